Context: an optimization exercise on an open-source flow, tuned for small area. The choices shown serve that exercise and are no tape-out recipe. In this exercise RTL edits were held to simulation tests only and were not proved equivalent to the original. Runs are listed by start time; runs that overlapped did not see each other's results, and the first one shown may already differ from the original design. The series may have gaps, and a smaller design here may also do less where the tests do not look. No activity file was given, so power comes from the tool's default toggle rates. The clock port is modelled as an ideal driver; clocking choices that lean on that would not hold on a real chip.

File: config.mk
export PLATFORM = sky130hd
export DESIGN_NAME = qoi_encoder
export DESIGN_NICKNAME = qoi_encoder
export VERILOG_FILES = /design/flow/design.v
export SDC_FILE = /design/flow/constraint.sdc
export NUM_CORES = 4
export LEC_CHECK = 0
export CAP_MARGIN = 20
export CORE_MARGIN = 2
export CORE_UTILIZATION = 40
export SLEW_MARGIN = 20
export SYNTH_HIERARCHICAL = 1
File: constraint.sdc
create_clock -name core_clock -period 10.0 [get_ports {clk}]
set_input_delay 2.0000 -clock core_clock [delete_from_list [all_inputs] [get_ports {clk}]]
set_output_delay 2.0000 -clock core_clock [all_outputs]
set_load 0.01 [all_outputs]
File: design.v
module qoi_encoder(
	input wire[7:0] r,
	input wire[7:0] g,
	input wire[7:0] b,
	input wire[7:0] a,
	input wire finish,
	input wire clk,
	input wire rst,
	output wire[39:0] chunk,
	output wire[2:0] chunk_len
);
reg[7:0] pr, pg, pb, pa;
reg[7:0] ppa;
reg[7:0] c0, c1;
reg[2:0] clen;
reg rep;       
reg[5:0] runm1;  
reg pre_run;   
reg pre_pend;  
reg ph;
reg[25:0] st[0:63];
reg[63:0] valid;
wire[5:0] h = r[5:0] * 6'd3 + g[5:0] * 6'd5 + b[5:0] * 6'd7 + a[5:0] * 6'd11;
wire[25:0] px26 = {r, g, b, a[7:6]};
wire[25:0] wd = px26 ^ {26{ph}};
wire[63:0] we = 64'd1 << h;
wire[25:0] rd = st[h];
wire match = valid[h] ? (rd == wd) : (h == 6'd0 && px26 == 26'd0);
wire[25:0] st_d[0:63];
genvar e, i;
generate for (e = 0; e < 64; e = e + 1) begin : ent
	wire nwe = ~we[e];
	for (i = 0; i < 26; i = i + 1) begin : bt
		qoi_encoder_cell c(.s(st[e][i]), .we(we[e]), .nwe(nwe), .d(wd[i]), .y(st_d[e][i]));
	end
	always @(posedge clk)
		st[e] <= st_d[e];
end endgenerate
wire is_rep = {pr, pg, pb, pa} == {r, g, b, a};
wire[7:0] vr = r - pr;
wire[7:0] vg = g - pg;
wire[7:0] vb = b - pb;
wire[7:0] vg_r = vr - vg;
wire[7:0] vg_b = vb - vg;
wire[7:0] vr_p2 = vr + 8'd2;
wire[7:0] vg_p2 = vg + 8'd2;
wire[7:0] vb_p2 = vb + 8'd2;
wire[7:0] vg_p32 = vg + 8'd32;
wire[7:0] vg_r_p8 = vg_r + 8'd8;
wire[7:0] vg_b_p8 = vg_b + 8'd8;
wire is_diff = vr_p2[7:2] == 0 && vg_p2[7:2] == 0 && vb_p2[7:2] == 0;
wire is_luma = vg_p32[7:6] == 0 && vg_r_p8[7:4] == 0 && vg_b_p8[7:4] == 0;
wire k = pre_run | pre_pend;
wire[7:0] pfx = pre_pend ? ppa : {2'b11, runm1};
assign chunk[7:0]   = k ? pfx : c0;
assign chunk[15:8]  = k ? c0 : c1;
assign chunk[23:16] = k ? c1 : pg;
assign chunk[31:24] = k ? pg : pb;
assign chunk[39:32] = k ? pb : pa;
assign chunk_len = (k && clen == 3'd5) ? 3'd5 : clen + {2'b00, k};
wire ovf = k && clen == 3'd5;
always @(posedge clk) begin
	ph <= ~ph;
	ppa <= pa;
	pr <= r;
	pg <= g;
	pb <= b;
	pa <= a;
	pre_pend <= ovf;
	c1 <= r;
	if (finish) begin
		clen <= 0;
		rep <= 0;
		pre_run <= rep;
	end else if (is_rep) begin
		clen <= 0;
		if (rep) begin
			runm1 <= runm1 + 6'd1;
			pre_run <= runm1 == 6'd60;
			rep <= runm1 != 6'd60;
		end else begin
			runm1 <= 0;
			pre_run <= 0;
			rep <= 1;
		end
	end else begin
		pre_run <= rep;
		rep <= 0;
		if (match) begin
			c0 <= {2'b00, h};
			clen <= 1;
		end else if (pa != a) begin
			c0 <= 8'hff;
			clen <= 5;
		end else if (is_diff) begin
			c0 <= {2'b01, vr_p2[1:0], vg_p2[1:0], vb_p2[1:0]};
			clen <= 1;
		end else if (is_luma) begin
			c0 <= {2'b10, vg_p32[5:0]};
			c1 <= {vg_r_p8[3:0], vg_b_p8[3:0]};
			clen <= 2;
		end else begin
			c0 <= 8'hfe;
			clen <= 4;
		end
	end
	if (rst) begin
		pr <= 0;
		pg <= 0;
		pb <= 0;
		pa <= 255;
		clen <= 0;
		rep <= 0;
		pre_run <= 0;
		pre_pend <= 0;
		valid <= 0;
	end else begin
		valid[h] <= 1'b1;
	end
end
endmodule
module qoi_encoder_cell(input wire s, input wire we, input wire nwe, input wire d, output wire y);
assign y = ~((s | we) & (nwe | d));
endmodule
File: run.sh
#!/bin/bash
# synth_recipe.tcl (not shown) runs the flow's synth.tcl, then flattens the netlist and writes it again
# the make line also repeats each setting of config.mk as NAME=value (left out here)
make -C /OpenROAD-flow-scripts/flow DESIGN_CONFIG=/design/flow/config.mk WORK_HOME=/design/flow/orfs CLKGATE_MAP_FILE= SYNTH_SCRIPT=/design/flow/synth_recipe.tcl finish
==> results of run 1 <==
[worst paths after layout]
| kind | cells after the start | to |
|---|---|---|
| worst max-delay path | 27 | c1[2]$_DFF_P_ |
| worst min-delay path | 0 | ppa[7]$_DFF_P_ |
| worst max register to register | 23 | c1[1]$_DFF_P_ |
| worst min register to register | 0 | ppa[7]$_DFF_P_ |
[Yosys stat by module (local to each module, per instance)]
module	cell area (um^2)	cells
qoi_encoder	56200	4816
qoi_encoder_cell	6.26	1
[cell families (layout without fill, tap and decap cells)]
logic type / Yosys count / in the layout / share of synthesized area
compound gates: 2922 / 2922 / 0.295
xor+xnor: 116 / 116 / 0.0160
fa+ha+maj: 112 / 112 / 0.0242
buf+inv: 485 / 1568 / 0.0290
flops: 1797 / 1797 / 0.543
mux: 150 / 150 / 0.0280
other cells: 0 / 8 / 0
simple gates: 898 / 898 / 0.0655
[sequential cells by signal (all words and copies together) (netlist names)]
signal and cells:
pb 8, pre_pend 1, pre_run 1, runm1 6, c1 8, pa 8, pr 8, pg 8
ph 1, c0 8, st 1664, ppa 8, valid 64, rep 1, clen 3
[timing repair]
item | 4_1_cts | 5_1_grt
resized for setup | 4 | 9
hold buffers | 0 | 0
setup endpoints to repair | 8 | 18
pin swaps | 0 | 0
[metrics by stage]
step	hold slack [ps]	utilization	worst slack [ps]	cells	setup TNS, ps
final	415	0.513	-124	9760	-831
after global routing	416	0.513	3.70	9752	0
after CTS	409	0.512	24.5	9752	0
after detailed placement	406	0.473	-1170	9407	-18430
after global placement	399	0.473	-2010	9406	-34580
after floorplan	360	-	792	6480	0
[metal layers]
layer  vias to the layer above  track usage
met5                         -            0
met2                      6284        0.635
met4                        24        0.362
met3                      1899        0.165
met1                     35273        0.575
li1                      27933            -
[layout make-up]
type	instances	area, um^2	area share
multi-input cells	4198	29200	0.344
inverters	175	657	0.00775
repair buffers	1048	9570	0.113
clock buffers	272	5540	0.0654
flip-flops and latches	1797	36100	0.426
clock inverters	73	912	0.0108
well taps	2189	2740	0.0323
diodes	8	20.0	0.000236
[cell usage in the layout, fill, tap and decap left out, types with 35 or more instances in the layout]
cell type,count
a21oi_1,220
a221oi_1,134
a222oi_1,59
a22o_1,91
a22oi_1,279
a31oi_1,36
buf_12,121
buf_4,849
clkbuf_16,190
clkbuf_8,48
clkdlybuf4s50_1,76
clkinv_2,39
dfxtp_1,1782
ha_1,79
inv_1,161
mux2_2,45
mux2i_1,78
nand2_1,274
nand3_1,111
nor2_1,205
nor3_1,40
o21ai_0,130
o22ai_1,1702
xnor2_1,56
xor2_1,35
==> run_results.csv, run 1 <==
group,metric,value,unit
setup_path,critical_path_class,"input port to flip-flop",
synth,async_flop_share,0,
synth,syn_nets,6627,
die,die_y,412,um
setup_path,crit_path_start,"b[1]",
setup_path,cp_slowest_cell,"fa_4",
die,coreArea,165000,um^2
routing,wl,404000,um
timing,fmax,98.8,MHz
global_routing,grt_max_degree,98,
setup_path,critical_path.top_delay_family,"adder cells",
routing,top_layer_used,"met5",
synth,synth.most_common_cell,"dfxtp_1",
status,so.violations,"setup timing",
die,num_rows,149,
clock_network,clock_latency,890,ps
routing,first_pass_iters,8,
routing,route.met2.wl,159000,um
cells_and_area,drive_gt1_frac,0.194,
clock_network,cts_tree,"built",
routing,wl_met1,146000,um
placed_design,gp_congestion,1.05,
setup_path,cp-end-kind,"flip-flop",
timing,rsz0062_at_grt,"no",
die,pin_count,78,
setup_path,crit_required,10760,ps
synth,yosys.area.top_type_share,0.536,
routing,route.detailed.drc,0,
die,fp.dieW,412,um
timing,setup_violations,8,
timing,tightest_slew,1330,ps
synth,syn_inst,6480,
die,die-area,170000,um^2
setup_path,cp_slowest_stage_delay,670,ps
setup_path,crit_buf_inv,9,
cells_and_area,nFillCells,15170,
placed_design,dpl.hpwl,271000,um
clock_network,cts_buffers,190,
setup_path,r2r_setup_slack,3970,ps
global_routing,antenna_found_initial,26,
cells_and_area,final_area,84700,um^2
clock_network,cts_buffer_depth,3,
synth,synthTopCellsByCount,"dfxtp_1, o22ai_1, a22oi_1",
synth,yosys.area.top_type,"dfxtp_1",
synth,yosys_warnings,9,
timing,hold_viol,0,
cells_and_area,finalNetCount,7557,
clock_network,clk_pin_slew,60,ps
setup_path,critPathLaunchType,"input port",
synth,ys.flop_type,"dfxtp_1",
timing,clock_skew,44.9,ps
routing,wl_met3,58200,um
synth,synth-seq-area-share,0.543,
routing,viasPerCell,7.32,
placed_design,placed_area,78200,um^2
die,initial_core_util,0.403,
cells_and_area,area_growth,27.3,%
min_path,hold_class,"flip-flop to flip-flop",
status,status,"finished with violations",
placed_design,numPortBuffers,77,
min_path,min_from,"pa[7]$_SDFF_PP1_",
setup_path,arrival,10880,ps
global_routing,grt_pass1_vias,65276,
setup_path,cp_max_fo,21,
routing,vias,71413,
synth,synth.avg_cell_area,10.3,um^2
synth,synth-seq-cells,1797,
synth,yosysUniqueCellTypes,89,
global_routing,grtUsageTotal,0.459,
timing,relSlewSlack,0.0891,
setup_path,r2r-start,"pb[1]$_SDFF_PP0_",
clock_network,htree_levels,4,
synth,syn-cell-area,66600,um^2
timing,fin_crit_sh,1.01,
clock_network,numClockSinks,1797,
timing,setup_ws,-124,ps
routing,final_antenna_net_count,0,
timing,period_needed,10120,ps
global_routing,grt_overflow,0,
clock_network,post_cts_buffers,0,
clock_network,cts-root-buf,"clkbuf_16",
synth,synth_edf_count,14,
timing,drv_slew,0,
run,maxCapViolCount,0,
routing,drtIter0Drc,12224,
global_routing,grt_pass1_wl,543000,um
routing,wl_per_cell,41.4,um
synth,yosys-top-cells-area,"dfxtp_1, o22ai_1, a22oi_1",
Power of run 1 is left out: the tool's default activity adds up to more than one toggle a clock period on the data nets, which glitch-free logic cannot reach.
==> inputs of run 2 (changes only) <==
==> design.v (replaced) <==
module qoi_encoder(
	input wire[7:0] r,
	input wire[7:0] g,
	input wire[7:0] b,
	input wire[7:0] a,
	input wire finish,
	input wire clk,
	input wire rst,
	output wire[39:0] chunk,
	output wire[2:0] chunk_len
);
reg[7:0] pr, pg, pb, pa;
reg[7:0] ppa;
reg[5:0] ph_hash;  
reg wv;            
reg pix;           
reg[7:0] c0;
reg[7:0] c1;
reg[2:0] clen;
reg rep;         
reg[5:0] runm1;  
reg pre_run;     
reg pre_pend;    
reg ph;
reg[25:0] st[0:63];
reg[63:0] valid;
wire[25:0] cur26 = {pr, pg, pb, pa[7:6]};
wire[25:0] wd = cur26 ^ {26{ph}};
wire[63:0] we = 64'd1 << ph_hash;
wire[25:0] st_d[0:63];
genvar e, i;
generate for (e = 0; e < 64; e = e + 1) begin : ent
	wire wr = we[e] & wv;
	wire nwr = ~wr;
	for (i = 0; i < 26; i = i + 1) begin : bt
		qoi_encoder_cell c(.s(st[e][i]), .we(wr), .nwe(nwr), .d(wd[i]), .y(st_d[e][i]));
	end
	always @(posedge clk)
		st[e] <= st_d[e];
end endgenerate
wire[26:0] rdn[0:21];
wire[26:0] rd;
generate for (e = 0; e < 21; e = e + 1) begin : rg
	for (i = 0; i < 27; i = i + 1) begin : rb
		qoi_encoder_sel3 s(
			.a0(i < 26 ? st[3*e][i] : valid[3*e]), .s0(we[3*e]),
			.a1(i < 26 ? st[3*e+1][i] : valid[3*e+1]), .s1(we[3*e+1]),
			.a2(i < 26 ? st[3*e+2][i] : valid[3*e+2]), .s2(we[3*e+2]),
			.y(rdn[e][i]));
	end
end endgenerate
assign rdn[21] = ~({valid[63], st[63]} & {27{we[63]}});
generate for (i = 0; i < 27; i = i + 1) begin : ro
	wire[21:0] col;
	for (e = 0; e < 22; e = e + 1) begin : rc
		assign col[e] = rdn[e][i];
	end
	assign rd[i] = ~&col;
end endgenerate
wire match = rd[26] ? (rd[25:0] == wd) : (ph_hash == 6'd0 && cur26 == 26'd0);
wire k = pre_run | pre_pend;
wire[7:0] pfx = pre_pend ? ppa : {2'b11, runm1};
wire[7:0] b0 = match ? {2'b00, ph_hash} : c0;
wire[2:0] len = !pix ? 3'd0 : match ? 3'd1 : clen;
assign chunk[7:0]   = k ? pfx : b0;
assign chunk[15:8]  = k ? b0 : c1;
assign chunk[23:16] = k ? c1 : pg;
assign chunk[31:24] = k ? pg : pb;
assign chunk[39:32] = k ? pb : pa;
assign chunk_len = (k && len == 3'd5) ? 3'd5 : len + {2'b00, k};
wire ovf = k && len == 3'd5;
wire[5:0] h = r[5:0] * 6'd3 + g[5:0] * 6'd5 + b[5:0] * 6'd7 + a[5:0] * 6'd11;
wire is_rep = {pr, pg, pb, pa} == {r, g, b, a};
wire[7:0] vr = r - pr;
wire[7:0] vg = g - pg;
wire[7:0] vb = b - pb;
wire[7:0] vg_r = vr - vg;
wire[7:0] vg_b = vb - vg;
wire is_diff = (vr[7:1] == 7'h00 || vr[7:1] == 7'h7f) &&
               (vg[7:1] == 7'h00 || vg[7:1] == 7'h7f) &&
               (vb[7:1] == 7'h00 || vb[7:1] == 7'h7f);
wire is_luma = (vg[7:5] == 3'h0 || vg[7:5] == 3'h7) &&
               (vg_r[7:3] == 5'h00 || vg_r[7:3] == 5'h1f) &&
               (vg_b[7:3] == 5'h00 || vg_b[7:3] == 5'h1f);
always @(posedge clk) begin
	ph <= ~ph;
	ppa <= pa;
	pr <= r;
	pg <= g;
	pb <= b;
	pa <= a;
	ph_hash <= h;
	wv <= !finish;
	pre_pend <= ovf;
	c1 <= r;
	if (pa != a) begin
		c0 <= 8'hff;
		clen <= 5;
	end else if (is_diff) begin
		c0 <= {2'b01, ~vr[1], vr[0], ~vg[1], vg[0], ~vb[1], vb[0]};
		clen <= 1;
	end else if (is_luma) begin
		c0 <= {2'b10, ~vg[5], vg[4:0]};
		c1 <= {~vg_r[3], vg_r[2:0], ~vg_b[3], vg_b[2:0]};
		clen <= 2;
	end else begin
		c0 <= 8'hfe;
		clen <= 4;
	end
	if (finish) begin
		pix <= 0;
		rep <= 0;
		pre_run <= rep;
	end else if (is_rep) begin
		pix <= 0;
		if (rep) begin
			runm1 <= runm1 + 6'd1;
			pre_run <= runm1 == 6'd60;
			rep <= runm1 != 6'd60;
		end else begin
			runm1 <= 0;
			pre_run <= 0;
			rep <= 1;
		end
	end else begin
		pix <= 1;
		pre_run <= rep;
		rep <= 0;
	end
	if (wv)
		valid[ph_hash] <= 1'b1;
	if (rst) begin
		pr <= 0;
		pg <= 0;
		pb <= 0;
		pa <= 255;
		wv <= 0;
		pix <= 0;
		rep <= 0;
		pre_run <= 0;
		pre_pend <= 0;
		valid <= 0;
	end
end
endmodule
module qoi_encoder_cell(input wire s, input wire we, input wire nwe, input wire d, output wire y);
assign y = ~((s | we) & (nwe | d));
endmodule
module qoi_encoder_sel3(input wire a0, input wire s0, input wire a1, input wire s1,
	input wire a2, input wire s2, output wire y);
assign y = ~(a0 & s0 | a1 & s1 | a2 & s2);
endmodule
--- a/config.mk
+++ b/config.mk
@@ -8,5 +8,5 @@
 export CAP_MARGIN = 20
 export CORE_MARGIN = 2
-export CORE_UTILIZATION = 40
+export CORE_UTILIZATION = 65
 export SLEW_MARGIN = 20
 export SYNTH_HIERARCHICAL = 1
==> run 2 against run 1 <==
Still fails the layout checks on setup timing. Cell area is 17% lower. Synthesized cell count is 16% lower. Count of clock-buffer cells in the layout is 16 lower. Critical path depth is 10 lower. Utilization is 25 points higher. Maximum frequency is 0.83% higher. First-iteration DRC count is 4.7% lower. Global-route usage is 1.0 points higher. Setup slack better by 84 ps. Sequential share of layout area is 8.6 points higher. Critical path type is now flip-flop to primary output. Highest routed layer unchanged.
==> run_results.csv, run 2 <==
group,metric,value,unit
timing,hold_viol,0,
die,initial_core_util,0.653,
clock_network,clk_pin_slew,60,ps
synth,synth-seq-area-share,0.597,
power,intPower,14.9,mW
placed_design,gp_congestion,1.07,
clock_network,ctsHoldBuffers,0,
die,pin_count,78,
global_routing,grtUsageTotal,0.469,
cells_and_area,top_register,"st",
synth,synth_xor_area_frac,0.0141,
global_routing,grt_pass1_wl,339000,um
placed_design,dpl.hpwl,144000,um
synth,synth.avg_cell_area,11.2,um^2
cells_and_area,layout_common_cells,"dfxtp_1, o22ai_1, a222oi_1, clkbuf_16, buf_4",
power,clkPwrFrac,0.299,
global_routing,grt_pass1_vias,51628,
power,switching_power,7.40,mW
timing,period_needed,10040,ps
synth,yosysUniqueCellTypes,69,
synth,synth_compound_area_frac,0.287,
routing,first_pass_iters,14,
run,maxCapViolCount,0,
synth,ys.flop_type,"dfxtp_1",
cells_and_area,largest_register_ffs,1664,
cells_and_area,final_area,70600,um^2
placed_design,dp_cells,6875,
die,coreArea,92900,um^2
setup_path,critPathLaunchType,"flip-flop",
power,p_per_area,315,nW/um^2
synth,yosys.area.top_type,"dfxtp_1",
setup_path,cp-endpoint,"chunk[11]",
routing,wl_per_cell,32.5,um
placed_design,numPortBuffers,77,
power,combPwrFrac,0.246,
routing,drtIter0Drc,11647,
timing,hold_ws,395,ps
die,fp.dieW,310,um
clock_network,cts_buffer_depth,3,
cells_and_area,final_core_util,0.760,
synth,syn_nets,5551,
synth,yosys_warnings,9,
global_routing,grt_overflow,0,
global_routing,antenna_found_initial,6,
timing,tightest_slew,1230,ps
timing,setup_ws,-39.9,ps
setup_path,critical_path_class,"flip-flop to primary output",
synth,synth_top_family_by_area,"compound AO/OA/AOI/OAI gates",
setup_path,ff2ff_path_depth,16,
setup_path,cp_max_fo,27,
synth,synthMuxAreaShare,0.00320,
setup_path,cp-end-kind,"primary output",
synth,async_flop_share,0,
timing,drv_slew,0,
synth,synth-seq-cells,1805,
timing,setup_violations,3,
cells_and_area,reg_top3,"st x1664, valid x64",
routing,vias,57241,
routing,wl,233000,um
routing,route.detailed.drc,0,
timing,clock_skew,34.6,ps
clock_network,numClockSinks,1805,
synth,syn_inst,5423,
clock_network,cts_buffers,171,
synth,synthTopCellsByCount,"dfxtp_1, o22ai_1, a222oi_1",
min_path,whs_path_depth,0,
placed_design,placed_area,64800,um^2
timing,rsz0062_at_grt,"no",
setup_path,crit_path_start,"ph_hash[0]$_DFF_P_",
global_routing,met3_usage,0.140,
setup_path,arrival,8040,ps
setup_path,r2r-start,"ph_hash[0]$_DFF_P_",
power,swShare,0.333,
die,die-area,95800,um^2
timing,fmax,99.6,MHz
synth,yosys-top-cells-area,"dfxtp_1, o22ai_1, a222oi_1",
cells_and_area,area_growth,16.4,%
synth,synth_edf_count,6,
setup_path,r2r_setup_slack,3840,ps
synth,syn-cell-area,60700,um^2
clock_network,htree_levels,4,
synth,synth_fa_ha_area_frac,0.0226,
status,status,"finished with violations",
status,so.violations,"setup timing",
clock_network,cts_resized,0,
timing,fin_crit_sh,1.00,
global_routing,busiest_layer,"met2",
die,num_rows,112,
clock_network,clock_latency,790,ps
synth,yosys.area.top_type_share,0.594,
placed_design,dpl_worst_slack,1300,ps
cells_and_area,finalNetCount,5924,
synth,synth-simple-area-share,0.0634,
cells_and_area,layout_commonest_cell,"dfxtp_1",
routing,final_antenna_net_count,0,
setup_path,reg2reg_to,"pre_pend$_SDFF_PP0_",
global_routing,use_met2,0.659,
power,ir_drop,0.199,mV
power,power_leakage,27.7,nW
synth,synth.most_common_cell,"dfxtp_1",
routing,viasPerCell,7.96,
timing,relSlewSlack,0.180,
setup_path,crit_required,8000,ps
cells_and_area,drive_gt1_frac,0.101,
global_routing,grtUsageMet1,0.634,
clock_network,post_cts_buffers,0,
power,seqPwrFrac,0.454,
clock_network,cts-root-buf,"clkbuf_16",
timing,setup_tns,-65.7,ps
global_routing,grt_max_degree,101,
cells_and_area,fin_cells,7190,
power,power,22.3,mW
die,die_y,310,um
clock_network,cts_tree,"built",
min_path,hold_class,"flip-flop to flip-flop",
-- run 2: cell types whose count changed after synthesis, moves of 44 or more --
cell / change
o21ai_0: -106
mux2_2: -44
nand2_1: -103
a21oi_1: -133
a22o_1: -91
buf_1: -45
a221oi_1: -135
a22oi_1: -274
nand4_1: +126
mux2i_1: -62
a222oi_1: +508
clkbuf_1: -150
buf_2: -57
-- run 2: cell families (layout without fill, tap and decap cells) --
logic type	count (synthesis)	in the layout
AO/OA/AOI/OAI	2432	2432
XOR/XNOR	95	95
adder cells (fa/ha/maj)	93	93
flip-flops	1805	1805
multiplexers	19	19
other	0	3
buffers and inverters	206	716
AND/OR/NAND/NOR	773	773
-- run 2: worst max-delay path, stage by stage, from the launching register on --
cell and delay [ps]:
dfxtp_1 630, inv_1 140, ha_1 270, ha_1 330, inv_1 520, nor2_2 80
buf_4 270, a222oi_1 630, nand4_1 520, nor4_2 650, nand3_2 130, xor2_1 190
or4_1 550, or3_4 370, o41ai_4 750, mux2i_1 490, a21oi_1 130, clkdlybuf4s50_1 540
-- run 2: Yosys stat by module, one instance, submodules excluded --
| module | cell area (um^2) | copies in the design | flip-flops and latches | cells |
|---|---|---|---|---|
| qoi_encoder_cell | 6.26 | 1664 | 0 | 1 |
| qoi_encoder_sel3 | 10.0 | 567 | 0 | 1 |
| qoi_encoder | 44600 | 1 | 1805 | 3192 |
-- run 2: worst min-delay path by stage --
stage	start	to	slack (ps)
6_report	pa[0]$_SDFF_PP1_	ppa[0]$_DFF_P_	390
5_1_grt	pa[5]$_SDFF_PP1_	ppa[5]$_DFF_P_	410
4_1_cts	pa[0]$_SDFF_PP1_	ppa[0]$_DFF_P_	400
3_5_place_dp	pa[0]$_SDFF_PP1_	ppa[0]$_DFF_P_	390
3_3_place_gp	pa[0]$_SDFF_PP1_	ppa[0]$_DFF_P_	380
2_1_floorplan	pa[0]$_SDFF_PP1_	ppa[0]$_DFF_P_	360
-- run 2: layer usage --
layer  vias up  part of all wire  wire [um]
met3       880              0.15      33900
met5         -           0.00015         35
li1      23751                 -          -
met1     27997              0.37      86100
met2      4607              0.41      95900
met4         6             0.075      17500
-- run 2: area by class of cell --
type                       instances  area [um^2]
antenna                            3         7.51
clock buffer                     256         5210
clock inverter                    54          599
fill                            6438        22300
inverter                         152          571
multi-input combinational       3412        24400
sequential                      1805        36200
tap                             1254         1570
timing repair buffer             254         2110
-- run 2: power by group through the flow --
stage	Clock, mW	Combinational (mW)	Sequential (mW)
after global placement	0	4.98	10.1
after detailed placement	0	5.10	10.2
after floorplan	0	3.11	9.89
after global routing	6.93	5.60	10.3
after CTS	6.63	5.12	10.1
final	6.66	5.48	10.1
==> inputs of run 3 (changes only) <==
--- a/design.v
+++ b/design.v
@@ -7,11 +7,11 @@
 	input wire clk,
 	input wire rst,
-	output wire[39:0] chunk,
-	output wire[2:0] chunk_len
+	output reg[39:0] chunk,
+	output reg[2:0] chunk_len
 );
 reg[7:0] pr, pg, pb, pa;
 reg[7:0] ppa;
 reg[5:0] ph_hash;  
-reg wv;            
+reg[7:0] sel_lo, sel_hi;
 reg pix;           
 reg[7:0] c0;
@@ -27,10 +27,11 @@
 wire[25:0] cur26 = {pr, pg, pb, pa[7:6]};
 wire[25:0] wd = cur26 ^ {26{ph}};
-wire[63:0] we = 64'd1 << ph_hash;
+wire[63:0] we;
 wire[25:0] st_d[0:63];
 genvar e, i;
 generate for (e = 0; e < 64; e = e + 1) begin : ent
-	wire wr = we[e] & wv;
-	wire nwr = ~wr;
+	assign we[e] = sel_lo[e % 8] & sel_hi[e / 8];
+	wire wr = we[e];
+	wire nwr = ~(sel_lo[e % 8] & sel_hi[e / 8]);
 	for (i = 0; i < 26; i = i + 1) begin : bt
 		qoi_encoder_cell c(.s(st[e][i]), .we(wr), .nwe(nwr), .d(wd[i]), .y(st_d[e][i]));
@@ -63,10 +64,6 @@
 wire[7:0] b0 = match ? {2'b00, ph_hash} : c0;
 wire[2:0] len = !pix ? 3'd0 : match ? 3'd1 : clen;
-assign chunk[7:0]   = k ? pfx : b0;
-assign chunk[15:8]  = k ? b0 : c1;
-assign chunk[23:16] = k ? c1 : pg;
-assign chunk[31:24] = k ? pg : pb;
-assign chunk[39:32] = k ? pb : pa;
-assign chunk_len = (k && len == 3'd5) ? 3'd5 : len + {2'b00, k};
+wire[39:0] chunk_d = {k ? pb : pa, k ? pg : pb, k ? c1 : pg, k ? b0 : c1, k ? pfx : b0};
+wire[2:0] chunk_len_d = (k && len == 3'd5) ? 3'd5 : len + {2'b00, k};
 wire ovf = k && len == 3'd5;
 wire[5:0] h = r[5:0] * 6'd3 + g[5:0] * 6'd5 + b[5:0] * 6'd7 + a[5:0] * 6'd11;
@@ -85,4 +82,6 @@
 always @(posedge clk) begin
 	ph <= ~ph;
+	chunk <= chunk_d;
+	chunk_len <= chunk_len_d;
 	ppa <= pa;
 	pr <= r;
@@ -91,5 +90,6 @@
 	pa <= a;
 	ph_hash <= h;
-	wv <= !finish;
+	sel_lo <= (8'd1 << h[2:0]) & {8{!finish && !rst}};
+	sel_hi <= 8'd1 << h[5:3];
 	pre_pend <= ovf;
 	c1 <= r;
@@ -128,6 +128,5 @@
 		rep <= 0;
 	end
-	if (wv)
-		valid[ph_hash] <= 1'b1;
+	valid <= valid | we;
 	if (rst) begin
 		pr <= 0;
@@ -135,5 +134,4 @@
 		pb <= 0;
 		pa <= 255;
-		wv <= 0;
 		pix <= 0;
 		rep <= 0;
--- a/config.mk
+++ b/config.mk
@@ -9,4 +9,7 @@
 export CORE_MARGIN = 2
 export CORE_UTILIZATION = 65
+export CTS_BUF_LIST = sky130_fd_sc_hd__clkbuf_8
+export CTS_CLUSTER_DIAMETER = 45
+export CTS_CLUSTER_SIZE = 16
 export SLEW_MARGIN = 20
 export SYNTH_HIERARCHICAL = 1
==> run 3 against run 2 <==
The run now finishes clean. Maximum frequency grew 44%. Critical path depth shrank 2. Largest power group unchanged. Non-clock buffer count shrank 8. Cell count shrank 2.3%. Sequential share of layout area grew 3.6 points.
==> run_results.csv, run 3 <==
group,metric,value,unit
power,swShare,0.293,
setup_path,cp_slowest_cell,"a211oi_1",
global_routing,grt_pass1_vias,48121,
synth,async_flop_share,0,
clock_network,clk_pin_slew,90,ps
cells_and_area,layout_common_cells,"dfxtp_1, o22ai_1, a222oi_1, clkbuf_8, nor2_1",
global_routing,grtUsageTotal,0.395,
setup_path,path_cells,"nand2_1, buf_4, clkinv_1, buf_4, a222oi_1, nand4_1, a211oi_1, a21oi_1, or4_1, nor4_1, a41oi_2, mux2i_1, nand2_1, o21ai_0, o21ai_0",
placed_design,placed_area,64800,um^2
synth,syn_inst,5317,
synth,yosysUniqueCellTypes,74,
clock_network,cts_tree,"built",
placed_design,dpl.hpwl,118000,um
synth,yosys.area.top_type,"dfxtp_1",
timing,fmax,143,MHz
synth,syn_nets,5436,
cells_and_area,reg_top3,"st x1664, valid x64, chunk x40",
synth,synth.most_common_cell,"dfxtp_1",
setup_path,r2r-start,"sel_lo[2]$_DFF_P_",
timing,setup_violations,0,
synth,synthTopCellsByCount,"dfxtp_1, o22ai_1, a222oi_1",
power,ir_drop,0.221,mV
routing,first_pass_iters,10,
timing,drv_slew,0,
min_path,hold_class,"flip-flop to flip-flop",
timing,period_needed,6980,ps
placed_design,gp_congestion,0.945,
cells_and_area,drive_gt1_frac,0.0815,
synth,yosys_warnings,9,
power,intPower,13.1,mW
clock_network,cts_resized,0,
timing,clock_skew,47.1,ps
routing,final_antenna_net_count,0,
cells_and_area,area_growth,11.9,%
setup_path,crit_path_start,"sel_lo[2]$_DFF_P_",
cells_and_area,multiInputGateArea,23300,um^2
synth,synth.avg_cell_area,11.5,um^2
die,num_rows,112,
setup_path,arrival,7690,ps
cells_and_area,regArea,37400,um^2
synth,synth_edf_count,6,
die,coreArea,93000,um^2
setup_path,critPathLaunchType,"flip-flop",
global_routing,antenna_found_initial,10,
clock_network,cts-root-buf,"clkbuf_8",
setup_path,critical_path_class,"flip-flop to flip-flop",
timing,fin_crit_sh,0.698,
cells_and_area,final_area,68200,um^2
timing,relSlewSlack,0.197,
die,die-area,96200,um^2
die,fp.dieW,310,um
timing,hold_viol,0,
timing,rsz0062_at_grt,"no",
timing,setup_tns,0,ps
synth,synth-seq-cells,1863,
global_routing,grt_pass1_wl,292000,um
setup_path,crit_required,10710,ps
timing,tightest_slew,1190,ps
cells_and_area,final_core_util,0.733,
synth,syn-cell-area,60900,um^2
routing,drtIter0Drc,7844,
min_path,min_from,"pa[1]$_SDFF_PP1_",
die,die_y,310,um
power,clkPwrFrac,0.249,
setup_path,cp_slowest_stage_delay,940,ps
synth,synth-seq-area-share,0.613,
run,maxCapViolCount,0,
clock_network,cts_buffer_depth,3,
cells_and_area,largest_register_ffs,1664,
power,power_leakage,26.7,nW
clock_network,post_cts_buffers,0,
synth,ys.flop_type,"dfxtp_1",
clock_network,cts_buffers,155,
die,initial_core_util,0.655,
setup_path,cp_max_fo,34,
cells_and_area,layout_commonest_cell,"dfxtp_1",
synth,yosys-top-cells-area,"dfxtp_1, o22ai_1, a222oi_1",
power,combPwrFrac,0.174,
routing,vias,52687,
routing,route.detailed.drc,0,
clock_network,ctsHoldBuffers,0,
routing,wl,196000,um
synth,yosys.area.top_type_share,0.610,
cells_and_area,finalNetCount,5792,
power,seqPwrFrac,0.577,
timing,hold_ws,391,ps
global_routing,grt_overflow,0,
routing,wl_per_cell,27.8,um
clock_network,htree_levels,4,
cells_and_area,top_register,"st",
clock_network,numClockSinks,1863,
clock_network,clock_latency,890,ps
routing,viasPerCell,7.50,
power,p_per_area,271,nW/um^2
cells_and_area,nFillCells,6958,
die,pin_count,78,
power,switching_power,5.40,mW
setup_path,cp-end-kind,"flip-flop",
placed_design,numPortBuffers,77,
status,status,"no timing/DRC/antenna violations",
global_routing,grt_max_degree,67,
-- run 3: cell families after synthesis --
family,count (synthesis),synth area share
AOI/OAI and AO/OA,2402,0.283
DFF,1863,0.613
and+or+nand+nor,662,0.0539
buffers and inverters,191,0.0121
xor gates and xnor gates,90,0.0132
adders and majority gates,88,0.0214
muxes,21,0.00361
-- run 3: layout make-up --
cell class | count | area share
inverter | 144 | 0.00793
antenna | 2 | 0.0000734
tap | 1254 | 0.0230
clock buffer | 182 | 0.0367
sequential | 1863 | 0.548
timing repair buffer | 246 | 0.0299
clock inverter | 72 | 0.0120
multi-input combinational | 3263 | 0.342
-- run 3: final timing paths --
check | to | slack, ps | depth (start not counted)
max reg2reg | chunk[4]$_DFF_P_ | 3020 | 15
max | chunk[4]$_DFF_P_ | 3020 | 15
min reg2reg | ppa[1]$_DFF_P_ | 390 | 0
min | ppa[1]$_DFF_P_ | 390 | 0
-- run 3: metrics by stage --
step,cells,power (mW),setup slack (ps)
3_3_place_gp,6770,13.7,2610
2_1_floorplan,5317,12.7,3860
6_report,7026,18.5,3020
3_5_place_dp,6770,13.9,2520
4_1_cts,7024,18.4,3290
5_1_grt,7025,19.2,2810
-- run 3: layer usage --
layer  vias to the layer above  part of all wire  track usage
li1                      23264                 -            -
met2                      2906              0.43        0.592
met3                       551              0.11       0.0823
met4                         6             0.054        0.203
met5                         -           0.00035            0
met1                     25960              0.40        0.542
-- run 3: Yosys stat by module (local to each module, per instance) --
module,cells inside,cell area [um^2]
qoi_encoder,3086,44800
qoi_encoder_sel3,1,10.0
qoi_encoder_cell,1,6.26
-- run 3: power by group through the flow --
| stage | sequential, mW | combinational (mW) | clock [mW] |
|---|---|---|---|
| after global placement | 10.7 | 2.99 | 0 |
| final | 10.6 | 3.21 | 4.60 |
| after floorplan | 10.5 | 2.26 | 0 |
| after CTS | 10.6 | 3.13 | 4.63 |
| after detailed placement | 10.8 | 3.13 | 0 |
| after global routing | 10.9 | 3.48 | 4.89 |
-- run 3: worst max-delay path: cells and delay by family (launching register included) --
kind                   cells  cell delay (ps)
AOI/OAI and AO/OA          6             2340
muxes                      1              780
and+or+nand+nor            5             1600
DFF                        1              560
buffers and inverters      3             1490
==> inputs of run 4 (changes only) <==
--- a/design.v
+++ b/design.v
@@ -12,10 +12,12 @@
 reg[7:0] pr, pg, pb, pa;
 reg[7:0] ppa;
-reg[5:0] ph_hash;  
 reg[7:0] sel_lo, sel_hi;
+wire[5:0] ph_hash = {
+	|sel_hi[7:4], sel_hi[7] | sel_hi[6] | sel_hi[3] | sel_hi[2], sel_hi[7] | sel_hi[5] | sel_hi[3] | sel_hi[1],
+	|sel_lo[7:4], sel_lo[7] | sel_lo[6] | sel_lo[3] | sel_lo[2], sel_lo[7] | sel_lo[5] | sel_lo[3] | sel_lo[1]};
 reg pix;           
 reg[7:0] c0;
 reg[7:0] c1;
-reg[2:0] clen;
+wire[2:0] clen = c0[7:6] == 2'b11 ? (c0[0] ? 3'd5 : 3'd4) : c0[7] ? 3'd2 : 3'd1;
 reg rep;         
 reg[5:0] runm1;  
@@ -59,5 +61,5 @@
 	assign rd[i] = ~&col;
 end endgenerate
-wire match = rd[26] ? (rd[25:0] == wd) : (ph_hash == 6'd0 && cur26 == 26'd0);
+wire match = rd[26] ? (rd[25:0] == wd) : (sel_lo[0] && sel_hi[0] && cur26 == 26'd0);
 wire k = pre_run | pre_pend;
 wire[7:0] pfx = pre_pend ? ppa : {2'b11, runm1};
@@ -89,5 +91,4 @@
 	pb <= b;
 	pa <= a;
-	ph_hash <= h;
 	sel_lo <= (8'd1 << h[2:0]) & {8{!finish && !rst}};
 	sel_hi <= 8'd1 << h[5:3];
@@ -96,15 +97,11 @@
 	if (pa != a) begin
 		c0 <= 8'hff;
-		clen <= 5;
 	end else if (is_diff) begin
 		c0 <= {2'b01, ~vr[1], vr[0], ~vg[1], vg[0], ~vb[1], vb[0]};
-		clen <= 1;
 	end else if (is_luma) begin
 		c0 <= {2'b10, ~vg[5], vg[4:0]};
 		c1 <= {~vg_r[3], vg_r[2:0], ~vg_b[3], vg_b[2:0]};
-		clen <= 2;
 	end else begin
 		c0 <= 8'hfe;
-		clen <= 4;
 	end
 	if (finish) begin
--- a/config.mk
+++ b/config.mk
@@ -9,7 +9,7 @@
 export CORE_MARGIN = 2
 export CORE_UTILIZATION = 65
-export CTS_BUF_LIST = sky130_fd_sc_hd__clkbuf_8
-export CTS_CLUSTER_DIAMETER = 45
-export CTS_CLUSTER_SIZE = 16
+export CTS_BUF_LIST = sky130_fd_sc_hd__clkbuf_16
+export CTS_CLUSTER_DIAMETER = 80
+export CTS_CLUSTER_SIZE = 32
 export SLEW_MARGIN = 20
 export SYNTH_HIERARCHICAL = 1
==> run 4 against run 3 <==
Sequential power barely moved. Maximum frequency down 4.1%. Sequential cell count shrank 9. Hold slack lost 19 ps.
==> run_results.csv, run 4 <==
group,metric,value,unit
synth,yosys_warnings,9,
synth,synth.avg_cell_area,11.6,um^2
timing,setup_ws,2730,ps
synth,synth-seq-cells,1854,
routing,first_pass_iters,14,
clock_network,cts_tree,"built",
die,pin_count,78,
power,p_per_area,261,nW/um^2
timing,setup_violations,0,
synth,synth-seq-area-share,0.613,
timing,clock_skew,47.5,ps
synth,synth_compound_area_frac,0.280,
cells_and_area,drive_gt1_frac,0.0594,
synth,synth.most_common_cell,"dfxtp_1",
routing,final_antenna_net_count,0,
power,power_leakage,25.9,nW
timing,fin_crit_sh,0.727,
run,maxCapViolCount,0,
synth,synth_xor_area_frac,0.0177,
synth,synthMuxAreaShare,0.00570,
placed_design,gp_congestion,0.955,
timing,rsz0062_at_grt,"no",
die,initial_core_util,0.658,
clock_network,clock_latency,710,ps
global_routing,grt_pass1_wl,293000,um
cells_and_area,area_growth,9.64,%
power,ir_drop,0.222,mV
synth,yosys.area.top_type_share,0.611,
min_path,hold_class,"flip-flop to flip-flop",
status,status,"no timing/DRC/antenna violations",
cells_and_area,largest_register_ffs,1664,
global_routing,grt_pass1_vias,47108,
synth,ys.flop_type,"dfxtp_1",
cells_and_area,layout_commonest_cell,"dfxtp_1",
cells_and_area,reg_top3,"st x1664, valid x64, chunk x40",
cells_and_area,nFillCells,6755,
routing,wl,198000,um
placed_design,numPortBuffers,77,
die,num_rows,111,
synth,synth_edf_count,6,
routing,route.detailed.drc,0,
placed_design,dpl_worst_slack,2850,ps
die,coreArea,92100,um^2
synth,synth_fa_ha_area_frac,0.0211,
cells_and_area,regArea,37200,um^2
cells_and_area,finalNetCount,5632,
timing,hold_viol,0,
cells_and_area,top_register,"st",
setup_path,critPathLaunchType,"flip-flop",
die,fp.dieW,309,um
clock_network,cts_buffers,69,
setup_path,cp-end-kind,"flip-flop",
clock_network,clk_pin_slew,120,ps
routing,wl_per_cell,29.2,um
timing,relSlewSlack,0.300,
setup_path,arrival,7850,ps
timing,tightest_slew,1050,ps
synth,async_flop_share,0,
routing,drtIter0Drc,8300,
placed_design,dpl.hpwl,121000,um
clock_network,post_cts_buffers,0,
cells_and_area,layout_common_cells,"dfxtp_1, o22ai_1, a222oi_1, buf_4, nor2_1",
synth,yosys.area.top_type,"dfxtp_1",
global_routing,antenna_found_initial,27,
synth,synth_top_family_by_area,"compound AO/OA/AOI/OAI gates",
synth,yosys-top-cells-area,"dfxtp_1, o22ai_1, a222oi_1",
timing,setup_tns,0,ps
die,die_y,309,um
timing,drv_slew,0,
synth,syn_nets,5361,
clock_network,cts-root-buf,"clkbuf_16",
global_routing,grt_max_degree,71,
global_routing,grt_overflow,0,
setup_path,crit_required,10580,ps
synth,synthTopCellsByCount,"dfxtp_1, o22ai_1, a222oi_1",
die,die-area,95700,um^2
routing,viasPerCell,7.66,
global_routing,grtUsageTotal,0.401,
setup_path,critical_path_class,"flip-flop to flip-flop",
cells_and_area,multiInputGateArea,23200,um^2
synth,syn-cell-area,60600,um^2
synth,syn_inst,5242,
clock_network,htree_levels,3,
synth,yosysUniqueCellTypes,68,
clock_network,cts_buffer_depth,3,
synth,synth-simple-area-share,0.0501,
routing,vias,51927,
timing,period_needed,7270,ps
timing,fmax,137,MHz
setup_path,cp_max_fo,30,
clock_network,numClockSinks,1854,
clock_network,ctsHoldBuffers,0,
clock_network,cts_resized,0,
==> run 4: cell types whose count changed in the layout (fill, tap and decap cells not counted), sizes merged, moves of 24 or more <==
cell | previous run | this run
a211oi | 25 | 1
clkbuf | 182 | 71
xor2 | 41 | 66
a21oi | 49 | 14
nand2 | 162 | 137
clkinv | 49 | 24
==> run 4: worst max-delay path, stage by stage (launching register included) <==
cell and delay, ps:
dfxtp_1 600, nand2_1 160, buf_4 390, clkinv_1 730
buf_4 510, a222oi_1 410, nand4_1 400, or4_1 620
a2111oi_0 430, xor2_1 190, nand4_1 150, nor4_2 880
a41o_1 680, nor2_1 170, a21boi_0 200, ha_1 170
ha_1 160, nand2_1 50, mux2_2 250
==> run 4: report_power, final <==
group	leakage (nW)	total [mW]	internal [mW]	switching, mW
combinational	9.48	3.24	1.46	1.78
clock	0.940	3.54	1.34	2.20
sequential	15.5	10.6	9.46	1.11
total	25.9	17.4	12.3	5.09
==> run 4: cells by family (layout without fill, tap and decap cells) <==
family,count (synthesis),count (layout)
compound gates,2356,2356
xor+xnor,121,121
fa+ha+maj,86,86
buf+inv,192,472
flops,1854,1854
mux,31,31
other cells,0,11
simple gates,602,602
==> run 4: per-stage QoR <==
stage | area [um^2] | utilization | total power, mW | std cells | hold WS (ps)
floorplan | 60600 | - | 12.7 | 5242 | 360
global placement | 64500 | 0.701 | 13.6 | 6685 | 381
detailed placement | 64500 | 0.701 | 13.8 | 6685 | 381
CTS | 66400 | 0.721 | 17.2 | 6765 | 377
global route | 66400 | 0.721 | 18.1 | 6766 | 369
finish | 66400 | 0.722 | 17.4 | 6776 | 372
==> run 4: final cells by class <==
type,count,area share
sequential,1854,0.560
multi-input combinational,3196,0.349
timing repair buffer,247,0.0308
clock buffer,71,0.0267
tap,1243,0.0234
inverter,145,0.00819
clock inverter,9,0.00181
antenna,11,0.000414
==> run 4: layer usage <==
metal  up-vias  routed length, um  track usage
met5         -                252            0
met4        30              11300        0.205
met3       557              23000       0.0924
met2      3017              85800        0.601
met1     25557              77700        0.544
li1      22766                  -            -
==> run 4: path summary, 6_finish.rpt <==
kind / endpoint / cells past startpoint / start / slack [ps]
hold reg to reg: ppa[2]$_DFF_P_ / 0 / pa[2]$_SDFF_PP1_ / 370
setup reg to reg: chunk_len[2]$_SDFF_PP1_ / 18 / sel_lo[7]$_DFF_P_ / 2730
hold / removal: ppa[2]$_DFF_P_ / 0 / pa[2]$_SDFF_PP1_ / 370
setup / recovery: chunk_len[2]$_SDFF_PP1_ / 18 / sel_lo[7]$_DFF_P_ / 2730
==> run 4: modules after synthesis, one instance, submodules excluded <==
| module | cell area, um^2 | cells |
|---|---|---|
| qoi_encoder | 44500 | 3011 |
| qoi_encoder_sel3 | 10.0 | 1 |
| qoi_encoder_cell | 6.26 | 1 |
==> inputs of run 5 (changes only) <==
--- a/config.mk
+++ b/config.mk
@@ -6,10 +6,10 @@
 export NUM_CORES = 4
 export LEC_CHECK = 0
-export CAP_MARGIN = 20
+export CAP_MARGIN = 10
 export CORE_MARGIN = 2
-export CORE_UTILIZATION = 65
+export CORE_UTILIZATION = 80
 export CTS_BUF_LIST = sky130_fd_sc_hd__clkbuf_16
 export CTS_CLUSTER_DIAMETER = 80
 export CTS_CLUSTER_SIZE = 32
-export SLEW_MARGIN = 20
+export SLEW_MARGIN = 10
 export SYNTH_HIERARCHICAL = 1
==> run 5 against run 4 <==
Global-route usage is 9.4 points higher. Power is 1.2% higher. Via count is 5.2% higher. Critical path type unchanged.
==> run_results.csv, run 5 <==
group,metric,value,unit
clock_network,post_cts_buffers,0,
synth,syn_inst,5242,
cells_and_area,top_register,"st",
timing,fin_crit_sh,0.706,
global_routing,grt_overflow,0,
cells_and_area,reg_top3,"st x1664, valid x64, chunk x40",
die,die-area,78000,um^2
routing,final_antenna_net_count,0,
cells_and_area,nFillCells,3567,
power,ir_drop,0.229,mV
clock_network,htree_levels,3,
clock_network,cts_resized,0,
routing,first_pass_iters,15,
cells_and_area,regArea,37200,um^2
power,combPwrFrac,0.189,
synth,yosys_warnings,9,
run,maxCapViolCount,0,
timing,drv_slew,0,
power,intPower,12.3,mW
synth,synth-seq-cells,1854,
cells_and_area,multiInputGateArea,23200,um^2
placed_design,placed_area,64100,um^2
routing,viasPerCell,8.42,
routing,drtIter0Drc,11212,
die,die_y,279,um
die,initial_core_util,0.811,
setup_path,critPathLaunchType,"flip-flop",
clock_network,cts_buffer_depth,3,
clock_network,cts_buffers,69,
synth,ys.flop_type,"dfxtp_1",
power,seqPwrFrac,0.609,
cells_and_area,final_area,66100,um^2
min_path,hold_class,"flip-flop to flip-flop",
clock_network,ctsHoldBuffers,0,
setup_path,crit_required,10570,ps
global_routing,grt_pass1_vias,51891,
synth,synth.most_common_cell,"dfxtp_1",
synth,synth_edf_count,6,
timing,rsz0062_at_grt,"no",
routing,wl_per_cell,30.9,um
setup_path,critical_path_class,"flip-flop to flip-flop",
timing,relSlewSlack,0.134,
global_routing,antenna_found_initial,17,
clock_network,numClockSinks,1854,
routing,wl,201000,um
synth,yosys.area.top_type_share,0.611,
timing,tightest_slew,1300,ps
power,power_leakage,26.0,nW
synth,async_flop_share,0,
cells_and_area,layout_commonest_cell,"dfxtp_1",
power,swShare,0.302,
synth,synthTopCellsByCount,"dfxtp_1, o22ai_1, a222oi_1",
clock_network,clk_pin_slew,120,ps
die,pin_count,78,
die,coreArea,74700,um^2
timing,setup_violations,0,
routing,route.detailed.drc,0,
min_path,min_from,"pa[5]$_SDFF_PP1_",
clock_network,clock_latency,690,ps
setup_path,ff2ff_path_depth,18,
setup_path,r2r-start,"sel_lo[6]$_DFF_P_",
die,fp.dieW,279,um
placed_design,gp_congestion,0.972,
setup_path,cp-end-kind,"flip-flop",
setup_path,reg2reg_to,"chunk_len[2]$_SDFF_PP1_",
timing,period_needed,7060,ps
cells_and_area,area_growth,9.02,%
placed_design,numPortBuffers,77,
die,num_rows,100,
setup_path,r2r_setup_slack,2940,ps
synth,syn_nets,5361,
synth,yosys-top-cells-area,"dfxtp_1, o22ai_1, a222oi_1",
global_routing,grtUsageTotal,0.494,
cells_and_area,final_core_util,0.884,
synth,synth.avg_cell_area,11.6,um^2
cells_and_area,finalNetCount,5626,
cells_and_area,largest_register_ffs,1664,
power,switching_power,5.29,mW
status,status,"no timing/DRC/antenna violations",
setup_path,arrival,7630,ps
timing,hold_viol,0,
timing,clock_skew,37.6,ps
global_routing,grt_pass1_wl,300000,um
placed_design,dpl.hpwl,121000,um
timing,setup_tns,0,ps
cells_and_area,layout_common_cells,"dfxtp_1, o22ai_1, a222oi_1, nor2_1, buf_4",
power,p_per_area,266,nW/um^2
synth,yosys.area.top_type,"dfxtp_1",
min_path,whs_path_depth,0,
routing,vias,54648,
synth,yosysUniqueCellTypes,68,
clock_network,cts_tree,"built",
cells_and_area,drive_gt1_frac,0.0562,
synth,synth-seq-area-share,0.613,
power,clkPwrFrac,0.202,
setup_path,cp_max_fo,32,
timing,fmax,142,MHz
timing,hold_ws,398,ps
min_path,holdPathEnd,"ppa[5]$_DFF_P_",
global_routing,grt_max_degree,79,
clock_network,cts-root-buf,"clkbuf_16",
synth,syn-cell-area,60600,um^2
run 5: cell counts after synthesis:
No cell type changed its count.
run 5: cell type report:
cell class / count / area share
Sequential cell: 1854 / 0.563
Multi-Input combinational cell: 3196 / 0.351
Timing Repair Buffer: 241 / 0.0303
Clock buffer: 72 / 0.0273
Tap cell: 969 / 0.0184
Inverter: 145 / 0.00824
Clock inverter: 9 / 0.00197
Antenna cell: 7 / 0.000265
run 5: cell families after synthesis:
kind of cell	Yosys count	share of synthesized area
simple gates	602	0.0501
buf+inv	192	0.0121
mux	31	0.00570
compound gates	2356	0.280
fa+ha+maj	86	0.0211
flops	1854	0.613
xor+xnor	121	0.0177
run 5: metal layers:
metal  GRT usage  wire [um]  vias to the layer above  share of wire
met2       0.729      84800                     4718           0.42
met4       0.394      18900                       24          0.094
met1       0.611      66900                    25970           0.33
met3       0.140      30000                     1216           0.15
li1            -          -                    22720              -
met5     0.00250        147                        -        0.00073
run 5: worst max path at each step:
stage / from / endpoint / slack [ps]
after floorplan: b[2] / sel_hi[4]$_SDFF_PN0_ / 3960
after global placement: b[1] / sel_hi[6]$_SDFF_PN0_ / 3020
after detailed placement: b[1] / sel_hi[5]$_SDFF_PN0_ / 2860
after CTS: sel_lo[6]$_DFF_P_ / chunk_len[2]$_SDFF_PP1_ / 3230
after global routing: sel_lo[6]$_DFF_P_ / chunk_len[2]$_SDFF_PP1_ / 2750
final: sel_lo[6]$_DFF_P_ / chunk_len[2]$_SDFF_PP1_ / 2940
run 5: power by group through the flow:
stage	combinational [mW]	clock, mW	sequential (mW)
after floorplan	2.26	0	10.4
after global placement	2.86	0	10.6
after detailed placement	3.08	0	10.8
after CTS	3.17	3.50	10.6
after global routing	3.49	3.75	10.9
final	3.32	3.54	10.7
run 5: modules after synthesis, one instance, submodules excluded:
module,copies in the design,flops+latches,cell area [um^2],cells inside
qoi_encoder_sel3,567,0,10.0,1
qoi_encoder_cell,1664,0,6.26,1
qoi_encoder,1,1854,44500,3011
run 5: stage by stage:
step	cells	total power, mW	worst slack, ps
after floorplan	5242	12.7	3960
after global placement	6405	13.5	3020
after detailed placement	6405	13.8	2860
after CTS	6486	17.3	3230
after global routing	6487	18.1	2750
final	6493	17.6	2940
run 5: critical path: stages (launching register included):
cell       delay (ps)
dfxtp_1           630
nand2_1           200
buf_4             370
clkinv_1          820
buf_4             530
a222oi_1          290
nand4_1           420
or4_1             690
a2111oi_0         410
xor2_1            200
nand4_1           140
nor4_1            400
a41o_1            750
nor2_1            190
a21boi_0          230
ha_1              180
ha_1              150
nand2_1            50
mux2_2            260
==> inputs of run 6 (changes only) <==
--- a/design.v
+++ b/design.v
@@ -7,6 +7,6 @@
 	input wire clk,
 	input wire rst,
-	output reg[39:0] chunk,
-	output reg[2:0] chunk_len
+	output wire[39:0] chunk,
+	output wire[2:0] chunk_len
 );
 reg[7:0] pr, pg, pb, pa;
@@ -64,9 +64,18 @@
 wire k = pre_run | pre_pend;
 wire[7:0] pfx = pre_pend ? ppa : {2'b11, runm1};
-wire[7:0] b0 = match ? {2'b00, ph_hash} : c0;
-wire[2:0] len = !pix ? 3'd0 : match ? 3'd1 : clen;
-wire[39:0] chunk_d = {k ? pb : pa, k ? pg : pb, k ? c1 : pg, k ? b0 : c1, k ? pfx : b0};
-wire[2:0] chunk_len_d = (k && len == 3'd5) ? 3'd5 : len + {2'b00, k};
-wire ovf = k && len == 3'd5;
+wire[7:0] hb = {2'b00, ph_hash};
+wire[7:0] x0 = k ? pfx : hb;   
+wire[7:0] y0 = k ? pfx : c0;   
+wire[7:0] x1 = k ? hb : c1;
+wire[7:0] y1 = k ? c0 : c1;
+wire[2:0] len_x = {2'b00, k} + {2'b00, pix};
+wire[2:0] len_y = !pix ? {2'b00, k} : (k && clen == 3'd5) ? 3'd5 : clen + {2'b00, k};
+assign chunk[7:0]   = match ? x0 : y0;
+assign chunk[15:8]  = match ? x1 : y1;
+assign chunk[23:16] = k ? c1 : pg;
+assign chunk[31:24] = k ? pg : pb;
+assign chunk[39:32] = k ? pb : pa;
+assign chunk_len = match ? len_x : len_y;
+wire ovf = k && pix && !match && clen == 3'd5;
 wire[5:0] h = r[5:0] * 6'd3 + g[5:0] * 6'd5 + b[5:0] * 6'd7 + a[5:0] * 6'd11;
 wire is_rep = {pr, pg, pb, pa} == {r, g, b, a};
@@ -84,6 +93,4 @@
 always @(posedge clk) begin
 	ph <= ~ph;
-	chunk <= chunk_d;
-	chunk_len <= chunk_len_d;
 	ppa <= pa;
 	pr <= r;
--- a/config.mk
+++ b/config.mk
@@ -6,10 +6,10 @@
 export NUM_CORES = 4
 export LEC_CHECK = 0
-export CAP_MARGIN = 10
+export CAP_MARGIN = 20
 export CORE_MARGIN = 2
-export CORE_UTILIZATION = 80
+export CORE_UTILIZATION = 65
 export CTS_BUF_LIST = sky130_fd_sc_hd__clkbuf_16
 export CTS_CLUSTER_DIAMETER = 80
-export CTS_CLUSTER_SIZE = 32
-export SLEW_MARGIN = 10
+export CTS_CLUSTER_SIZE = 28
+export SLEW_MARGIN = 20
 export SYNTH_HIERARCHICAL = 1
==> run 6 against run 5 <==
Still clean. Power down 1.2%. Hold slack worse by 10 ps. Sequential power about the same. Cell count increased by 3.3%. Maximum frequency is 28% lower. Combinational power decreased by 1%. Register-to-register slack improved by 740 ps. First-iteration DRC count fell by 18%. Via count is 4.4% lower. Area after synthesis down 1.3%. Clock power is 3% higher. Die area up 21%. Critical endpoint is now chunk[8]. Largest cell class unchanged. Largest power group unchanged.
==> run_results.csv, run 6 <==
group,metric,value,unit
status,status,"no timing/DRC/antenna violations",
power,power_leakage,25.6,nW
placed_design,dpl.hpwl,131000,um
cells_and_area,layout_common_cells,"dfxtp_1, o22ai_1, a222oi_1, buf_4, nor2_1",
placed_design,numPortBuffers,77,
cells_and_area,layout_commonest_cell,"dfxtp_1",
synth,syn-cell-area,59800,um^2
run,maxCapViolCount,0,
die,pin_count,78,
setup_path,cp-end-kind,"primary output",
timing,clock_skew,43.1,ps
clock_network,post_cts_buffers,0,
timing,setup_violations,0,
clock_network,htree_levels,3,
synth,synthTopCellsByCount,"dfxtp_1, o22ai_1, a222oi_1",
routing,drtIter0Drc,9187,
power,power,17.3,mW
synth,synth-seq-cells,1811,
routing,viasPerCell,7.79,
setup_path,crit_required,8000,ps
synth,yosys.area.top_type,"dfxtp_1",
routing,wl_per_cell,30.9,um
die,initial_core_util,0.655,
cells_and_area,final_core_util,0.722,
setup_path,critical_path.top_delay_family,"simple AND/OR/NAND/NOR gates",
synth,yosys-top-cells-area,"dfxtp_1, o22ai_1, a222oi_1",
clock_network,cts_buffer_depth,3,
global_routing,grt_overflow,0,
cells_and_area,top_register,"st",
setup_path,path_cells,"nand2_1, buf_4, clkinv_1, buf_4, a222oi_1, nand4_1, or4_1, a2111oi_0, xor2_1, nand4_1, nor4_1, a31o_1, mux2i_1, o21ai_0, clkdlybuf4s50_1",
synth,ys.flop_type,"dfxtp_1",
clock_network,numClockSinks,1811,
clock_network,clock_latency,700,ps
cells_and_area,largest_register_ffs,1664,
clock_network,cts_resized,0,
cells_and_area,area_growth,10.3,%
timing,drv_slew,0,
setup_path,cp_max_fo,38,
synth,async_flop_share,0,
routing,vias,52243,
setup_path,crit_buf_inv,4,
power,intPower,12.2,mW
routing,route.detailed.drc,0,
die,die-area,94500,um^2
power,seqPwrFrac,0.601,
placed_design,dpl_worst_slack,1280,ps
timing,relSlewSlack,0.214,
global_routing,antenna_found_initial,18,
setup_path,critPathLaunchType,"flip-flop",
synth,yosys.area.top_type_share,0.604,
placed_design,gp_congestion,0.998,
cells_and_area,fin_cells,6706,
cells_and_area,finalNetCount,5625,
synth,synth_edf_count,6,
synth,syn_nets,5324,
cells_and_area,reg_top3,"st x1664, valid x64",
cells_and_area,drive_gt1_frac,0.0642,
min_path,hold_class,"flip-flop to flip-flop",
global_routing,grt_pass1_wl,302000,um
synth,synth.avg_cell_area,11.5,um^2
power,p_per_area,263,nW/um^2
power,ir_drop,0.184,mV
die,num_rows,111,
timing,rsz0062_at_grt,"no",
routing,wl,207000,um
timing,setup_tns,0,ps
placed_design,placed_area,63900,um^2
timing,fin_crit_sh,0.976,
timing,tightest_slew,1170,ps
synth,yosysUniqueCellTypes,75,
global_routing,grtUsageTotal,0.421,
setup_path,cp_slowest_cell,"a31o_1",
power,clkPwrFrac,0.210,
synth,synth-seq-area-share,0.607,
clock_network,ctsHoldBuffers,0,
clock_network,cts-root-buf,"clkbuf_16",
setup_path,critical_path_class,"flip-flop to primary output",
placed_design,dp_cells,6613,
die,die_y,307,um
power,swShare,0.298,
power,combPwrFrac,0.189,
timing,setup_ws,239,ps
synth,yosys_warnings,9,
timing,period_needed,9760,ps
clock_network,clk_pin_slew,110,ps
cells_and_area,final_area,66000,um^2
synth,syn_inst,5204,
setup_path,arrival,7760,ps
timing,fmax,102,MHz
clock_network,cts_buffers,76,
die,coreArea,91400,um^2
timing,hold_viol,0,
clock_network,cts_tree,"built",
timing,hold_ws,388,ps
global_routing,grt_max_degree,78,
die,fp.dieW,307,um
routing,first_pass_iters,14,
cells_and_area,nFillCells,6721,
routing,final_antenna_net_count,0,
global_routing,grt_pass1_vias,47089,
power,switching_power,5.18,mW
synth,synth.most_common_cell,"dfxtp_1",
setup_path,cp_slowest_stage_delay,780,ps
run 6: cell types whose count changed after synthesis, moves of 4 or more:
| cell | before | now |
|---|---|---|
| nand4_1 | 121 | 125 |
| nor4_1 | 21 | 12 |
| mux2i_1 | 15 | 10 |
| o21ai_1 | 0 | 8 |
| a22oi_1 | 4 | 0 |
| clkbuf_1 | 40 | 33 |
| mux2_2 | 12 | 17 |
| nand2_1 | 137 | 147 |
| dfxtp_1 | 1848 | 1805 |
run 6: area by class of cell:
type / count / area (um^2) / share of cell area
flip-flops and latches: 1811 / 36300 / 0.550
multi-input cells: 3207 / 23300 / 0.353
clock buffers: 78 / 1950 / 0.0296
well taps: 1186 / 1480 / 0.0225
inverters: 143 / 537 / 0.00814
repair buffers: 266 / 2310 / 0.0350
clock inverters: 7 / 81.3 / 0.00123
diodes: 8 / 20.0 / 0.000303
run 6: power by group through the flow:
stage | clock network, mW | logic [mW] | registers (mW)
after floorplan | 0 | 2.29 | 10.2
after global placement | 0 | 3.03 | 10.5
after detailed placement | 0 | 3.17 | 10.5
after CTS | 3.64 | 3.17 | 10.4
after global routing | 3.88 | 3.51 | 10.6
final | 3.64 | 3.28 | 10.4
run 6: worst paths after layout:
path                     startpoint                  end  slack (ps)  cells past startpoint
setup / recovery  sel_lo[4]$_DFF_P_             chunk[8]         240                     15
hold / removal     pa[0]$_SDFF_PP1_       ppa[0]$_DFF_P_         390                      0
setup reg to reg  sel_lo[4]$_DFF_P_  pre_pend$_SDFF_PP0_        3680                     15
hold reg to reg    pa[0]$_SDFF_PP1_       ppa[0]$_DFF_P_         390                      0
run 6: cell families after synthesis:
logic type | Yosys count | synth area share
AO/OA/AOI/OAI | 2367 | 0.285
XOR/XNOR | 122 | 0.0182
adder cells (fa/ha/maj) | 86 | 0.0215
buffers and inverters | 186 | 0.0120
flip-flops | 1811 | 0.607
multiplexers | 30 | 0.00573
AND/OR/NAND/NOR | 602 | 0.0500
run 6: routing by layer:
layer	global-route usage	vias up	routed length (um)
li1	-	22710	-
met1	0.552	25575	77900
met2	0.631	3266	89600
met3	0.0999	674	24200
met4	0.262	18	15100
met5	0	-	143
run 6: per-module statistics from Yosys (local to each module, per instance):
module	cells inside	copies in the design
qoi_encoder_cell	1	1664
qoi_encoder_sel3	1	567
qoi_encoder	2973	1
run 6: worst register-to-register path: stages, from the launching register on:
cell and delay [ps]:
dfxtp_1 500, nand2_1 130, buf_4 330, clkinv_1 560
buf_4 450, a222oi_1 330, nand4_1 670, or4_1 640
a2111oi_0 420, xor2_1 220, nand4_1 170, nor4_1 460
a31o_1 780, inv_1 230, nand2_1 170, nor4_1 60
==> inputs of run 7 (changes only) <==
==> flow/run.sh (new file) <==
#!/bin/bash
# The standard layout (standard.sh: the standard synthesis, then ORFS
# through finish), with two ORFS steps given other arguments:
#  - the port buffers are sky130_fd_sc_hd__buf_1 cells (every input and
#    output port still gets its own buffer);
#  - clock tree synthesis uses clkbuf_16 leaf clusters of up to 32 sinks
#    and inserts no dummy loads.
# make's full output goes to standard.log in the work folder; ORFS keeps
# each step's log under orfs/logs/.
set -euo pipefail
export BUFFER_PORTS_ARGS="-buffer_cell sky130_fd_sc_hd__buf_1"
export CTS_ARGS="-sink_clustering_enable -repair_clock_nets -sink_clustering_size 32 -sink_clustering_max_diameter 80 -buf_list sky130_fd_sc_hd__clkbuf_16 -dont_use_dummy_load"
bash standard.sh > standard.log 2>&1
==> standard.sh (new file) <==
#!/bin/bash
# synth_recipe.tcl (not shown) runs the flow's synth.tcl, then flattens the netlist and writes it again
# the make line also repeats each setting of config.mk as NAME=value (left out here)
make -C /OpenROAD-flow-scripts/flow DESIGN_CONFIG=/design/flow/config.mk WORK_HOME=/design/flow/orfs CLKGATE_MAP_FILE= SYNTH_SCRIPT=/design/flow/synth_recipe.tcl "${@:-finish}"
--- a/config.mk
+++ b/config.mk
@@ -9,7 +9,4 @@
 export CORE_MARGIN = 2
 export CORE_UTILIZATION = 65
-export CTS_BUF_LIST = sky130_fd_sc_hd__clkbuf_16
-export CTS_CLUSTER_DIAMETER = 80
-export CTS_CLUSTER_SIZE = 28
 export SLEW_MARGIN = 20
 export SYNTH_HIERARCHICAL = 1
removed: run.sh
==> run 7 against run 6 <==
Still clean on timing, DRC and antenna. Sequential cell count unchanged. Cell count decreased by 0.25%. Hold slack got worse by 34 ps. Setup slack improved by 470 ps. Global-route usage decreased by 0.58 points.
==> run_results.csv, run 7 <==
group,metric,value,unit
status,status,"no timing/DRC/antenna violations",
die,die_y,307,um
synth,syn_inst,5204,
power,clkPwrFrac,0.197,
die,initial_core_util,0.655,
routing,drtIter0Drc,8535,
cells_and_area,area_growth,8.91,%
timing,setup_violations,0,
cells_and_area,drive_gt1_frac,0.0624,
cells_and_area,layout_commonest_cell,"dfxtp_1",
clock_network,ctsHoldBuffers,0,
power,ir_drop,0.210,mV
placed_design,gp_congestion,0.974,
clock_network,post_cts_buffers,0,
power,p_per_area,261,nW/um^2
routing,first_pass_iters,14,
setup_path,crit_required,8000,ps
clock_network,cts-root-buf,"clkbuf_16",
synth,syn-cell-area,59800,um^2
setup_path,cp-end-kind,"primary output",
min_path,hold_class,"flip-flop to flip-flop",
die,pin_count,78,
cells_and_area,top_register,"st",
synth,synth-seq-cells,1811,
synth,syn_nets,5324,
die,num_rows,111,
routing,final_antenna_net_count,0,
routing,vias,51856,
clock_network,cts_buffer_depth,3,
die,coreArea,91400,um^2
power,power_leakage,25.3,nW
timing,period_needed,9290,ps
timing,tightest_slew,1210,ps
setup_path,critPathLaunchType,"flip-flop",
global_routing,grt_overflow,0,
power,combPwrFrac,0.190,
placed_design,dp_cells,6617,
cells_and_area,nFillCells,6785,
global_routing,grtUsageTotal,0.415,
timing,relSlewSlack,0.170,
clock_network,numClockSinks,1811,
clock_network,cts_buffers,68,
power,intPower,12.0,mW
clock_network,htree_levels,3,
clock_network,clk_pin_slew,120,ps
cells_and_area,reg_top3,"st x1664, valid x64",
cells_and_area,finalNetCount,5621,
die,die-area,94500,um^2
cells_and_area,fin_cells,6689,
die,fp.dieW,307,um
global_routing,grt_pass1_vias,46992,
clock_network,cts_tree,"built",
timing,fin_crit_sh,0.929,
timing,fmax,108,MHz
setup_path,critical_path_class,"flip-flop to primary output",
placed_design,dpl_worst_slack,1620,ps
routing,route.detailed.drc,0,
cells_and_area,final_core_util,0.713,
synth,synth-seq-area-share,0.607,
timing,hold_viol,0,
synth,ys.flop_type,"dfxtp_1",
power,seqPwrFrac,0.613,
synth,yosys.area.top_type_share,0.604,
synth,yosys_warnings,9,
synth,async_flop_share,0,
synth,yosysUniqueCellTypes,75,
cells_and_area,layout_common_cells,"dfxtp_1, o22ai_1, a222oi_1, buf_4, nor2_1",
synth,synth.avg_cell_area,11.5,um^2
power,switching_power,5.02,mW
placed_design,dpl.hpwl,128000,um
synth,yosys-top-cells-area,"dfxtp_1, o22ai_1, a222oi_1",
timing,setup_tns,0,ps
synth,synthTopCellsByCount,"dfxtp_1, o22ai_1, a222oi_1",
routing,wl,203000,um
cells_and_area,largest_register_ffs,1664,
timing,hold_ws,354,ps
global_routing,grt_pass1_wl,300000,um
routing,viasPerCell,7.75,
setup_path,cp_max_fo,44,
run,maxCapViolCount,0,
global_routing,grt_max_degree,78,
placed_design,numPortBuffers,77,
synth,synth_edf_count,6,
routing,wl_per_cell,30.4,um
power,swShare,0.296,
clock_network,clock_latency,690,ps
clock_network,cts_resized,0,
global_routing,antenna_found_initial,9,
timing,rsz0062_at_grt,"no",
timing,clock_skew,90.3,ps
timing,drv_slew,0,
timing,setup_ws,713,ps
setup_path,arrival,7290,ps
synth,synth.most_common_cell,"dfxtp_1",
synth,yosys.area.top_type,"dfxtp_1",
==> run 7: kinds of logic after synthesis <==
kind of cell | Yosys count | synth area share
flops | 1811 | 0.607
simple gates | 602 | 0.0500
compound gates | 2367 | 0.285
fa+ha+maj | 86 | 0.0215
xor+xnor | 122 | 0.0182
buf+inv | 186 | 0.0120
mux | 30 | 0.00573
==> run 7: layer usage <==
| layer | track usage | routed length, um | vias up |
|---|---|---|---|
| met2 | 0.630 | 87900 | 2990 |
| met4 | 0.223 | 13000 | 8 |
| met5 | 0 | 46 | - |
| li1 | - | - | 22671 |
| met3 | 0.0907 | 23600 | 553 |
| met1 | 0.557 | 78700 | 25634 |
==> run 7: worst paths after layout <==
check                        from                   to  slack (ps)  cells past startpoint
max          sel_hi[2]$_SDFF_PP0_             chunk[8]         710                     15
min              pa[4]$_SDFF_PP1_       ppa[4]$_DFF_P_         350                      0
max reg2reg  sel_hi[2]$_SDFF_PP0_  pre_pend$_SDFF_PP0_        3790                     15
min reg2reg      pa[4]$_SDFF_PP1_       ppa[4]$_DFF_P_         350                      0
==> run 7: per-stage QoR <==
step,power (mW),cell area (um^2)
after CTS,16.9,65100
after floorplan,12.5,59800
final,17.0,65100
after global placement,13.5,63400
after global routing,17.7,65100
after detailed placement,13.7,63400
==> run 7: area by class of cell <==
class / instances / area (um^2) / area share
inverters: 143 / 537 / 0.00824
clock buffers: 68 / 1700 / 0.0261
well taps: 1186 / 1480 / 0.0228
multi-input cells: 3207 / 23300 / 0.357
diodes: 4 / 10.0 / 0.000154
repair buffers: 270 / 1820 / 0.0280
flip-flops and latches: 1811 / 36300 / 0.557
==> run 7: worst max-delay path: stages, from the launching register on <==
cell and delay, ps:
dfxtp_1 410, nand2_1 100, buf_4 350, clkinv_1 390
buf_4 410, a222oi_1 560, nand4_1 490, or4_1 630
a2111oi_0 450, xor2_1 190, nand4_1 150, nor4_1 630
a31o_1 800, mux2i_1 220, o21ai_0 530, buf_1 210
==> run 7: power by group through the flow <==
| stage | Sequential (mW) | Combinational (mW) | Clock (mW) |
|---|---|---|---|
| after detailed placement | 10.5 | 3.15 | 0 |
| after global routing | 10.6 | 3.46 | 3.60 |
| after floorplan | 10.2 | 2.29 | 0 |
| after global placement | 10.5 | 3.01 | 0 |
| final | 10.4 | 3.23 | 3.35 |
| after CTS | 10.4 | 3.14 | 3.36 |
==> run 7: Yosys stat by module, one instance, submodules excluded <==
module | cell area (um^2) | times used | flip-flops and latches
qoi_encoder | 43700 | 1 | 1811
qoi_encoder_sel3 | 10.0 | 567 | 0
qoi_encoder_cell | 6.26 | 1664 | 0
==> inputs of run 8 (changes only) <==
--- a/design.v
+++ b/design.v
@@ -78,5 +78,5 @@
 assign chunk_len = match ? len_x : len_y;
 wire ovf = k && pix && !match && clen == 3'd5;
-wire[5:0] h = r[5:0] * 6'd3 + g[5:0] * 6'd5 + b[5:0] * 6'd7 + a[5:0] * 6'd11;
+wire[5:0] h = (r[5:0] + g[5:0] + b[5:0] + a[5:0]) + {r[4:0] + b[4:0] + a[4:0], 1'b0} + {g[3:0] + b[3:0], 2'b00} + {a[2:0], 3'b000};
 wire is_rep = {pr, pg, pb, pa} == {r, g, b, a};
 wire[7:0] vr = r - pr;
==> run 8 against run 7 <==
Count of clock-buffer cells in the layout is 1 higher. Cell area is 0.42% lower. Critical path type unchanged. Critical endpoint is now chunk[0]. Global-route usage shrank 0.39 points. Non-clock buffer count is 8 lower. Sequential power about the same. Highest routed layer unchanged. Power fell by 2.9%. Largest power group unchanged.
==> run_results.csv, run 8 <==
group,metric,value,unit
power,power,16.5,mW
synth,synth_compound_area_frac,0.287,
synth,synth-seq-cells,1811,
die,fp.dieW,307,um
synth,synth_xor_area_frac,0.0173,
clock_network,ctsHoldBuffers,0,
power,intPower,11.6,mW
clock_network,cts_buffer_depth,3,
power,seqPwrFrac,0.610,
clock_network,cts_tree,"built",
clock_network,clk_pin_slew,120,ps
power,clkPwrFrac,0.205,
synth,synth_fa_ha_area_frac,0.0190,
routing,drtIter0Drc,8676,
synth,yosys.area.top_type_share,0.606,
timing,tightest_slew,1230,ps
cells_and_area,largest_register_ffs,1664,
clock_network,numClockSinks,1811,
cells_and_area,top_register,"st",
cells_and_area,layout_common_cells,"dfxtp_1, o22ai_1, a222oi_1, buf_4, nor2_1",
global_routing,grt_pass1_vias,46775,
timing,hold_viol,0,
synth,synth.most_common_cell,"dfxtp_1",
synth,ys.flop_type,"dfxtp_1",
power,combPwrFrac,0.185,
global_routing,grt_pass1_wl,298000,um
run,maxCapViolCount,0,
die,die_y,307,um
synth,synth.avg_cell_area,11.4,um^2
setup_path,crit_path_start,"sel_hi[3]$_SDFF_PP0_",
power,switching_power,4.86,mW
timing,fin_crit_sh,0.908,
setup_path,cp_max_fo,32,
routing,route.detailed.drc,0,
synth,syn-cell-area,59600,um^2
routing,final_antenna_net_count,0,
setup_path,r2r-start,"sel_hi[3]$_SDFF_PP0_",
die,die-area,94200,um^2
global_routing,antenna_found_initial,25,
timing,fmax,110,MHz
placed_design,dpl_worst_slack,1970,ps
setup_path,critical_path_class,"flip-flop to primary output",
synth,yosysUniqueCellTypes,69,
timing,clock_skew,64.1,ps
timing,drv_slew,0,
die,initial_core_util,0.653,
timing,setup_violations,0,
placed_design,numPortBuffers,77,
timing,setup_ws,916,ps
timing,setup_tns,0,ps
power,ir_drop,0.202,mV
setup_path,r2r_setup_slack,4150,ps
clock_network,cts_buffers,69,
setup_path,crit_required,8000,ps
setup_path,cp-end-kind,"primary output",
timing,relSlewSlack,0.174,
cells_and_area,drive_gt1_frac,0.0604,
placed_design,placed_area,63100,um^2
die,pin_count,78,
global_routing,grt_max_degree,66,
routing,vias,51810,
synth,synth-simple-area-share,0.0511,
setup_path,path_cells,"nand2_1, buf_4, clkinv_1, buf_4, a222oi_1, nand4_1, or4_1, a2111oi_0, xor2_1, nand4_1, nor4_1, a31o_2, mux2i_1, mux2_2, o21ai_0, buf_1",
setup_path,arrival,7080,ps
clock_network,cts-root-buf,"clkbuf_16",
power,power_leakage,25.2,nW
synth,synthMuxAreaShare,0.00489,
cells_and_area,final_area,64900,um^2
clock_network,post_cts_buffers,0,
setup_path,cp_slowest_cell,"clkinv_1",
cells_and_area,finalNetCount,5609,
synth,syn_nets,5321,
synth,yosys.area.top_type,"dfxtp_1",
synth,async_flop_share,0,
setup_path,reg2reg_to,"pre_pend$_SDFF_PP0_",
setup_path,critPathLaunchType,"flip-flop",
timing,period_needed,9080,ps
synth,yosys-top-cells-area,"dfxtp_1, o22ai_1, a222oi_1",
setup_path,ff2ff_path_depth,13,
global_routing,grt_overflow,0,
cells_and_area,reg_top3,"st x1664, valid x64",
status,status,"no timing/DRC/antenna violations",
timing,rsz0062_at_grt,"no",
setup_path,cp-endpoint,"chunk[0]",
placed_design,dpl.hpwl,125000,um
routing,wl,200000,um
placed_design,gp_congestion,1.00,
power,swShare,0.295,
cells_and_area,area_growth,8.81,%
power,p_per_area,254,nW/um^2
synth,syn_inst,5212,
synth,synth_top_family_by_area,"compound AO/OA/AOI/OAI gates",
routing,wl_per_cell,29.9,um
setup_path,cp_slowest_stage_delay,880,ps
clock_network,htree_levels,3,
global_routing,grtUsageTotal,0.412,
synth,synth-seq-area-share,0.609,
die,num_rows,111,
cells_and_area,layout_commonest_cell,"dfxtp_1",
clock_network,clock_latency,690,ps
synth,synthTopCellsByCount,"dfxtp_1, o22ai_1, a222oi_1",
synth,synth_edf_count,6,
synth,yosys_warnings,9,
min_path,hold_class,"flip-flop to flip-flop",
die,coreArea,91200,um^2
clock_network,cts_resized,0,
routing,first_pass_iters,12,
routing,viasPerCell,7.74,
run 8: changes by cell type in the layout (fill, tap and decap cells not counted), moves of 7 or more:
cell and change:
xnor2_1 -18, xor2_1 +13, clkinv_1 -16, nand2_1 +7, o21ai_0 +8, inv_2 +8, o21ai_1 -7, nor2_1 +12
ha_1 -9
run 8: cell type report:
cell class              instances  area [um^2]
clock buffers                  69         1730
well taps                    1186         1480
multi-input cells            3217        23100
flip-flops and latches       1811        36300
fillers                      6879        26400
repair buffers                262         1710
inverters                     139          522
diodes                          6         15.0
run 8: modules after synthesis, one instance, submodules excluded:
module	cells inside	cell area, um^2
qoi_encoder	2981	43500
qoi_encoder_sel3	1	10.0
qoi_encoder_cell	1	6.26
run 8: logic make-up (layout without fill, tap and decap cells):
logic type / after synthesis / after routing
compound gates: 2377 / 2377
xor+xnor: 116 / 116
fa+ha+maj: 75 / 75
buf+inv: 184 / 470
flops: 1811 / 1811
mux: 27 / 27
other cells: 0 / 6
simple gates: 622 / 622
run 8: worst min path at each step:
stage                          start             end  slack (ps)  cells past startpoint
floorplan           pa[0]$_SDFF_PP1_  ppa[0]$_DFF_P_         360                      0
global placement    pa[5]$_SDFF_PP1_  ppa[5]$_DFF_P_         390                      0
detailed placement  pa[2]$_SDFF_PP1_  ppa[2]$_DFF_P_         400                      0
CTS                 pa[5]$_SDFF_PP1_  ppa[5]$_DFF_P_         400                      0
global route        pa[1]$_SDFF_PP1_  ppa[1]$_DFF_P_         410                      0
finish              pa[1]$_SDFF_PP1_  ppa[1]$_DFF_P_         410                      0
run 8: critical path: cells and delay by family (launching register included):
| kind | cells | cell delay [ps] |
|---|---|---|
| and+or+nand+nor | 5 | 1470 |
| muxes | 2 | 490 |
| AOI/OAI and AO/OA | 4 | 1640 |
| xor gates and xnor gates | 1 | 270 |
| DFF | 1 | 510 |
| buffers and inverters | 4 | 1970 |
run 8: stage by stage:
step	utilization	std cells	hold slack (ps)
global route	0.711	6686	406
detailed placement	0.692	6615	398
global placement	0.692	6614	394
floorplan	-	5212	360
finish	0.711	6690	412
CTS	0.711	6684	403
run 8: power by group through the flow:
stage / logic [mW] / registers, mW / clock network, mW
global route: 3.25 / 10.3 / 3.63
detailed placement: 2.95 / 10.2 / 0
CTS: 2.95 / 10.0 / 3.39
finish: 3.05 / 10.1 / 3.38
floorplan: 2.10 / 9.90 / 0
global placement: 2.83 / 10.1 / 0
run 8: layer usage:
| metal | track usage | wire length (um) | up-vias |
|---|---|---|---|
| met5 | 0 | 140 | - |
| met4 | 0.217 | 12100 | 24 |
| met3 | 0.0930 | 23800 | 565 |
| met2 | 0.602 | 84500 | 3075 |
| met1 | 0.570 | 79800 | 25463 |
| li1 | - | - | 22683 |
==> inputs of run 9 (changes only) <==
--- a/config.mk
+++ b/config.mk
@@ -9,4 +9,5 @@
 export CORE_MARGIN = 2
 export CORE_UTILIZATION = 65
+export PLACE_DENSITY = 0.85
 export SLEW_MARGIN = 20
 export SYNTH_HIERARCHICAL = 1
==> run 9 against run 8 <==
Critical path depth unchanged. Sequential share of layout area up 0.065 points. Die area unchanged. Highest routed layer unchanged. Count of clock-buffer cells in the layout unchanged. Setup slack better by 240 ps. Critical endpoint unchanged. Largest cell class unchanged.
==> run_results.csv, run 9 <==
group,metric,value,unit
setup_path,worst-path-stages,16,
placed_design,dpl.hpwl,119000,um
synth,synth-seq-cells,1811,
clock_network,cts_resized,0,
cells_and_area,nFillCells,6323,
timing,fmax,113,MHz
die,pin_count,78,
clock_network,post_cts_buffers,0,
synth,yosysUniqueCellTypes,69,
global_routing,grtUsageMet1,0.512,
global_routing,grtUsageTotal,0.394,
synth,synthTopCellsByCount,"dfxtp_1, o22ai_1, a222oi_1",
setup_path,cp_max_fo,28,
timing,fin_crit_sh,0.884,
timing,clock_skew,68.5,ps
clock_network,numClockSinks,1811,
die,die-area,94200,um^2
run,maxCapViolCount,0,
setup_path,ff2ff_path_depth,13,
cells_and_area,largest_register_ffs,1664,
die,coreArea,91200,um^2
power,ir_drop,0.201,mV
synth,synth_edf_count,6,
global_routing,grt_pass1_vias,48955,
setup_path,crit_required,8000,ps
cells_and_area,reg_top3,"st x1664, valid x64",
min_path,whs_path_depth,0,
cells_and_area,drive_gt1_frac,0.0560,
timing,drv_slew,0,
global_routing,grt_overflow,0,
setup_path,path_cells,"nand2_1, buf_4, inv_1, buf_4, a222oi_1, nand4_1, or4_1, a2111oi_0, xor2_1, nand4_1, nor4_1, a31o_2, mux2i_1, mux2_2, o21ai_0, buf_1",
setup_path,reg2reg_to,"pre_pend$_SDFF_PP0_",
cells_and_area,area_growth,8.69,%
timing,hold_viol,0,
global_routing,use_met2,0.586,
placed_design,numPortBuffers,77,
synth,yosys-top-cells-area,"dfxtp_1, o22ai_1, a222oi_1",
synth,yosys.area.top_type,"dfxtp_1",
power,power,16.5,mW
timing,setup_ws,1160,ps
power,power_leakage,25.3,nW
synth,synth.avg_cell_area,11.4,um^2
timing,setup_tns,0,ps
timing,tightest_slew,1130,ps
global_routing,antenna_found_initial,22,
global_routing,met3_usage,0.115,
routing,wl,194000,um
clock_network,clock_latency,690,ps
setup_path,critical_path_class,"flip-flop to primary output",
synth,yosys.area.top_type_share,0.606,
setup_path,crit_path_start,"sel_lo[1]$_DFF_P_",
status,status,"no timing/DRC/antenna violations",
synth,syn_nets,5321,
min_path,min_from,"pa[4]$_SDFF_PP1_",
routing,viasPerCell,7.88,
setup_path,critical_path.top_delay_family,"simple AND/OR/NAND/NOR gates",
timing,rsz0062_at_grt,"no",
cells_and_area,finalNetCount,5598,
clock_network,cts_tree,"built",
synth,async_flop_share,0,
placed_design,dpl_worst_slack,2200,ps
routing,final_antenna_net_count,0,
clock_network,ctsHoldBuffers,0,
cells_and_area,layout_commonest_cell,"dfxtp_1",
setup_path,r2r_setup_slack,4380,ps
timing,period_needed,8840,ps
setup_path,cp_slowest_stage_delay,660,ps
placed_design,dp_cells,6604,
setup_path,cp-end-kind,"primary output",
synth,synth.most_common_cell,"dfxtp_1",
setup_path,arrival,6840,ps
routing,wl_per_cell,29.0,um
setup_path,cp_slowest_cell,"or4_1",
synth,yosys_warnings,9,
setup_path,r2r-start,"sel_lo[1]$_DFF_P_",
cells_and_area,fin_cells,6680,
timing,relSlewSlack,0.244,
clock_network,cts-root-buf,"clkbuf_16",
synth,ys.flop_type,"dfxtp_1",
clock_network,cts_buffer_depth,3,
setup_path,crit_buf_inv,4,
die,num_rows,111,
routing,route.detailed.drc,0,
die,fp.dieW,307,um
clock_network,htree_levels,3,
global_routing,grt_pass1_wl,291000,um
timing,setup_violations,0,
placed_design,placed_area,63100,um^2
routing,vias,52614,
routing,first_pass_iters,14,
min_path,hold_class,"flip-flop to flip-flop",
cells_and_area,final_core_util,0.710,
global_routing,grt_max_degree,66,
synth,synth-seq-area-share,0.609,
power,p_per_area,255,nW/um^2
min_path,holdPathEnd,"ppa[4]$_DFF_P_",
die,initial_core_util,0.653,
clock_network,cts_buffers,69,
synth,syn-cell-area,59600,um^2
routing,drtIter0Drc,9260,
setup_path,critPathLaunchType,"flip-flop",
synth,syn_inst,5212,
timing,hold_ws,395,ps
placed_design,gp_congestion,0.973,
cells_and_area,layout_common_cells,"dfxtp_1, o22ai_1, a222oi_1, nor2_1, buf_4",
clock_network,clk_pin_slew,120,ps
cells_and_area,final_area,64800,um^2
die,die_y,307,um
global_routing,busiest_layer,"met2",
cells_and_area,top_register,"st",
[run 9: cell types whose count changed in the layout (fill, tap and decap cells not counted)]
| cell | before | now |
|---|---|---|
| inv_2 | 15 | 1 |
| buf_12 | 2 | 3 |
| clkinv_1 | 26 | 8 |
| buf_8 | 1 | 0 |
| diode_2 | 6 | 7 |
| inv_1 | 98 | 130 |
| buf_4 | 182 | 171 |
[run 9: per-layer routing]
metal / part of all wire / up-vias / wire [um]
met3: 0.14 / 770 / 26700
met5: 0.00091 / - / 176
met2: 0.43 / 3604 / 83200
met1: 0.37 / 25548 / 70800
li1: - / 22668 / -
met4: 0.067 / 24 / 13100
[run 9: area by class of cell]
type	instances	area (um^2)	share of cell area
Multi-Input combinational cell	3217	23100	0.356
Sequential cell	1811	36300	0.560
Inverter	139	522	0.00805
Timing Repair Buffer	251	1640	0.0253
Clock buffer	69	1730	0.0266
Tap cell	1186	1480	0.0229
Antenna cell	7	17.5	0.000270
[run 9: cells by family after synthesis]
family	after synthesis	share of synthesized area
mux	27	0.00489
simple gates	622	0.0511
xor+xnor	116	0.0173
fa+ha+maj	75	0.0190
buf+inv	184	0.0118
flops	1811	0.609
compound gates	2377	0.287
[run 9: worst max-delay path by stage]
stage / to / slack [ps]
detailed placement: sel_hi[1]$_SDFF_PP0_ / 2200
finish: chunk[0] / 1160
CTS: chunk[0] / 1520
global route: chunk[0] / 990
global placement: sel_hi[2]$_SDFF_PP0_ / 2220
floorplan: sel_hi[1]$_SDFF_PP0_ / 2870
[run 9: where the power goes]
part	total, mW	leakage [nW]	internal [mW]	switching (mW)
logic	3.05	9.36	1.33	1.73
clock network	3.36	0.850	1.26	2.10
registers	10.1	15.1	9.06	1.04
[run 9: per-module statistics from Yosys, one instance, submodules excluded]
module	copies in the design	cells inside
qoi_encoder_sel3	567	1
qoi_encoder	1	2981
qoi_encoder_cell	1664	1
==> inputs of run 10 (changes only) <==
--- a/config.mk
+++ b/config.mk
@@ -9,5 +9,5 @@
 export CORE_MARGIN = 2
 export CORE_UTILIZATION = 65
-export PLACE_DENSITY = 0.85
+export PLACE_DENSITY = 0.95
 export SLEW_MARGIN = 20
 export SYNTH_HIERARCHICAL = 1
==> run 10 against run 9 <==
Critical path depth is the same. Still clean on timing, DRC and antenna. Clock skew grew 47 ps. Combinational power grew 2%. Power grew 0.96%. Highest routed layer unchanged. Area after synthesis is the same. Largest cell class unchanged. Cell count grew 0.10%. Sequential cell count is the same. First-iteration DRC count grew 31%. Critical endpoint unchanged. Global-route usage grew 2.0 points. Setup slack lost 480 ps.
==> run_results.csv, run 10 <==
group,metric,value,unit
status,status,"no timing/DRC/antenna violations",
clock_network,cts_tree,"built",
cells_and_area,top_register,"st",
synth,syn-cell-area,59600,um^2
power,ir_drop,0.252,mV
synth,yosys.area.top_type_share,0.606,
die,pin_count,78,
die,initial_core_util,0.653,
synth,synth-seq-cells,1811,
clock_network,clock_latency,750,ps
cells_and_area,largest_register_ffs,1664,
setup_path,critical_path_class,"flip-flop to primary output",
timing,drv_slew,0,
clock_network,cts_buffer_depth,3,
clock_network,post_cts_buffers,0,
synth,synth.avg_cell_area,11.4,um^2
setup_path,crit_required,8000,ps
clock_network,htree_levels,3,
cells_and_area,regArea,36300,um^2
die,die_y,307,um
placed_design,gp_congestion,1.04,
global_routing,grtUsageTotal,0.414,
clock_network,cts_buffers,69,
global_routing,grt_max_degree,66,
setup_path,critPathLaunchType,"flip-flop",
cells_and_area,layout_common_cells,"dfxtp_1, o22ai_1, a222oi_1, nor2_1, buf_4",
timing,fmax,107,MHz
cells_and_area,area_growth,8.70,%
clock_network,cts_resized,0,
synth,yosys_warnings,9,
cells_and_area,multiInputGateArea,23100,um^2
min_path,hold_class,"flip-flop to flip-flop",
cells_and_area,fin_cells,6687,
power,power_leakage,25.3,nW
global_routing,grt_overflow,0,
global_routing,grt_pass1_vias,51901,
cells_and_area,final_core_util,0.710,
synth,yosysUniqueCellTypes,69,
routing,vias,54812,
clock_network,clk_pin_slew,120,ps
setup_path,cp_max_fo,34,
timing,relSlewSlack,0.231,
die,die-area,94200,um^2
die,num_rows,111,
synth,synth_edf_count,6,
synth,synth.most_common_cell,"dfxtp_1",
run,maxCapViolCount,0,
cells_and_area,final_area,64800,um^2
timing,fin_crit_sh,0.933,
synth,async_flop_share,0,
synth,syn_nets,5321,
placed_design,dpl.hpwl,125000,um
timing,hold_ws,407,ps
timing,setup_violations,0,
timing,rsz0062_at_grt,"no",
setup_path,cp-end-kind,"primary output",
timing,tightest_slew,1150,ps
global_routing,antenna_found_initial,32,
cells_and_area,finalNetCount,5592,
routing,drtIter0Drc,12116,
timing,setup_tns,0,ps
synth,ys.flop_type,"dfxtp_1",
cells_and_area,drive_gt1_frac,0.0547,
cells_and_area,layout_commonest_cell,"dfxtp_1",
die,coreArea,91200,um^2
synth,yosys.area.top_type,"dfxtp_1",
timing,hold_viol,0,
timing,period_needed,9330,ps
power,p_per_area,257,nW/um^2
routing,wl_per_cell,30.5,um
placed_design,dp_cells,6595,
routing,wl,204000,um
routing,route.detailed.drc,0,
synth,synthTopCellsByCount,"dfxtp_1, o22ai_1, a222oi_1",
clock_network,numClockSinks,1811,
synth,yosys-top-cells-area,"dfxtp_1, o22ai_1, a222oi_1",
clock_network,ctsHoldBuffers,0,
timing,clock_skew,115,ps
clock_network,cts-root-buf,"clkbuf_16",
routing,first_pass_iters,22,
routing,viasPerCell,8.20,
die,fp.dieW,307,um
global_routing,grt_pass1_wl,304000,um
placed_design,numPortBuffers,77,
setup_path,arrival,7330,ps
placed_design,placed_area,63000,um^2
synth,syn_inst,5212,
power,power,16.7,mW
cells_and_area,nFillCells,5838,
cells_and_area,reg_top3,"st x1664, valid x64",
synth,synth-seq-area-share,0.609,
timing,setup_ws,675,ps
routing,final_antenna_net_count,0,
placed_design,dpl_worst_slack,2130,ps
[run 10: changes by cell type in the layout (fill, tap and decap cells not counted), sizes merged]
cell / change
diode: +13
clkbuf: +1
inv: +3
buf: -7
clkinv: -3
[run 10: logic make-up (layout without fill, tap and decap cells)]
family,Yosys count,in the layout,synth area share
AO/OA/AOI/OAI,2377,2377,0.287
flip-flops,1811,1811,0.609
AND/OR/NAND/NOR,622,622,0.0511
buffers and inverters,184,453,0.0118
XOR/XNOR,116,116,0.0173
adder cells (fa/ha/maj),75,75,0.0190
multiplexers,27,27,0.00489
other,0,20,0
[run 10: final cells by class]
type,count,area share
sequential,1811,0.560
timing repair buffer,245,0.0249
multi-input combinational,3217,0.356
inverter,139,0.00805
tap,1186,0.0229
antenna,20,0.000772
clock buffer,69,0.0266
[run 10: per-layer routing]
metal	part of all wire	global-route usage	wire length [um]	up-vias
met5	0.00087	0.00465	177	-
met4	0.090	0.309	18400	20
met3	0.16	0.150	32100	1327
met2	0.42	0.599	84700	4802
met1	0.34	0.506	68300	26009
li1	-	-	-	22654
[run 10: modules after synthesis, one instance, submodules excluded]
| module | area, um^2 | cells inside |
|---|---|---|
| qoi_encoder_sel3 | 10.0 | 1 |
| qoi_encoder_cell | 6.26 | 1 |
| qoi_encoder | 43500 | 2981 |
[run 10: critical path: stages, from the launching register on]
cell and delay (ps):
dfxtp_1 630, nand2_1 180, buf_4 360, clkinv_1 950, buf_4 570, a222oi_1 390
nand4_1 390, or4_1 620, a2111oi_0 520, xor2_1 190, nand4_1 120, nor4_1 300
a31o_2 560, mux2i_1 170, mux2_2 300, o21ai_0 150, buf_1 170
[run 10: final timing paths]
path | startpoint | endpoint | slack [ps] | cells after the start
max reg2reg | sel_lo[4]$_DFF_P_ | pre_pend$_SDFF_PP0_ | 3930 | 13
max | sel_lo[4]$_DFF_P_ | chunk[0] | 670 | 16
min | pa[4]$_SDFF_PP1_ | ppa[4]$_DFF_P_ | 410 | 0
min reg2reg | pa[4]$_SDFF_PP1_ | ppa[4]$_DFF_P_ | 410 | 0
[run 10: power by group]
group	total, mW	internal [mW]	switching, mW
clock	3.38	1.25	2.13
sequential	10.2	9.06	1.12
combinational	3.11	1.32	1.79
total	16.7	11.6	5.04
==> inputs of run 11 (changes only) <==
--- a/config.mk
+++ b/config.mk
@@ -8,6 +8,6 @@
 export CAP_MARGIN = 20
 export CORE_MARGIN = 2
-export CORE_UTILIZATION = 65
-export PLACE_DENSITY = 0.95
+export CORE_UTILIZATION = 75
+export PLACE_DENSITY = 0.85
 export SLEW_MARGIN = 20
 export SYNTH_HIERARCHICAL = 1
==> run 11 against run 10 <==
Still clean. Global-route usage grew 5.5 points. Routed wire length shrank 2.1%. Die area shrank 13%. Critical endpoint is now chunk[1]. Highest routed layer unchanged.
==> run_results.csv, run 11 <==
group,metric,value,unit
cells_and_area,final_area,64700,um^2
timing,tightest_slew,1120,ps
routing,viasPerCell,8.13,
timing,rsz0062_at_grt,"no",
placed_design,dpl_worst_slack,2220,ps
clock_network,cts_buffers,67,
cells_and_area,finalNetCount,5609,
power,ir_drop,0.210,mV
routing,final_antenna_net_count,0,
clock_network,cts_buffer_depth,3,
timing,clock_skew,65.4,ps
synth,synth-seq-cells,1811,
setup_path,arrival,6730,ps
cells_and_area,top_register,"st",
synth,yosys-top-cells-area,"dfxtp_1, o22ai_1, a222oi_1",
routing,top_layer_used,"met5",
die,coreArea,78900,um^2
global_routing,grt_pass1_vias,48955,
synth,synth.most_common_cell,"dfxtp_1",
timing,drv_slew,0,
die,fp.dieW,286,um
clock_network,cts_resized,0,
timing,fmax,115,MHz
synth,yosys.area.top_type_share,0.606,
global_routing,grt_max_degree,66,
die,pin_count,78,
die,num_rows,103,
global_routing,grt_overflow,0,
synth,synth_edf_count,6,
clock_network,numClockSinks,1811,
synth,ys.flop_type,"dfxtp_1",
cells_and_area,reg_top3,"st x1664, valid x64",
synth,async_flop_share,0,
cells_and_area,layout_common_cells,"dfxtp_1, o22ai_1, a222oi_1, buf_4, nor2_1",
synth,yosysUniqueCellTypes,69,
cells_and_area,drive_gt1_frac,0.0577,
cells_and_area,largest_register_ffs,1664,
placed_design,numPortBuffers,77,
status,status,"no timing/DRC/antenna violations",
setup_path,crit_path_start,"sel_hi[2]$_SDFF_PP0_",
placed_design,dpl.hpwl,123000,um
synth,yosys_warnings,9,
timing,setup_ws,1270,ps
clock_network,clk_pin_slew,110,ps
synth,syn_inst,5212,
placed_design,gp_congestion,0.985,
setup_path,critical_path_class,"flip-flop to primary output",
timing,setup_tns,0,ps
timing,setup_violations,0,
timing,hold_viol,0,
clock_network,ctsHoldBuffers,0,
clock_network,clock_latency,670,ps
setup_path,crit_required,8000,ps
cells_and_area,area_growth,8.53,%
routing,route.detailed.drc,0,
synth,synth-seq-area-share,0.609,
placed_design,placed_area,63000,um^2
min_path,min_from,"pa[1]$_SDFF_PP1_",
cells_and_area,layout_commonest_cell,"dfxtp_1",
synth,syn-cell-area,59600,um^2
setup_path,critPathLaunchType,"flip-flop",
power,power_leakage,25.4,nW
clock_network,cts-root-buf,"clkbuf_16",
routing,vias,53397,
power,p_per_area,255,nW/um^2
routing,wl_met3,29100,um
die,die_y,286,um
cells_and_area,nFillCells,4797,
clock_network,htree_levels,3,
timing,period_needed,8730,ps
clock_network,post_cts_buffers,0,
clock_network,cts_tree,"built",
routing,wl_per_cell,30.4,um
setup_path,r2r-start,"sel_hi[2]$_SDFF_PP0_",
synth,syn_nets,5321,
routing,first_pass_iters,15,
die,die-area,81800,um^2
global_routing,grtUsageTotal,0.469,
routing,route.met2.wl,82800,um
synth,synthTopCellsByCount,"dfxtp_1, o22ai_1, a222oi_1",
global_routing,grt_pass1_wl,296000,um
power,power,16.5,mW
min_path,hold_class,"flip-flop to flip-flop",
routing,drtIter0Drc,9554,
timing,fin_crit_sh,0.873,
routing,wl,199000,um
setup_path,cp-end-kind,"primary output",
timing,relSlewSlack,0.254,
run,maxCapViolCount,0,
die,initial_core_util,0.756,
synth,synth.avg_cell_area,11.4,um^2
setup_path,cp_max_fo,27,
routing,wl_met1,71200,um
synth,yosys.area.top_type,"dfxtp_1",
global_routing,antenna_found_initial,54,
[run 11: cell counts after synthesis]
Identical to the previous run, type by type.
[run 11: stage by stage]
| stage | hold WS, ps | util | cells |
|---|---|---|---|
| final | 422 | 0.820 | 6569 |
| after detailed placement | 400 | 0.798 | 6480 |
| after global placement | 399 | 0.798 | 6480 |
| after CTS | 420 | 0.820 | 6547 |
| after floorplan | 360 | - | 5212 |
| after global routing | 427 | 0.820 | 6554 |
[run 11: logic make-up after synthesis]
group / count (synthesis) / synth area share
compound gates: 2377 / 0.287
flops: 1811 / 0.609
simple gates: 622 / 0.0511
buf+inv: 184 / 0.0118
xor+xnor: 116 / 0.0173
fa+ha+maj: 75 / 0.0190
mux: 27 / 0.00489
[run 11: worst paths after layout]
path	slack [ps]	endpoint	cells past startpoint
worst max-delay path	1270	chunk[1]	15
worst min-delay path	420	ppa[1]$_DFF_P_	0
worst max register to register	4490	pre_pend$_SDFF_PP0_	12
worst min register to register	420	ppa[1]$_DFF_P_	0
[run 11: metal layers]
metal	GRT usage	vias to the layer above
met5	0.00581	-
met4	0.336	52
met3	0.155	911
met2	0.655	3962
met1	0.612	25757
li1	-	22715
[run 11: per-module statistics from Yosys, one instance, submodules excluded]
module / cells inside / flip-flops and latches / copies in the design
qoi_encoder_sel3: 1 / 0 / 567
qoi_encoder_cell: 1 / 0 / 1664
qoi_encoder: 2981 / 1811 / 1
[run 11: worst max-delay path, cell delays in order (launching register included)]
cell and delay, ps:
dfxtp_1 510, nand2_1 190, buf_4 360, clkinv_1 670
buf_4 420, a222oi_1 330, nand4_1 500, or4_1 650
a2111oi_0 450, xnor2_1 130, nor4_1 450, a31o_2 600
mux2i_1 210, mux2_2 290, o21ai_0 150, buf_1 170
[run 11: final cells by class]
type	count	area, um^2	area share
Tap cell	1050	1310	0.0203
Multi-Input combinational cell	3217	23100	0.357
Antenna cell	21	52.6	0.000812
Sequential cell	1811	36300	0.561
Clock buffer	67	1680	0.0259
Timing Repair Buffer	264	1730	0.0267
Inverter	139	522	0.00806
[run 11: power breakdown]
group | switching [mW] | leakage, nW | total [mW] | internal (mW)
registers | 1.06 | 15.1 | 10.1 | 9.06
logic | 1.74 | 9.41 | 3.06 | 1.32
clock network | 2.08 | 0.826 | 3.31 | 1.22

separate check: timing with driven ports:
The results above use ideal ports. As a check the final layouts listed here were re-extracted and re-timed, cells and wires unchanged. Step 1 (the two cells are an assumption about what drives the block):
set clk [get_ports {clk}]
set_driving_cell -lib_cell sky130_fd_sc_hd__clkbuf_16 $clk
set_driving_cell -lib_cell sky130_fd_sc_hd__buf_2 [delete_from_list [all_inputs] $clk]
Step 2, shift: input delay + t, output delay - t, t = (earliest + latest rising clock arrival at the registers) / 2. This alone moves slack from input paths to output paths. Three values: ideal ports, drivers, drivers and shift; two values: the first two.
run | t, ns | setup slack, ns | worst setup path after step 2
run 1 | 0.963 | -0.124 / -0.053 / -1.016 | input to register
run 2 | 0.847 | -0.040 / -0.110 / 0.737 | register to output
run 3 | 0.933 | 3.023 / 3.023 / 2.437 | input to register
run 4 | 0.764 | 2.725 / 2.725 / 2.725 | register to register
run 5 | 0.742 | 2.941 / 2.941 / 2.661 | input to register
run 6 | 0.747 | 0.239 / 0.167 / 0.914 | register to output
run 7 | 0.723 | 0.713 / 0.637 / 1.360 | register to output
run 8 | 0.732 | 0.916 / 0.846 / 1.577 | register to output
run 9 | 0.728 | 1.157 / 1.087 / 1.816 | register to output
run 10 | 0.764 | 0.675 / 0.605 / 1.370 | register to output
run 11 | 0.718 | 1.273 / 1.194 / 1.912 | register to output
The setup slack of run 1, which loses most, moves by +0.071 ns with the drivers and by -0.892 ns with both steps.
